Context: an optimization exercise on an open-source flow, tuned for small area. The choices shown serve that exercise and are no tape-out recipe. The RTL was checked by simulation tests, not by an equivalence proof against the original design. Runs are listed by start time; runs that overlapped did not see each other's results, and the first one shown may already differ from the original design. Some runs may be left out. An edit can pass the tests and still lose a function that they never use. The flow treats the clock pin as an ideal source, which a real chip does not have. No activity file was given, so power comes from the tool's default toggle rates.

<file path="design/flow/config.mk">
export PLATFORM = sky130hd
export DESIGN_NAME = MultTop
export DESIGN_NICKNAME = MultTop
export VERILOG_FILES = /design/flow/design.v
export SDC_FILE = /design/flow/constraint.sdc
export NUM_CORES = 4
export LEC_CHECK = 0
export CAP_MARGIN = 20
export CORE_MARGIN = 2
export CORE_UTILIZATION = 40
export SLEW_MARGIN = 20
</file>
<file path="design/flow/constraint.sdc">
create_clock -name core_clock -period 12.0 [get_ports {clk}]
set_input_delay 2.4000 -clock core_clock [delete_from_list [all_inputs] [get_ports {clk}]]
set_output_delay 2.4000 -clock core_clock [all_outputs]
set_load 0.01 [all_outputs]
</file>
<file path="design/flow/design.v">
`timescale 1ns / 1ps
module BCD_SEG(
    input wire [3:0] BCD, 
    output reg [7:0] s
);
    always @(*) begin
        case(BCD)
            0: s = 8'b0000_0011; 
            1: s = 8'b1001_1111;
            2: s = 8'b0010_0101;
            3: s = 8'b0000_1101;
            4: s = 8'b1001_1001;
            5: s = 8'b0100_1001;
            6: s = 8'b0100_0001;
            7: s = 8'b0001_1111;
            8: s = 8'b0000_0001;
            9: s = 8'b0000_1001;
            default s = 8'b0000_0000;
        endcase
end
endmodule
`timescale 1ns / 1ps
`default_nettype none
module Multi_Driver(
    input wire clk, 
    input wire reset, 
    input wire [15:0] sw,
    output reg [3:0] an,
    output reg [7:0] seg
    );
    wire [7:0] segValues [3:0]; 
    genvar i;
    generate 
        for(i = 0; i < 4; i = i + 1) begin
            BCD_SEG x(sw[3 + 4 * i:4 * i], segValues[i]); 
        end
    endgenerate
    parameter DELAY = 4095; 
    reg [11:0] count;  
    always @(posedge clk) begin
        if(count < (DELAY / 4)) begin
            an <= 4'b1110;
            seg <= segValues[0];
        end
        else if (count < (DELAY / 2)) begin
            an <= 4'b1101;
            seg <= segValues[1];
        end
        else if (count < ((3 * DELAY) / 4)) begin
            an <= 4'b1011;
            seg <= segValues[2];
        end
        else begin
            an <= 4'b0111;
            seg <= segValues[3];
        end
    end
    always @(posedge clk or posedge reset) begin
        if(reset) count <= 0;
        else count <= count + 1;
    end
endmodule
`timescale 1ns / 1ps
module COUNT_BCD(
    input wire clk,  
    input wire reset, 
    input wire en,  
    input wire [15:0] count, 
    output reg [19:0] BCD,
    output reg rdy
    );
    parameter IDLE = 0; 
    parameter SHIFT = 1;
    parameter ADD = 2;
    reg [15:0] count_p;  
    reg [4:0] shift_idx;  
    reg [1:0] state;  
    reg [19:0] BCD_temp;  
    always @(posedge clk or posedge reset) begin
        if(reset) begin
            BCD <= 0;
            rdy <= 0; 
            shift_idx <= 0; 
            count_p <= 0; 
            state <= IDLE;
        end
        else begin
            case(state)
                IDLE : begin  
                    if((count_p != count) && en) begin  
                        rdy <= 0;
                        BCD <= 0;  
                        count_p <= count;  
                        shift_idx <= 0;  
                        state <= SHIFT;  
                    end 
                    else state <= IDLE;  
                    rdy <= 0;  
                end
                SHIFT : begin  
                    BCD <= {BCD[18:0], count_p[15 - shift_idx]};  
                    shift_idx <= shift_idx + 1;  
                    state <= ADD;  
                    rdy <= 0;  
                end
                ADD : begin  
                    if(shift_idx == 16) begin
                        rdy <= 1;     
                        state <= IDLE;   
                    end
                    else begin  
                        BCD <= {(BCD[15:12] >= 5) ? BCD[15:12] + 4'd3 : BCD[15:12], 
                            (BCD[11:8] >= 5) ? BCD[11:8] + 4'd3 : BCD[11:8],
                            (BCD[7:4] >= 5) ? BCD[7:4] + 4'd3 : BCD[7:4],
                            (BCD[3:0] >= 5) ? BCD[3:0] + 4'd3 : BCD[3:0]}; 
                        state <= SHIFT;  
                        rdy <= 0;  
                    end
                end
            endcase             
        end
    end
endmodule
`timescale 1ns / 1ps
module combo_mult(input wire [7:0] a, input wire [7:0] b, output wire [15:0] res);
    wire [15:0] m [7:0];
    wire [15:0] sums [7:0];
    genvar i; 
    generate 
        for(i = 0; i < 8; i = i + 1) begin
            assign m[i] = (a[i] != 0) ? ({{8'b0}, b} << i) : 16'b0;
        end
    endgenerate
    assign res = m[0] + m[1] + m[2] + m[3] + m[4] + m[5] + m[6] + m[7];
endmodule
`timescale 1ns / 1ps
module MultTop(input wire clk, input wire reset, input wire [7:0] a, input wire [7:0] b, 
               output wire [3:0] an, output wire [7:0] seg);
    wire rdy;
    reg [15:0] latched_BCD;  
    wire [15:0] mult_out; 
    combo_mult ComboMultiplier(.a(a), .b(b), .res(mult_out));
    wire [19:0] BCD_out; 
    COUNT_BCD converter(.clk(clk), .reset(reset), .en(1), .count(mult_out), .BCD(BCD_out), .rdy(rdy));
    always @(posedge clk or posedge reset) begin
        if(reset) begin
            latched_BCD <= 0;
        end
        else if(rdy) begin
            latched_BCD <= BCD_out[15:0]; 
        end
    end
    wire [3:0] md_an; wire [7:0] md_seg; 
    Multi_Driver MD(.clk(clk), .reset(reset), .sw(latched_BCD), .an(md_an), .seg(md_seg));
    assign an = md_an;
    assign seg = md_seg;
endmodule
</file>
<file path="design/flow/run.sh">
#!/bin/bash
# synth_recipe.tcl (not shown) runs the flow's synth.tcl, then flattens the netlist and writes it again
# the make line also repeats each setting of config.mk as NAME=value (left out here)
make -C /OpenROAD-flow-scripts/flow DESIGN_CONFIG=/design/flow/config.mk WORK_HOME=/design/flow/orfs CLKGATE_MAP_FILE= SYNTH_SCRIPT=/design/flow/synth_recipe.tcl finish
</file>
==> flow_summary.ini, run 1 <==
[run_status]
status = no timing/DRC/antenna violations

[timing]
setup_viol = 0
relSlewSlack = 0.420
fin_crit_ns = 9.57
tns_ns = 0
period_share = 0.797
clock_skew_ns = 0.00358
layout_setup_ws_ns = 2.43
worst_pin_slew_ns = 0.870
fmax_mhz = 105
drv_slew = 0
final-hold-violation-count = 0
rsz0062_at_grt = false

[finish]
final_cell_mix = inv_1, ha_1, dfrtp_1
nets = 891
layout_commonest_cell = inv_1
area_growth_pct = 11.0
utilization = 0.452
layout-drive-gt1-share = 0.0697
stdcell_area_um2 = 7790
final_cells = 1000
antenna_cells = 0

[power]
sw_frac_of_total = 0.405
comb_power_share = 0.504
switchingPower_uw = 538
p_clk_frac = 0.213
leakagePower_nw = 3.54
powerDensity_nw_per_um2 = 171
p_int_uw = 791
max-vdd-ir-drop_mv = 0.0933
power_frac_seq = 0.283

[cts]
cts.clk_slew.worst_paths_ns = 0.06
cts-htree-levels = 3
post-cts-setup-buffers = 0
postCtsHoldBufs = 0
cts_resized = 0
clock-sinks = 80
cts_max_path_buffers = 2
clock_latency_ns = 0.34
cts-root-buf = clkbuf_16
cts_made_buffers = 9
cts_tree = built

[setup_path]
crit_path_max_incr_delay_ns = 0.56
crit_buf_inv = 4
crit_fanout = 13
cp.required_ns = 12.22
path_delay_family = adder cells
crit_slowest_cell = fa_1
critPathKind = in2reg
arrival_ns = 9.79
crit_top_cell = fa_1
cp-end-kind = flop
startpoint_type = input port

[synthesis]
synth_top_area_frac = 0.242
synth-main-ff-cell = dfrtp_1
yosysSeqAreaShare = 0.277
synth_edf_count = 0
async_flop_share = 0.850
synth_cells = 755
synth_warnings = 6
ys_ff_latch = 80
yosysUniqueCellTypes = 61
yosys.area.top_type = dfrtp_1
synthTopCellsByArea = dfrtp_1, ha_1, fa_1
synth_area_um2 = 7020
syn_avg_cell_area_um2 = 9.30

[die]
coreArea_um2 = 17200
fp.dieH_um = 136
io-pin-count = 30
start_util = 0.407
fp-row-count = 48
dieArea_um2 = 18600
die_x_um = 136

[flow_run]
max_cap_violations = 0

[detailed_routing]
drt_wl_total_um = 14500
drtIter0Drc = 258
num_vias = 5222
drtAntennaViolNets = 0
wl_per_cell_um = 14.5
drt_first_pass_iters = 4
vias_per_cell = 5.22
drc = 0

[grt]
grt_pass1_vias = 5182
grt_pass1_wl_um = 25500
grt-ovfl-total = 0
grt_max_degree = 69
grtUsageMet1 = 0.225
grt.total_usage = 0.171
grt_use_met2 = 0.295
top_usage_layer = met2
antenna_found_initial = 0
use_met3 = 0.0172

[placement]
gp_congestion = 0.806
placed_area_um2 = 7490
dp_cells = 984
dp_slack_ns = 2.04
place_hpwl_um = 11200
port_buffers = 29

[hold_path]
min_path_type = reg2reg
## per-stage QoR
stage / power (mW) / hold WS (ns)
floorplan: 0.922 / 0.423
global placement: 1.06 / 0.445
finish: 1.33 / 0.458
global route: 1.46 / 0.498
detailed placement: 1.05 / 0.452
CTS: 1.34 / 0.461
## state kept, by name, summed over array words and instances, names as in the netlist
signal	flops
MD.an	4
MD.count	12
MD.seg	8
converter.BCD	16
converter.count_p	16
converter.rdy	1
converter.shift_idx	5
converter.state	2
latched_BCD	16
## power groups by stage
stage                     Clock (mW)  Sequential [mW]  Combinational (mW)
after floorplan                    0            0.355               0.567
after global placement             0            0.382               0.676
after detailed placement           0            0.382               0.671
after CTS                      0.290            0.376               0.675
after global routing           0.303            0.385               0.771
final                          0.283            0.376               0.670
## area by class of cell
| cell class | instances | area [um2] |
|---|---|---|
| multi-input cells | 570 | 4660 |
| clock inverters | 7 | 78.8 |
| fillers | 1670 | 9450 |
| flip-flops and latches | 80 | 1940 |
| clock buffers | 9 | 225 |
| inverters | 77 | 289 |
| well taps | 225 | 282 |
| repair buffers | 32 | 313 |
## cells by family (layout without fill, tap and decap cells)
family / after synthesis / count (layout) / share of synthesized area
adder cells (fa/ha/maj): 103 / 103 / 0.220
AO/OA/AOI/OAI: 144 / 144 / 0.126
flip-flops: 80 / 80 / 0.277
XOR/XNOR: 45 / 45 / 0.0581
AND/OR/NAND/NOR: 230 / 230 / 0.175
multiplexers: 48 / 48 / 0.0845
buffers and inverters: 105 / 125 / 0.0593
## routing by layer
metal / part of all wire / vias up
li1: - / 2619
met5: 0 / -
met4: 0.016 / 0
met3: 0.024 / 12
met1: 0.46 / 2517
met2: 0.50 / 74
## cell usage after synthesis, drive strengths merged, types with 3 or more instances
cell and number:
a211o 3, a211oi 4, a21o 3, a21oi 36
a22oi 5, a31oi 4, a32oi 3, and2 58
and3 5, buf 7, clkbuf 21, dfrtp 68
dfxtp 12, fa 34, ha 69, inv 76
mux2 31, mux2i 12, mux4 5, nand2 55
nand2b 11, nand3 18, nand4 3, nor2 38
nor2b 7, nor3 8, nor3b 7, nor4 4
nor4b 3, o21ai 54, o21bai 4, o221ai 6
o22ai 6, o311ai 4, or2 3, or3 5
xnor2 35, xor2 9
## final timing paths
kind	endpoint	slack (ns)	depth (start not counted)	start
worst max-delay path	converter.count_p[10]	2.43	26	a[0]
worst min-delay path	MD.count[0]	0.46	1	MD.count[0]
worst max register to register	converter.count_p[10]	9.02	8	converter.count_p[4]
worst min register to register	MD.count[0]	0.46	1	MD.count[0]
max in group asynchronous	converter.shift_idx[3]	8.79	3	reset
min in group asynchronous	MD.count[3]	2.62	3	reset
==> run 2, diff against run 1 <==
==> design/flow/design.v (replaced) <==
`timescale 1ns / 1ps
module BCD_SEG(
    input wire [3:0] BCD,
    output reg [7:0] s
);
    always @(*) begin
        case(BCD)
            0: s = 8'b0000_0011;
            1: s = 8'b1001_1111;
            2: s = 8'b0010_0101;
            3: s = 8'b0000_1101;
            4: s = 8'b1001_1001;
            5: s = 8'b0100_1001;
            6: s = 8'b0100_0001;
            7: s = 8'b0001_1111;
            8: s = 8'b0000_0001;
            9: s = 8'b0000_1001;
            default s = 8'b0000_0001;
        endcase
    end
endmodule
`timescale 1ns / 1ps
`default_nettype none
module Multi_Driver(
    input wire clk,
    input wire reset,
    input wire ld,
    input wire [15:0] sw,
    output wire [3:0] an,
    output wire [7:0] seg
    );
    reg q;
    always @(posedge clk or posedge reset) begin
        if (reset) q <= 1'b0;
        else q <= 1'b1;
    end
    reg [11:0] c;
    reg [15:0] m;
    always @(posedge clk) begin
        c <= q ? c + 1'b1 : 12'd0;
        if (ld) m <= sw;
    end
    wire [1:0] sel = c[11:10] + {1'b0, (&c[9:0]) & ~(&c[11:10])};
    wire [3:0] digit = m[4 * sel +: 4];
    assign an = ~(4'b0001 << sel);
    BCD_SEG dec(.BCD(digit), .s(seg));
endmodule
`default_nettype wire
`timescale 1ns / 1ps
module COUNT_BCD(
    input wire clk,
    input wire reset,
    input wire [15:0] count,
    output wire [15:0] BCD,
    output reg ld
    );
    reg [15:0] p;
    reg [5:0] t;
    reg [15:0] w;
    wire busy = t[5] ? ~t[4] : (t[4:0] != 5'd0);
    wire differ = (p != count);
    wire step = ~t[5] & ~t[4];
    function [3:0] adj;
        input [3:0] d;
        adj = (d >= 5) ? d + 4'd3 : d;
    endfunction
    wire [15:0] wa = {adj(w[15:12]), adj(w[11:8]), adj(w[7:4]), adj(w[3:0])};
    wire [15:0] wn = {wa[14:0], p[0]};
    always @(posedge clk or posedge reset) begin
        if (reset) begin
            p <= 0;
            t <= 0;
            w <= 0;
        end else begin
            p <= busy ? {p[14:0], p[15]} : count;
            t <= busy ? t - 1'b1 : (differ ? 6'd32 : 6'd48);
            w <= step ? wn : 16'd0;
        end
    end
    always @(posedge clk or posedge reset) begin
        if (reset) ld <= 1'b1;
        else ld <= (t == 6'd0);
    end
    assign BCD = w;
endmodule
`timescale 1ns / 1ps
module combo_mult(input wire [7:0] a, input wire [7:0] b, output wire [15:0] res);
    wire [7:0] pp [0:7];
    wire [7:0] s [0:7];
    wire [7:0] c [0:7];
    genvar i, j;
    generate
        for (i = 0; i < 8; i = i + 1) begin : g_pp
            assign pp[i] = a[i] ? b : 8'd0;
        end
        assign s[0] = pp[0];
        assign c[0] = 8'd0;
        for (i = 1; i < 8; i = i + 1) begin : g_row
            for (j = 0; j < 8; j = j + 1) begin : g_col
                wire x = pp[i][j];
                wire y = (j < 7) ? s[i-1][j+1] : 1'b0;
                wire z = c[i-1][j];
                assign s[i][j] = x ^ y ^ z;
                assign c[i][j] = (x & y) | (x & z) | (y & z);
            end
        end
        for (i = 0; i < 8; i = i + 1) begin : g_lo
            assign res[i] = s[i][0];
        end
    endgenerate
    assign res[15:8] = {1'b0, s[7][7:1]} + c[7];
endmodule
`timescale 1ns / 1ps
module MultTop(input wire clk, input wire reset, input wire [7:0] a, input wire [7:0] b,
               output wire [3:0] an, output wire [7:0] seg);
    wire [15:0] mult_out;
    combo_mult ComboMultiplier(.a(a), .b(b), .res(mult_out));
    wire [15:0] bcd;
    wire ld;
    COUNT_BCD converter(.clk(clk), .reset(reset), .count(mult_out), .BCD(bcd), .ld(ld));
    Multi_Driver MD(.clk(clk), .reset(reset), .ld(ld), .sw(bcd), .an(an), .seg(seg));
endmodule
==> run 2 against run 1 <==
Critical path depth fell by 7. Non-clock buffer count fell by 3. Clock skew rose by 0.0025 ns. Global-route usage fell by 2.1 points. Area after synthesis fell by 30%. Largest cell class unchanged.
==> flow_summary.ini, run 2 <==
[run_status]
status = no timing/DRC/antenna violations

[synthesis]
async_flop_share = 0.588
synth_top_family_by_area = adder cells
syn_avg_cell_area_um2 = 9.86
synth-main-ff-cell = dfrtp_1
yosysSeqAreaShare = 0.348
ys_ff_latch = 68
yosysMostFrequentCell = nand2_1
synth-compound-area-share = 0.0607
synth-adder-area-share = 0.250
synthSimpleGateAreaFrac = 0.197
synthMuxAreaShare = 0.0182
synth_cells = 502
yosysUniqueCellTypes = 45
synth_area_um2 = 4950
synth_top_area_frac = 0.197
synthTopCellsByArea = dfrtp_1, fa_1, edfxtp_1
yosys-top-cells-count = nand2_1, and2_1, inv_1
yosys.area.top_type = dfrtp_1
synth_warnings = 4
synth-xor-area-share = 0.0743
synth_edf_count = 16

[detailed_routing]
drtIter0Drc = 171
num_vias = 3342
drtAntennaViolNets = 0
drt_wl_total_um = 8880
wl_per_cell_um = 12.6
drc = 0
drt_first_pass_iters = 4
vias_per_cell = 4.73

[cts]
cts.clk_slew.worst_paths_ns = 0.06
cts-root-buf = clkbuf_16
cts_max_path_buffers = 2
clock_latency_ns = 0.33
cts_made_buffers = 9
cts-htree-levels = 3
postCtsHoldBufs = 0
cts_tree = built
post-cts-setup-buffers = 0
clock-sinks = 68
cts_resized = 0

[finish]
multi_input_area_um2 = 2980
fill_cells = 1145
top_regs = MD.m (16), converter.p (16), converter.w (16)
antenna_cells = 0
layout_commonest_cell = nand2_1
stdcell_area_um2 = 5700
area_growth_pct = 15.2
final_cells = 706
layout-drive-gt1-share = 0.0465
final_cell_mix = nand2_1, and2_1, inv_1
regArea_um2 = 1720
nets = 624

[grt]
grt_pass1_vias = 3410
grtUsageMet1 = 0.181
grt_pass1_wl_um = 15600
grt_use_met2 = 0.264
antenna_found_initial = 0
top_usage_layer = met2
grt-ovfl-total = 0
use_met3 = 0.0290
grt_max_degree = 41
grt.total_usage = 0.149

[timing]
hold_ws_ns = 0.450
tns_ns = 0
period_share = 0.675
relSlewSlack = 0.296
setup_viol = 0
rsz0062_at_grt = false
final-hold-violation-count = 0
drv_slew = 0
fin_crit_ns = 8.11
clock_skew_ns = 0.00604
fmax_mhz = 123
worst_pin_slew_ns = 1.06

[placement]
placed_area_um2 = 5410
dp_cells = 690
place_hpwl_um = 7020
port_buffers = 28
gp_congestion = 0.765

[power]
max-vdd-ir-drop_mv = 0.0741
leakagePower_nw = 2.52
powerDensity_nw_per_um2 = 192
p_total_mw = 1.10

[setup_path]
cp.required_ns = 12.27
r2r_setup_slack_ns = 9.31
critPathKind = in2reg
cp-end-kind = flop
startpoint_type = input port
arrival_ns = 8.38
crit_fanout = 8

[die]
io-pin-count = 30
die_x_um = 115
fp-row-count = 40
fp.dieH_um = 115
dieArea_um2 = 13300
coreArea_um2 = 12100
start_util = 0.410

[flow_run]
max_cap_violations = 0

[hold_path]
min_path_type = reg2reg
run 2: power breakdown:
part	switching (mW)	leakage [nW]	total [mW]	internal (mW)
sequential	0.0448	0.766	0.337	0.292
clock	0.0980	0.136	0.259	0.161
combinational	0.275	1.62	0.499	0.224
total	0.418	2.52	1.10	0.678
run 2: cells by family (layout without fill, tap and decap cells):
kind of cell	count (synthesis)	in the layout
XOR/XNOR	42	42
flip-flops	68	68
buffers and inverters	65	100
AO/OA/AOI/OAI	53	53
AND/OR/NAND/NOR	196	196
multiplexers	4	4
other	1	2
adder cells (fa/ha/maj)	73	73
run 2: stage by stage:
| stage | setup slack, ns | util |
|---|---|---|
| floorplan | 4.36 | - |
| global placement | 3.62 | 0.448 |
| detailed placement | 3.54 | 0.448 |
| CTS | 3.88 | 0.473 |
| global route | 3.48 | 0.473 |
| finish | 3.89 | 0.473 |
run 2: worst paths after layout:
| kind | from | end | cells after the start |
|---|---|---|---|
| worst max-delay path | b[6] | converter.t[4] | 19 |
| worst min-delay path | MD.c[0] | MD.c[0] | 1 |
| worst max register to register | converter.t[4] | converter.t[4] | 6 |
| worst min register to register | MD.c[0] | MD.c[0] | 1 |
| max in group asynchronous | reset | converter.ld | 3 |
| min in group asynchronous | reset | converter.w[12] | 3 |
run 2: worst max-delay path: stages:
cell and delay, ns:
clkdlybuf4s50_1 0.51, and2_1 0.22, ha_1 0.28, inv_1 0.05, fa_1 0.49, inv_1 0.05
fa_1 0.40, fa_1 0.53, fa_1 0.45, fa_1 0.54, fa_1 0.42, ha_1 0.22
fa_1 0.40, xor2_1 0.22, xnor2_1 0.14, nand2_1 0.06, or4_1 0.54, nor4_1 0.29
a31o_1 0.17
run 2: cell type report:
class | count | share of cell area
multi-input cells | 370 | 0.522
flip-flops and latches | 68 | 0.302
repair buffers | 29 | 0.0505
clock buffers | 11 | 0.0408
well taps | 168 | 0.0369
inverters | 55 | 0.0362
clock inverters | 5 | 0.0110
run 2: routing by layer:
| layer | vias to the layer above | share of wire |
|---|---|---|
| li1 | 1659 | - |
| met5 | - | 0 |
| met1 | 1625 | 0.44 |
| met3 | 10 | 0.026 |
| met2 | 48 | 0.51 |
| met4 | 0 | 0.017 |
==> run 3, diff against run 2 <==
--- a/design/flow/config.mk
+++ b/design/flow/config.mk
@@ -10,2 +10,3 @@
 export CORE_UTILIZATION = 40
+export CTS_BUF_LIST = sky130_fd_sc_hd__clkbuf_4
 export SLEW_MARGIN = 20
==> run 3 against run 2 <==
Power decreased by 9.9%. Critical path type unchanged. Critical path depth is the same. Fmax grew 1.3%. Worst hold slack improved by 0.011 ns. Design area fell by 2.6%.
==> flow_summary.ini, run 3 <==
[grt]
grt_pass1_vias = 3385
grt_pass1_wl_um = 15400
grt_max_degree = 41
antenna_found_initial = 0
grt.total_usage = 0.147
grt-ovfl-total = 0

[timing]
fmax_mhz = 125
fin_crit_ns = 8.00
tns_ns = 0
clock_skew_ns = 0.0139
worst_pin_slew_ns = 1.06
setup_viol = 0
period_share = 0.667
drv_slew = 0
hold_ws_ns = 0.461
rsz0062_at_grt = false
relSlewSlack = 0.294
final-hold-violation-count = 0

[synthesis]
yosysSeqAreaShare = 0.348
synth-main-ff-cell = dfrtp_1
syn_avg_cell_area_um2 = 9.86
yosysMostFrequentCell = nand2_1
synth_warnings = 4
synth_cells = 502
async_flop_share = 0.588
yosys-top-cells-count = nand2_1, and2_1, inv_1
synthTopCellsByArea = dfrtp_1, fa_1, edfxtp_1
synth_edf_count = 16
yosysUniqueCellTypes = 45
synth_top_area_frac = 0.197
ys_ff_latch = 68
yosys.area.top_type = dfrtp_1
synth_area_um2 = 4950

[cts]
postCtsHoldBufs = 0
cts_max_path_buffers = 2
cts.clk_slew.worst_paths_ns = 0.12
clock_latency_ns = 0.41
cts-root-buf = clkbuf_4
cts-htree-levels = 3
post-cts-setup-buffers = 0
cts_resized = 0
clock-sinks = 68
cts_tree = built
cts_made_buffers = 9

[die]
io-pin-count = 30
fp-row-count = 40
die_x_um = 115
fp.dieH_um = 115
start_util = 0.410
coreArea_um2 = 12100
dieArea_um2 = 13300

[flow_run]
max_cap_violations = 0

[finish]
fill_cells = 1167
nets = 624
layout_commonest_cell = nand2_1
regArea_um2 = 1720
antenna_cells = 0
layout-drive-gt1-share = 0.0502
area_growth_pct = 12.2
final_cell_mix = nand2_1, and2_1, inv_1
top_regs = MD.m (16), converter.p (16), converter.w (16)
multi_input_area_um2 = 2980

[detailed_routing]
wl_per_cell_um = 12.4
drtIter0Drc = 146
drt_first_pass_iters = 4
num_vias = 3329
drt_wl_total_um = 8740
drc = 0
drtAntennaViolNets = 0
vias_per_cell = 4.72

[power]
max-vdd-ir-drop_mv = 0.0635
powerDensity_nw_per_um2 = 178
leakagePower_nw = 2.46

[placement]
gp_congestion = 0.765
port_buffers = 28
place_hpwl_um = 7020

[setup_path]
r2r_cells = 6
cp-endpoint = converter.t[4]
cp.required_ns = 12.35
startpoint_type = input port
crit_fanout = 8
arrival_ns = 8.36
cp-end-kind = flop
critPathKind = in2reg
timing.rr.end = converter.t[4]
crit_path_start = b[6]
regToRegStartpoint = converter.t[4]
r2r_setup_slack_ns = 9.31

[hold_path]
min_path_type = reg2reg

[run_status]
status = no timing/DRC/antenna violations
run 3: final cells by class:
class / instances / share of cell area
timing repair buffer: 29 / 0.0518
multi-input combinational: 370 / 0.537
clock inverter: 5 / 0.0113
clock buffer: 11 / 0.0149
sequential: 68 / 0.310
inverter: 55 / 0.0372
tap: 168 / 0.0379
run 3: worst min path at each step:
| stage | startpoint | end | slack (ns) | depth (start not counted) |
|---|---|---|---|---|
| CTS | MD.c[0] | MD.c[0] | 0.46 | 1 |
| global placement | MD.c[0] | MD.c[0] | 0.43 | 1 |
| detailed placement | MD.c[0] | MD.c[0] | 0.44 | 1 |
| finish | MD.c[0] | MD.c[0] | 0.46 | 1 |
| global route | MD.c[0] | MD.c[0] | 0.50 | 1 |
| floorplan | MD.c[0] | MD.c[0] | 0.42 | 1 |
run 3: layer usage:
metal	vias up	GRT usage	share of wire
li1	1662	-	-
met1	1612	0.179	0.45
met2	43	0.257	0.50
met3	12	0.0274	0.028
met4	0	0.0562	0.020
met5	-	0	0
run 3: kinds of logic (layout without fill, tap and decap cells):
kind of cell | after synthesis | in the layout | share of synthesized area
AO/OA/AOI/OAI | 53 | 53 | 0.0607
XOR/XNOR | 42 | 42 | 0.0743
adder cells (fa/ha/maj) | 73 | 73 | 0.250
buffers and inverters | 65 | 100 | 0.0506
flip-flops | 68 | 68 | 0.348
multiplexers | 4 | 4 | 0.0182
other | 1 | 2 | 0.000758
AND/OR/NAND/NOR | 196 | 196 | 0.197
run 3: worst max-delay path: stages:
cell	delay [ns]
clkdlybuf4s50_1	0.51
and2_1	0.22
ha_1	0.27
inv_1	0.05
fa_1	0.49
inv_1	0.05
fa_1	0.40
fa_1	0.53
fa_1	0.45
fa_1	0.54
fa_1	0.42
ha_1	0.22
fa_1	0.40
xor2_1	0.22
xnor2_1	0.14
nand2_1	0.06
or4_1	0.53
nor4_1	0.28
a31o_1	0.17
run 3: metrics by stage:
| step | total power, mW | utilization | instance area, um2 | instances | worst slack (ns) |
|---|---|---|---|---|---|
| global placement | 0.834 | 0.448 | 5410 | 690 | 3.62 |
| CTS | 1.00 | 0.460 | 5550 | 706 | 3.99 |
| floorplan | 0.736 | - | 4950 | 503 | 4.36 |
| finish | 0.987 | 0.460 | 5550 | 706 | 4.00 |
| global route | 1.09 | 0.460 | 5550 | 706 | 3.59 |
| detailed placement | 0.847 | 0.448 | 5410 | 690 | 3.54 |
run 3: power breakdown:
part	leakage [nW]	internal, mW	switching, mW
registers	0.766	0.291	0.0448
logic	1.62	0.224	0.275
clock network	0.0733	0.0689	0.0824
==> run 4, diff against run 3 <==
--- a/design/flow/design.v
+++ b/design/flow/design.v
@@ -17,3 +17,8 @@
             9: s = 8'b0000_1001;
-            default s = 8'b0000_0001;
+            10: s = 8'b0010_0001;
+            11: s = 8'b0000_1101;
+            12: s = 8'b0000_1001;
+            13: s = 8'b0100_1001;
+            14: s = 8'b0100_0001;
+            default s = 8'b0001_1111;
         endcase
@@ -64,3 +69,8 @@
         input [3:0] d;
-        adj = (d >= 5) ? d + 4'd3 : d;
+        begin
+            adj[3] = d[3] | (d[2] & d[1]) | (d[2] & d[0]);
+            adj[2] = (d[2] & ~d[1] & ~d[0]) | (d[3] & d[0]);
+            adj[1] = (~d[2] & d[1]) | (d[1] & d[0]) | (d[3] & ~d[0]);
+            adj[0] = (~d[3] & ~d[2] & d[0]) | (d[2] & d[1] & ~d[0]) | (d[3] & ~d[0]);
+        end
     endfunction
@@ -87,26 +97,115 @@
 module combo_mult(input wire [7:0] a, input wire [7:0] b, output wire [15:0] res);
-    wire [7:0] pp [0:7];
-    wire [7:0] s [0:7];
-    wire [7:0] c [0:7];
-    genvar i, j;
-    generate
-        for (i = 0; i < 8; i = i + 1) begin : g_pp
-            assign pp[i] = a[i] ? b : 8'd0;
-        end
-        assign s[0] = pp[0];
-        assign c[0] = 8'd0;
-        for (i = 1; i < 8; i = i + 1) begin : g_row
-            for (j = 0; j < 8; j = j + 1) begin : g_col
-                wire x = pp[i][j];
-                wire y = (j < 7) ? s[i-1][j+1] : 1'b0;
-                wire z = c[i-1][j];
-                assign s[i][j] = x ^ y ^ z;
-                assign c[i][j] = (x & y) | (x & z) | (y & z);
-            end
-        end
-        for (i = 0; i < 8; i = i + 1) begin : g_lo
-            assign res[i] = s[i][0];
-        end
-    endgenerate
-    assign res[15:8] = {1'b0, s[7][7:1]} + c[7];
+    wire n1 = (a[0]&b[2]) ^ (a[1]&b[1]) ^ (a[2]&b[0]);
+    wire n2 = ((a[0]&b[2]) & (a[1]&b[1])) | ((a[0]&b[2]) & (a[2]&b[0])) | ((a[1]&b[1]) & (a[2]&b[0]));
+    wire n3 = (a[0]&b[3]) ^ (a[1]&b[2]) ^ (a[2]&b[1]);
+    wire n4 = ((a[0]&b[3]) & (a[1]&b[2])) | ((a[0]&b[3]) & (a[2]&b[1])) | ((a[1]&b[2]) & (a[2]&b[1]));
+    wire n5 = (a[0]&b[4]) ^ (a[1]&b[3]) ^ (a[2]&b[2]);
+    wire n6 = ((a[0]&b[4]) & (a[1]&b[3])) | ((a[0]&b[4]) & (a[2]&b[2])) | ((a[1]&b[3]) & (a[2]&b[2]));
+    wire n7 = (a[0]&b[5]) ^ (a[1]&b[4]) ^ (a[2]&b[3]);
+    wire n8 = ((a[0]&b[5]) & (a[1]&b[4])) | ((a[0]&b[5]) & (a[2]&b[3])) | ((a[1]&b[4]) & (a[2]&b[3]));
+    wire n9 = (a[3]&b[2]) ^ (a[4]&b[1]) ^ (a[5]&b[0]);
+    wire n10 = ((a[3]&b[2]) & (a[4]&b[1])) | ((a[3]&b[2]) & (a[5]&b[0])) | ((a[4]&b[1]) & (a[5]&b[0]));
+    wire n11 = (a[0]&b[6]) ^ (a[1]&b[5]) ^ (a[2]&b[4]);
+    wire n12 = ((a[0]&b[6]) & (a[1]&b[5])) | ((a[0]&b[6]) & (a[2]&b[4])) | ((a[1]&b[5]) & (a[2]&b[4]));
+    wire n13 = (a[3]&b[3]) ^ (a[4]&b[2]) ^ (a[5]&b[1]);
+    wire n14 = ((a[3]&b[3]) & (a[4]&b[2])) | ((a[3]&b[3]) & (a[5]&b[1])) | ((a[4]&b[2]) & (a[5]&b[1]));
+    wire n15 = (a[0]&b[7]) ^ (a[1]&b[6]) ^ (a[2]&b[5]);
+    wire n16 = ((a[0]&b[7]) & (a[1]&b[6])) | ((a[0]&b[7]) & (a[2]&b[5])) | ((a[1]&b[6]) & (a[2]&b[5]));
+    wire n17 = (a[3]&b[4]) ^ (a[4]&b[3]) ^ (a[5]&b[2]);
+    wire n18 = ((a[3]&b[4]) & (a[4]&b[3])) | ((a[3]&b[4]) & (a[5]&b[2])) | ((a[4]&b[3]) & (a[5]&b[2]));
+    wire n19 = (a[1]&b[7]) ^ (a[2]&b[6]) ^ (a[3]&b[5]);
+    wire n20 = ((a[1]&b[7]) & (a[2]&b[6])) | ((a[1]&b[7]) & (a[3]&b[5])) | ((a[2]&b[6]) & (a[3]&b[5]));
+    wire n21 = (a[4]&b[4]) ^ (a[5]&b[3]) ^ (a[6]&b[2]);
+    wire n22 = ((a[4]&b[4]) & (a[5]&b[3])) | ((a[4]&b[4]) & (a[6]&b[2])) | ((a[5]&b[3]) & (a[6]&b[2]));
+    wire n23 = (a[2]&b[7]) ^ (a[3]&b[6]) ^ (a[4]&b[5]);
+    wire n24 = ((a[2]&b[7]) & (a[3]&b[6])) | ((a[2]&b[7]) & (a[4]&b[5])) | ((a[3]&b[6]) & (a[4]&b[5]));
+    wire n25 = (a[5]&b[4]) ^ (a[6]&b[3]) ^ (a[7]&b[2]);
+    wire n26 = ((a[5]&b[4]) & (a[6]&b[3])) | ((a[5]&b[4]) & (a[7]&b[2])) | ((a[6]&b[3]) & (a[7]&b[2]));
+    wire n27 = (a[3]&b[7]) ^ (a[4]&b[6]) ^ (a[5]&b[5]);
+    wire n28 = ((a[3]&b[7]) & (a[4]&b[6])) | ((a[3]&b[7]) & (a[5]&b[5])) | ((a[4]&b[6]) & (a[5]&b[5]));
+    wire n29 = (a[4]&b[7]) ^ (a[5]&b[6]) ^ (a[6]&b[5]);
+    wire n30 = ((a[4]&b[7]) & (a[5]&b[6])) | ((a[4]&b[7]) & (a[6]&b[5])) | ((a[5]&b[6]) & (a[6]&b[5]));
+    wire n31 = (a[5]&b[7]) ^ (a[6]&b[6]) ^ (a[7]&b[5]);
+    wire n32 = ((a[5]&b[7]) & (a[6]&b[6])) | ((a[5]&b[7]) & (a[7]&b[5])) | ((a[6]&b[6]) & (a[7]&b[5]));
+    wire n33 = n2 ^ n3 ^ (a[3]&b[0]);
+    wire n34 = (n2 & n3) | (n2 & (a[3]&b[0])) | (n3 & (a[3]&b[0]));
+    wire n35 = n4 ^ n5 ^ (a[3]&b[1]);
+    wire n36 = (n4 & n5) | (n4 & (a[3]&b[1])) | (n5 & (a[3]&b[1]));
+    wire n37 = n6 ^ n7 ^ n9;
+    wire n38 = (n6 & n7) | (n6 & n9) | (n7 & n9);
+    wire n39 = n8 ^ n10 ^ n11;
+    wire n40 = (n8 & n10) | (n8 & n11) | (n10 & n11);
+    wire n41 = n12 ^ n14 ^ n15;
+    wire n42 = (n12 & n14) | (n12 & n15) | (n14 & n15);
+    wire n43 = n17 ^ (a[6]&b[1]) ^ (a[7]&b[0]);
+    wire n44 = (n17 & (a[6]&b[1])) | (n17 & (a[7]&b[0])) | ((a[6]&b[1]) & (a[7]&b[0]));
+    wire n45 = n16 ^ n18 ^ n19;
+    wire n46 = (n16 & n18) | (n16 & n19) | (n18 & n19);
+    wire n47 = n20 ^ n22 ^ n23;
+    wire n48 = (n20 & n22) | (n20 & n23) | (n22 & n23);
+    wire n49 = n24 ^ n26 ^ n27;
+    wire n50 = (n24 & n26) | (n24 & n27) | (n26 & n27);
+    wire n51 = n28 ^ n29 ^ (a[7]&b[4]);
+    wire n52 = (n28 & n29) | (n28 & (a[7]&b[4])) | (n29 & (a[7]&b[4]));
+    wire n53 = n32 ^ (a[6]&b[7]) ^ (a[7]&b[6]);
+    wire n54 = (n32 & (a[6]&b[7])) | (n32 & (a[7]&b[6])) | ((a[6]&b[7]) & (a[7]&b[6]));
+    wire n55 = n34 ^ n35 ^ (a[4]&b[0]);
+    wire n56 = (n34 & n35) | (n34 & (a[4]&b[0])) | (n35 & (a[4]&b[0]));
+    wire n57 = n38 ^ n39 ^ n13;
+    wire n58 = (n38 & n39) | (n38 & n13) | (n39 & n13);
+    wire n59 = n40 ^ n41 ^ n43;
+    wire n60 = (n40 & n41) | (n40 & n43) | (n41 & n43);
+    wire n61 = n42 ^ n44 ^ n45;
+    wire n62 = (n42 & n44) | (n42 & n45) | (n44 & n45);
+    wire n63 = n46 ^ n47 ^ n25;
+    wire n64 = (n46 & n47) | (n46 & n25) | (n47 & n25);
+    wire n65 = n48 ^ n49 ^ (a[6]&b[4]);
+    wire n66 = (n48 & n49) | (n48 & (a[6]&b[4])) | (n49 & (a[6]&b[4]));
+    wire n67 = n52 ^ n30 ^ n31;
+    wire n68 = (n52 & n30) | (n52 & n31) | (n30 & n31);
+    wire n69 = n56 ^ n36 ^ n37;
+    wire n70 = (n56 & n36) | (n56 & n37) | (n36 & n37);
+    wire n71 = n60 ^ n61 ^ n21;
+    wire n72 = (n60 & n61) | (n60 & n21) | (n61 & n21);
+    wire n73 = n64 ^ n65 ^ (a[7]&b[3]);
+    wire n74 = (n64 & n65) | (n64 & (a[7]&b[3])) | (n65 & (a[7]&b[3]));
+    wire n75 = n66 ^ n50 ^ n51;
+    wire n76 = (n66 & n50) | (n66 & n51) | (n50 & n51);
+    wire n77 = n70 ^ n57 ^ (a[6]&b[0]);
+    wire n78 = (n70 & n57) | (n70 & (a[6]&b[0])) | (n57 & (a[6]&b[0]));
+    wire n79 = n72 ^ n62 ^ n63;
+    wire n80 = (n72 & n62) | (n72 & n63) | (n62 & n63);
+    wire n81 = n78 ^ n58 ^ n59;
+    wire n82 = (n78 & n58) | (n78 & n59) | (n58 & n59);
+    wire n83 = n82 ^ n71 ^ (a[7]&b[1]);
+    wire n84 = (n82 & n71) | (n82 & (a[7]&b[1])) | (n71 & (a[7]&b[1]));
+    wire n85 = (a[0]&b[1]) ^ (a[1]&b[0]);
+    wire n86 = (a[0]&b[1]) & (a[1]&b[0]);
+    wire n87 = n1 ^ n86;
+    wire n88 = n1 & n86;
+    wire n89 = n33 ^ n88;
+    wire n90 = n33 & n88;
+    wire n91 = n55 ^ n90;
+    wire n92 = n55 & n90;
+    wire n93 = n69 ^ n92;
+    wire n94 = n69 & n92;
+    wire n95 = n77 ^ n94;
+    wire n96 = n77 & n94;
+    wire n97 = n81 ^ n96;
+    wire n98 = n81 & n96;
+    wire n99 = n83 ^ n98;
+    wire n100 = n83 & n98;
+    wire n101 = n84 ^ n79 ^ n100;
+    wire n102 = (n84 & n79) | (n84 & n100) | (n79 & n100);
+    wire n103 = n80 ^ n73 ^ n102;
+    wire n104 = (n80 & n73) | (n80 & n102) | (n73 & n102);
+    wire n105 = n74 ^ n75 ^ n104;
+    wire n106 = (n74 & n75) | (n74 & n104) | (n75 & n104);
+    wire n107 = n76 ^ n67 ^ n106;
+    wire n108 = (n76 & n67) | (n76 & n106) | (n67 & n106);
+    wire n109 = n68 ^ n53 ^ n108;
+    wire n110 = (n68 & n53) | (n68 & n108) | (n53 & n108);
+    wire n111 = n54 ^ (a[7]&b[7]) ^ n110;
+    wire n112 = (n54 & (a[7]&b[7])) | (n54 & n110) | ((a[7]&b[7]) & n110);
+    assign res = {n112, n111, n109, n107, n105, n103, n101, n99, n97, n95, n93, n91, n89, n87, n85, (a[0]&b[0])};
 endmodule
==> run 4 against run 3 <==
Clock power decreased by 5%. First-iteration DRC count decreased by 2.1%. Flip-flop and latch count is the same. Largest cell class unchanged. Largest power group unchanged. Critical endpoint unchanged. Worst hold slack improved by 0.0069 ns.
==> flow_summary.ini, run 4 <==
[power]
leakagePower_nw = 2.28
powerDensity_nw_per_um2 = 169
p_total_uw = 876
max-vdd-ir-drop_mv = 0.0892

[detailed_routing]
drc = 0
wl_per_cell_um = 12.7
vias_per_cell = 4.80
drtIter0Drc = 143
drt_wl_total_um = 8040
drtAntennaViolNets = 0
drt_first_pass_iters = 4
num_vias = 3046

[finish]
final_cells = 634
antenna_cells = 0
nets = 567
area_growth_pct = 11.8
layout-drive-gt1-share = 0.0468
layout_commonest_cell = nand2_1
final_cell_mix = nand2_1, inv_1, fa_1
top_regs = MD.m (16), converter.p (16), converter.w (16)

[grt]
grt_pass1_vias = 3245
grt.total_usage = 0.139
antenna_found_initial = 0
grt_pass1_wl_um = 14300
grt_max_degree = 41
grt-ovfl-total = 0

[hold_path]
min_path_type = reg2reg

[setup_path]
arrival_ns = 9.99
crit_fanout = 8
cp.required_ns = 12.32
path_cells = clkdlybuf4s50_1 > nand2_1 > fa_1 > fa_1 > fa_1 > fa_1 > fa_1 > fa_1 > fa_1 > inv_1 > ha_1 > fa_1 > fa_1 > fa_1 > fa_1 > inv_1 > fa_1 > fa_1 > xor2_1 > nand4_1 > nor4_1 > a21oi_1 > o22ai_1
cp-end-kind = flop
crit_top_cell = fa_1
crit_slowest_cell = clkdlybuf4s50_1
crit_path_max_incr_delay_ns = 0.61
startpoint_type = input port
critPathKind = in2reg
r2r_setup_slack_ns = 9.81

[synthesis]
synthTopCellsByArea = dfrtp_1, fa_1, edfxtp_1
yosysMostFrequentCell = nand2_1
yosys.area.top_type = dfrtp_1
yosysUniqueCellTypes = 42
async_flop_share = 0.588
synth_top_area_frac = 0.211
synth_warnings = 3
yosys-top-cells-count = nand2_1, inv_1, fa_1
ys_ff_latch = 68
syn_avg_cell_area_um2 = 10.2
synth-main-ff-cell = dfrtp_1
synth_area_um2 = 4630
synth_edf_count = 16
synth_cells = 455
yosysSeqAreaShare = 0.372

[cts]
cts_tree = built
cts-root-buf = clkbuf_4
cts_made_buffers = 9
clock-sinks = 68
postCtsHoldBufs = 0
cts_max_path_buffers = 2
cts_resized = 0
cts.clk_slew.worst_paths_ns = 0.11
clock_latency_ns = 0.40
post-cts-setup-buffers = 0
cts-htree-levels = 3

[placement]
gp_congestion = 0.786
place_hpwl_um = 6120
port_buffers = 28
dp_cells = 618

[die]
fp.dieH_um = 112
fp-row-count = 39
dieArea_um2 = 12400
io-pin-count = 30
die_x_um = 112
coreArea_um2 = 11400
start_util = 0.407

[timing]
clock_skew_ns = 0.0162
final-hold-violation-count = 0
tns_ns = 0
worst_pin_slew_ns = 1.07
setup_viol = 0
period_share = 0.806
relSlewSlack = 0.286
fin_crit_ns = 9.67
drv_slew = 0
fmax_mhz = 103
rsz0062_at_grt = false

[flow_run]
max_cap_violations = 0

[run_status]
status = no timing/DRC/antenna violations
==> run 4: cell count changes after synthesis, moves of 5 or more <==
cell	previous run	this run
nand2_1	63	83
nor2_1	36	23
xor2_1	15	7
ha_1	30	15
fa_1	43	48
and2_1	57	43
xnor2_1	27	20
nand3_1	7	2
==> run 4: final timing paths <==
path                           startpoint              end  cells past startpoint
setup / recovery                     a[0]   converter.t[4]                     23
hold / removal                    MD.c[0]          MD.c[0]                      1
setup reg to reg           converter.t[0]   converter.p[0]                      6
hold reg to reg                   MD.c[0]          MD.c[0]                      1
max in group asynchronous           reset   converter.p[9]                      3
min in group asynchronous           reset  converter.p[15]                      3
==> run 4: worst max-delay path, delay by kind of cell <==
kind	cells	cell delay (ns)
AO/OA/AOI/OAI	2	0.32
XOR/XNOR	1	0.21
adder cells (fa/ha/maj)	14	5.71
buffers and inverters	3	0.72
AND/OR/NAND/NOR	3	0.63
==> run 4: cells by family after synthesis <==
logic type | after synthesis | synth area share
and+or+nand+nor | 179 | 0.185
DFF | 68 | 0.372
buffers and inverters | 65 | 0.0573
adders and majority gates | 63 | 0.248
AOI/OAI and AO/OA | 44 | 0.0522
xor gates and xnor gates | 28 | 0.0546
muxes | 7 | 0.0295
other | 1 | 0.000811
==> run 4: stage by stage <==
step                       util  hold slack (ns)  area (um2)  setup WS, ns
after floorplan               -            0.433        4630          2.77
after global placement    0.443            0.454        5040          2.05
after detailed placement  0.443            0.456        5040          1.95
after CTS                 0.455            0.473        5170          2.33
after global routing      0.455            0.505        5170          1.95
final                     0.455            0.468        5170          2.33
==> run 4: routing by layer <==
layer	global-route usage	vias up	routed length [um]
met1	0.170	1505	3700
met4	0.0272	0	54
met2	0.251	42	4010
li1	-	1495	-
met5	0	-	0
met3	0.0343	4	275
==> run 4: cell type report <==
class / count / area, um2
Clock inverter: 7 / 65.1
Inverter: 55 / 206
Tap cell: 143 / 179
Sequential cell: 68 / 1720
Multi-Input combinational cell: 323 / 2640
Timing Repair Buffer: 29 / 288
Fill cell: 1076 / 6200
Clock buffer: 9 / 67.6
==> run 4: report_power, final <==
group          internal [mW]  leakage [nW]  switching [mW]
Clock                 0.0629        0.0807          0.0813
Combinational          0.179          1.44           0.213
Sequential             0.294         0.759          0.0456
==> run 5, diff against run 4 <==
--- a/design/flow/config.mk
+++ b/design/flow/config.mk
@@ -10,3 +10,5 @@
 export CORE_UTILIZATION = 40
-export CTS_BUF_LIST = sky130_fd_sc_hd__clkbuf_4
+export CTS_BUF_LIST = sky130_fd_sc_hd__clkbuf_2 sky130_fd_sc_hd__clkbuf_4
+export CTS_CLUSTER_DIAMETER = 40
+export CTS_CLUSTER_SIZE = 10
 export SLEW_MARGIN = 20
==> run 5 against run 4 <==
Utilization stayed put. Largest power group unchanged. Worst setup slack stayed put. Routed wire length stayed put. Die area stayed put. First-iteration DRC count stayed put. Critical path depth stayed put. Sequential share of layout area stayed put. Still clean. Combinational power hardly changed. Design area stayed put. Fmax stayed put. Clock-buffer cell count stayed put. Register-to-register slack hardly changed.
==> flow_summary.ini, run 5 <==
[timing]
tns_ns = 0
final-hold-violation-count = 0
clock_skew_ns = 0.0162
worst_pin_slew_ns = 1.07
period_share = 0.806
drv_slew = 0
fmax_mhz = 103
layout_setup_ws_ns = 2.33
fin_crit_ns = 9.67
relSlewSlack = 0.286
setup_viol = 0
rsz0062_at_grt = false

[synthesis]
synth_cells = 455
synth-main-ff-cell = dfrtp_1
yosys-top-cells-count = nand2_1, inv_1, fa_1
yosysSeqAreaShare = 0.372
synth_edf_count = 16
yosysUniqueCellTypes = 42
synth_area_um2 = 4630
ys_ff_latch = 68
yosysMostFrequentCell = nand2_1
async_flop_share = 0.588
synth_warnings = 3
synthTopCellsByArea = dfrtp_1, fa_1, edfxtp_1
synth_top_area_frac = 0.211
syn_avg_cell_area_um2 = 10.2
yosys.area.top_type = dfrtp_1

[die]
coreArea_um2 = 11400
dieArea_um2 = 12400
fp-row-count = 39
fp.dieH_um = 112
io-pin-count = 30
die_x_um = 112
start_util = 0.407

[power]
powerDensity_nw_per_um2 = 169
p_int_uw = 537
p_total_uw = 876
leakagePower_nw = 2.28
max-vdd-ir-drop_mv = 0.0892
comb_power_share = 0.448
power_frac_seq = 0.388
p_clk_frac = 0.165
sw_frac_of_total = 0.388
switchingPower_uw = 340

[detailed_routing]
wl_per_cell_um = 12.7
drtIter0Drc = 143
drt_wl_total_um = 8040
drt_first_pass_iters = 4
num_vias = 3046
drtAntennaViolNets = 0
vias_per_cell = 4.80
drc = 0

[finish]
utilization = 0.455
nets = 567
regArea_um2 = 1720
layout-drive-gt1-share = 0.0468
top_regs = MD.m (16), converter.p (16), converter.w (16)
antenna_cells = 0
multi_input_area_um2 = 2640
fill_cells = 1076
final_cell_mix = nand2_1, inv_1, fa_1
layout_commonest_cell = nand2_1
stdcell_area_um2 = 5170
area_growth_pct = 11.8

[setup_path]
critPathKind = in2reg
r2r_cells = 6
cp.required_ns = 12.32
arrival_ns = 9.99
cp-end-kind = flop
startpoint_type = input port
crit_fanout = 8

[cts]
clock_latency_ns = 0.40
cts_tree = built
postCtsHoldBufs = 0
post-cts-setup-buffers = 0
cts.clk_slew.worst_paths_ns = 0.11
cts_made_buffers = 9
cts_max_path_buffers = 2
clock-sinks = 68
cts-root-buf = clkbuf_4
cts_resized = 0
cts-htree-levels = 3

[grt]
grt_pass1_wl_um = 14300
grt_max_degree = 41
grt_pass1_vias = 3245
antenna_found_initial = 0
grt.total_usage = 0.139
grt-ovfl-total = 0

[placement]
gp_congestion = 0.786
port_buffers = 28
dp_slack_ns = 1.95
placed_area_um2 = 5040
place_hpwl_um = 6120

[hold_path]
holdPathStages = 1
min_path_type = reg2reg

[run_status]
status = no timing/DRC/antenna violations

[flow_run]
max_cap_violations = 0
## run 5: cell counts after synthesis
Identical to the previous run, type by type.
## run 5: cell type report
cell class	count	share of cell area
Multi-Input combinational cell	323	0.511
Clock inverter	7	0.0126
Timing Repair Buffer	29	0.0557
Inverter	55	0.0399
Sequential cell	68	0.333
Tap cell	143	0.0346
Clock buffer	9	0.0131
## run 5: metrics by stage
step | cells | hold slack (ns)
6_report | 634 | 0.468
5_1_grt | 634 | 0.505
4_1_cts | 634 | 0.473
3_5_place_dp | 618 | 0.456
3_3_place_gp | 618 | 0.454
2_1_floorplan | 456 | 0.433
## run 5: routing by layer
metal / track usage / wire length, um
met5: 0 / 0
met4: 0.0272 / 54
met3: 0.0343 / 275
met2: 0.251 / 4010
met1: 0.170 / 3700
## run 5: final timing paths
| path | from | to | slack, ns |
|---|---|---|---|
| max in group asynchronous | reset | converter.p[9] | 9.21 |
| min in group asynchronous | reset | converter.p[15] | 2.41 |
| worst max register to register | converter.t[0] | converter.p[0] | 9.81 |
| worst max-delay path | a[0] | converter.t[4] | 2.33 |
| worst min-delay path | MD.c[0] | MD.c[0] | 0.47 |
| worst min register to register | MD.c[0] | MD.c[0] | 0.47 |
## run 5: worst max-delay path: stages
cell,delay (ns)
clkdlybuf4s50_1,0.61
nand2_1,0.13
fa_1,0.57
fa_1,0.44
fa_1,0.43
fa_1,0.46
fa_1,0.46
fa_1,0.46
fa_1,0.54
inv_1,0.04
ha_1,0.19
fa_1,0.38
fa_1,0.40
fa_1,0.39
fa_1,0.37
inv_1,0.07
fa_1,0.18
fa_1,0.44
xor2_1,0.21
nand4_1,0.11
nor4_1,0.39
a21oi_1,0.14
o22ai_1,0.18
## run 5: cell families (layout without fill, tap and decap cells)
family	after synthesis	after routing	synth area share
flip-flops	68	68	0.372
XOR/XNOR	28	28	0.0546
multiplexers	7	7	0.0295
AO/OA/AOI/OAI	44	44	0.0522
adder cells (fa/ha/maj)	63	63	0.248
buffers and inverters	65	100	0.0573
other	1	2	0.000811
AND/OR/NAND/NOR	179	179	0.185
## run 5: power by group through the flow
stage | registers [mW] | logic, mW | clock network (mW)
global placement | 0.343 | 0.390 | 0
floorplan | 0.332 | 0.313 | 0
global route | 0.347 | 0.454 | 0.161
CTS | 0.340 | 0.400 | 0.150
detailed placement | 0.345 | 0.397 | 0
finish | 0.340 | 0.392 | 0.144
==> run 6, diff against run 5 <==
==> design/flow/flow/run.sh (new file) <==
#!/bin/bash
# Layout flow: the standard flow (standard.sh), with the input/output port
# buffers made from the smallest buffer cell and a leaner clock tree (no dummy
# loads). Each step's full output goes to its own log file in this folder.
set -euo pipefail
bash standard.sh synth > synth.log 2>&1
bash standard.sh \
  BUFFER_PORTS_ARGS="-buffer_cell sky130_fd_sc_hd__buf_1" \
  CTS_ARGS="-sink_clustering_enable -repair_clock_nets -dont_use_dummy_load -buf_list {sky130_fd_sc_hd__clkbuf_4 sky130_fd_sc_hd__clkbuf_8} -sink_clustering_size 20 -sink_clustering_max_diameter 60" \
  finish > layout.log 2>&1
==> design/flow/standard.sh (new file) <==
#!/bin/bash
# synth_recipe.tcl (not shown) runs the flow's synth.tcl, then flattens the netlist and writes it again
# the make line also repeats each setting of config.mk as NAME=value (left out here)
make -C /OpenROAD-flow-scripts/flow DESIGN_CONFIG=/design/flow/config.mk WORK_HOME=/design/flow/orfs CLKGATE_MAP_FILE= SYNTH_SCRIPT=/design/flow/synth_recipe.tcl "${@:-finish}"
--- a/design/flow/config.mk
+++ b/design/flow/config.mk
@@ -10,5 +10,2 @@
 export CORE_UTILIZATION = 40
-export CTS_BUF_LIST = sky130_fd_sc_hd__clkbuf_2 sky130_fd_sc_hd__clkbuf_4
-export CTS_CLUSTER_DIAMETER = 40
-export CTS_CLUSTER_SIZE = 10
 export SLEW_MARGIN = 20
removed: design/flow/run.sh
==> run 6 against run 5 <==
Still clean. Non-clock buffer count is 1 higher. Critical path depth stayed put. Combinational power is 3% lower. Die area stayed put. Cell count is 0.95% lower. Sequential share of layout area is 1.2 points higher. Clock power is 3% lower. Worst hold slack better by 0.0025 ns. Sequential power hardly changed. Worst setup slack better by 0.40 ns. Largest power group unchanged.
==> flow_summary.ini, run 6 <==
[grt]
antenna_found_initial = 0
grt_pass1_wl_um = 14100
grt-ovfl-total = 0
grt_pass1_vias = 3137
grt_max_degree = 41
grt.total_usage = 0.139

[setup_path]
critPathKind = in2reg
startpoint_type = input port
crit_top_cell = fa_1
arrival_ns = 9.52
path_cells = buf_1 > nand2_1 > fa_1 > fa_1 > fa_1 > fa_1 > fa_1 > fa_1 > fa_1 > inv_1 > ha_1 > fa_1 > fa_1 > fa_1 > fa_1 > inv_1 > fa_1 > fa_1 > xor2_1 > nand4_1 > nor4_1 > a21oi_1 > o22ai_1
crit_path_max_incr_delay_ns = 0.59
crit_fanout = 8
cp.required_ns = 12.26
cp-end-kind = flop
crit_slowest_cell = fa_1

[cts]
clock-sinks = 68
cts_max_path_buffers = 2
cts-root-buf = clkbuf_8
cts.clk_slew.worst_paths_ns = 0.09
cts-htree-levels = 3
cts_made_buffers = 9
clock_latency_ns = 0.35
post-cts-setup-buffers = 0
cts_resized = 0
postCtsHoldBufs = 0
cts_tree = built

[placement]
place_hpwl_um = 6170
placed_area_um2 = 4860
dp_cells = 618
gp_congestion = 0.797
port_buffers = 28

[timing]
drv_slew = 0
setup_viol = 0
clock_skew_ns = 0.0250
worst_pin_slew_ns = 0.683
hold_ws_ns = 0.471
final-hold-violation-count = 0
tns_ns = 0
rsz0062_at_grt = false
relSlewSlack = 0.544
fin_crit_ns = 9.27
period_share = 0.772
fmax_mhz = 108

[synthesis]
syn_avg_cell_area_um2 = 10.2
yosysUniqueCellTypes = 42
synth_area_um2 = 4630
ys_ff_latch = 68
yosysSeqAreaShare = 0.372
synth_edf_count = 16
yosysMostFrequentCell = nand2_1
async_flop_share = 0.588
synth_top_area_frac = 0.211
synth_warnings = 3
synth-main-ff-cell = dfrtp_1
synth_cells = 455
yosys-top-cells-count = nand2_1, inv_1, fa_1
yosys.area.top_type = dfrtp_1
synthTopCellsByArea = dfrtp_1, fa_1, edfxtp_1

[die]
io-pin-count = 30
start_util = 0.407
fp.dieH_um = 112
coreArea_um2 = 11400
fp-row-count = 39
dieArea_um2 = 12400
die_x_um = 112

[power]
p_int_uw = 534
p_clk_frac = 0.162
power_frac_seq = 0.396
max-vdd-ir-drop_mv = 0.0694
comb_power_share = 0.442
switchingPower_uw = 328
powerDensity_nw_per_um2 = 173
leakagePower_nw = 2.19
sw_frac_of_total = 0.381

[detailed_routing]
drtAntennaViolNets = 0
drt_wl_total_um = 7970
wl_per_cell_um = 12.7
vias_per_cell = 4.87
num_vias = 3059
drtIter0Drc = 187
drt_first_pass_iters = 4
drc = 0

[finish]
area_growth_pct = 7.95
layout_commonest_cell = nand2_1
fill_cells = 1070
final_cell_mix = nand2_1, inv_1, fa_1
final_cells = 628
regArea_um2 = 1720
nets = 568
stdcell_area_um2 = 4990
layout-drive-gt1-share = 0.0351
multi_input_area_um2 = 2640
antenna_cells = 0
top_regs = MD.m (16), converter.p (16), converter.w (16)

[run_status]
status = no timing/DRC/antenna violations

[flow_run]
max_cap_violations = 0

[hold_path]
min_path_type = reg2reg
## run 6: layout make-up
cell class                      instances  area share
Clock buffer                            9      0.0248
Inverter                               55      0.0413
Multi-Input combinational cell        323       0.529
Sequential cell                        68       0.345
Tap cell                              143      0.0358
Timing Repair Buffer                   30      0.0241
## run 6: kinds of logic (layout without fill, tap and decap cells)
kind of cell               after synthesis  count (layout)  synth area share
and+or+nand+nor                        179             179             0.185
DFF                                     68              68             0.372
xor gates and xnor gates                28              28            0.0546
muxes                                    7               7            0.0295
buffers and inverters                   65              94            0.0573
adders and majority gates               63              63             0.248
AOI/OAI and AO/OA                       44              44            0.0522
other                                    1               2          0.000811
## run 6: through the flow
stage / power [mW] / setup slack (ns) / utilization
after floorplan: 0.646 / 2.77 / -
after global placement: 0.723 / 2.41 / 0.428
after detailed placement: 0.733 / 2.34 / 0.428
after CTS: 0.875 / 2.68 / 0.439
after global routing: 0.945 / 2.29 / 0.439
final: 0.861 / 2.73 / 0.439
## run 6: metal layers
metal / routed length (um) / up-vias / GRT usage
met1: 3520 / 1498 / 0.180
li1: - / 1491 / -
met4: 39 / 0 / 0.0313
met3: 395 / 5 / 0.0343
met5: 0 / - / 0
met2: 4010 / 65 / 0.239
## run 6: worst paths after layout
kind                            slack (ns)               to            from  cells after the start
min in group asynchronous             2.16   converter.p[0]           reset                      3
worst max-delay path                  2.73   converter.t[4]            a[0]                     23
max in group asynchronous             9.47     converter.ld           reset                      3
worst min-delay path                  0.47          MD.m[2]  converter.w[2]                      0
worst max register to register        9.89  converter.p[13]  converter.t[0]                      7
worst min register to register        0.47          MD.m[2]  converter.w[2]                      0
## run 6: critical path: cells and delay by family
family          cells  cell delay, ns
compound gates      2            0.27
xor+xnor            1            0.18
fa+ha+maj          14            5.72
buf+inv             3            0.35
simple gates        3            0.61
## run 6: power by group through the flow
stage	registers [mW]	clock network (mW)	logic, mW
6_report	0.341	0.140	0.380
5_1_grt	0.350	0.154	0.441
4_1_cts	0.341	0.146	0.388
3_5_place_dp	0.344	0	0.388
3_3_place_gp	0.343	0	0.380
2_1_floorplan	0.332	0	0.313
==> run 7, diff against run 6 <==
==> design/flow/flow/run.sh (replaced) <==
#!/bin/bash
# Layout flow: the standard flow (standard.sh) with three changes.
#  1. After the standard synthesis, polarity.py picks the polarity of each full
#     adder and of each gate that comes in both polarities so that the netlist
#     needs fewer inverters; Yosys proves the new netlist equivalent to the
#     synthesized one (registers unchanged), else the synthesized one is kept.
#  2. The input/output port buffers use the smallest buffer cell.
#  3. Clock tree without dummy loads; leaf buffers with many flip-flops are
#     upsized after CTS (post_cts.tcl).
# Each step's full output goes to its own log file in this folder.
set -euo pipefail
HERE=$(pwd)
RES=$HERE/orfs/results/$FLOW_PLATFORM/MultTop/base
bash standard.sh synth > synth.log 2>&1
cp $RES/1_2_yosys.v $HERE/synth_orig.v
if python3 $HERE/flow/polarity.py $HERE/synth_orig.v $HERE/synth_pol.v > polarity.log 2>&1; then
  sed -E 's/\b(_[0-9]+_)\b/\1p/g; s/\b(_polinv[c]?[0-9]+_)\b/\1p/g' $HERE/synth_pol.v > $HERE/synth_pol_renamed.v
  sed "s|LIB|$FLOW_HOME/platforms/$FLOW_PLATFORM/lib/sky130_fd_sc_hd__tt_025C_1v80.lib|; s|GOLD|$HERE/synth_orig.v|; s|GATE|$HERE/synth_pol_renamed.v|" \
    $HERE/flow/eq.ys > $HERE/eq_run.ys
  if yosys -s $HERE/eq_run.ys > equiv.log 2>&1; then
    cp $HERE/synth_pol.v $RES/1_2_yosys.v
    echo "using the polarity-optimised netlist" >> polarity.log
  else
    echo "equivalence not proven; keeping the synthesized netlist" >> polarity.log
  fi
fi
bash standard.sh \
  BUFFER_PORTS_ARGS="-buffer_cell sky130_fd_sc_hd__buf_1" \
  CTS_ARGS="-sink_clustering_enable -repair_clock_nets -dont_use_dummy_load -buf_list sky130_fd_sc_hd__clkbuf_4" \
  POST_CTS_TCL=$HERE/flow/post_cts.tcl \
  finish > layout.log 2>&1
==> design/flow/flow/eq.ys (new file) <==
read_liberty -ignore_miss_func LIB
read_verilog GOLD
rename MultTop gold
read_verilog GATE
rename MultTop gate
hierarchy -check
flatten
opt_clean
async2sync
equiv_make gold gate eq
hierarchy -top eq
equiv_simple -seq 2
equiv_induct
equiv_status -assert
==> design/flow/flow/polarity.py (new file) <==
#!/usr/bin/env python3
"""Signal polarity optimisation of a mapped sky130hd netlist (yosys write_verilog).

Full adders are self-dual: inverting all three inputs inverts both outputs. Many
two-level gates come in both polarities (and2/nand2, or2/nor2, xor2/xnor2, a21o/
a21oi, ...), the inverting one usually smaller. This script chooses, for every
full adder and every such gate, which polarity to build, so that the inverters
the netlist needs (at most one per signal) and the gates' area are as small as
possible. Flip-flops and every other cell are kept as they are.

usage: polarity.py IN.v OUT.v
"""
import random
import re
import sys

AREA = {
    'inv_1': 3.7536, 'inv_2': 3.7536, 'clkinv_1': 3.7536, 'clkinv_2': 5.0048,
    'and2_0': 6.256, 'and2_1': 6.256, 'nand2_1': 3.7536,
    'or2_0': 6.256, 'or2_1': 6.256, 'nor2_1': 3.7536,
    'xor2_1': 8.7584, 'xnor2_1': 8.7584,
    'and3_1': 6.256, 'nand3_1': 5.0048, 'or3_1': 6.256, 'nor3_1': 5.0048,
    'and4_1': 8.7584, 'nand4_1': 6.256, 'or4_1': 7.5072, 'nor4_1': 6.256,
    'a21o_1': 7.5072, 'a21oi_1': 5.0048, 'o21a_1': 7.5072, 'o21ai_0': 5.0048,
    'o21ai_1': 5.0048,
    'a22o_1': 8.7584, 'a22oi_1': 7.5072, 'o22a_1': 8.7584, 'o22ai_1': 6.256,
    'a211o_1': 8.7584, 'a211oi_1': 7.5072, 'o211a_1': 10.0096, 'o211ai_1': 7.5072,
    'a31o_1': 8.7584, 'a31oi_1': 6.256, 'o31a_1': 8.7584, 'o31ai_1': 7.5072,
    'a32o_1': 10.0096, 'a32oi_1': 8.7584, 'o32a_1': 10.0096, 'o32ai_1': 8.7584,
    'a2bb2o_1': 10.0096, 'a2bb2oi_1': 8.7584, 'o2bb2a_1': 10.0096, 'o2bb2ai_1': 8.7584,
    'a221o_1': 10.0096, 'a221oi_1': 8.7584, 'o221a_1': 11.2608, 'o221ai_1': 8.7584,
    'mux2_1': 11.2608, 'mux2i_1': 10.0096,
    'and2b_1': 7.5072, 'nor2b_1': 6.256, 'or2b_1': 7.5072, 'nand2b_1': 6.256,
    'and3b_1': 8.7584, 'nor3b_1': 7.5072, 'or3b_1': 8.7584, 'nand3b_1': 7.5072,
    'a21bo_1': 10.0096, 'a21boi_0': 7.5072, 'o21ba_1': 10.0096, 'o21bai_1': 7.5072,
}
# cell -> (complementary cell, output pin of cell, output pin of complement);
# the pin names of the inputs are the same in both.
PAIRS = [
    ('and2_1', 'nand2_1', 'X', 'Y'), ('and2_0', 'nand2_1', 'X', 'Y'),
    ('or2_1', 'nor2_1', 'X', 'Y'), ('or2_0', 'nor2_1', 'X', 'Y'),
    ('xor2_1', 'xnor2_1', 'X', 'Y'),
    ('and3_1', 'nand3_1', 'X', 'Y'), ('or3_1', 'nor3_1', 'X', 'Y'),
    ('and4_1', 'nand4_1', 'X', 'Y'), ('or4_1', 'nor4_1', 'X', 'Y'),
    ('a21o_1', 'a21oi_1', 'X', 'Y'), ('o21a_1', 'o21ai_0', 'X', 'Y'),
    ('a22o_1', 'a22oi_1', 'X', 'Y'), ('o22a_1', 'o22ai_1', 'X', 'Y'),
    ('a211o_1', 'a211oi_1', 'X', 'Y'), ('o211a_1', 'o211ai_1', 'X', 'Y'),
    ('a31o_1', 'a31oi_1', 'X', 'Y'), ('o31a_1', 'o31ai_1', 'X', 'Y'),
    ('a32o_1', 'a32oi_1', 'X', 'Y'), ('o32a_1', 'o32ai_1', 'X', 'Y'),
    ('a2bb2o_1', 'a2bb2oi_1', 'X', 'Y'), ('o2bb2a_1', 'o2bb2ai_1', 'X', 'Y'),
    ('a221o_1', 'a221oi_1', 'X', 'Y'), ('o221a_1', 'o221ai_1', 'X', 'Y'),
    ('mux2_1', 'mux2i_1', 'X', 'Y'),
    ('and2b_1', 'nor2b_1', None, None),  # placeholder, not a complement pair
]
COMP = {}
for a, b, pa, pb in PAIRS:
    if pa is None:
        continue
    COMP[a] = (b, pa, pb)
    if b not in COMP:
        COMP[b] = (a, pb, pa)
# nand2/nor2/xnor2 map back to the _1 versions
COMP['nand2_1'] = ('and2_1', 'Y', 'X')
COMP['nor2_1'] = ('or2_1', 'Y', 'X')
COMP['o21ai_1'] = ('o21a_1', 'Y', 'X')

INV = {'inv_1', 'inv_2', 'clkinv_1', 'clkinv_2'}
OUTPINS = {'X', 'Y', 'Q', 'Q_N', 'SUM', 'COUT', 'HI', 'LO'}
INV_AREA = AREA['inv_1']
PFX = 'sky130_fd_sc_hd__'

CELL_RE = re.compile(r'^\s*(' + PFX + r'\w+)\s+(\\\S+\s|\S+)\s*\((.*?)\);', re.M | re.S)
PIN_RE = re.compile(r'\.(\w+)\(\s*(\\\S+\s|[^()]*?)\s*\)')


def parse(text):
    cells = []
    first = None
    last = None
    for m in CELL_RE.finditer(text):
        if first is None:
            first = m.start()
        last = m.end()
        typ = m.group(1)[len(PFX):]
        name = m.group(2).strip()
        pins = [(p, n.strip()) for p, n in PIN_RE.findall(m.group(3))]
        cells.append({'type': typ, 'name': name, 'pins': pins})
    return text[:first], cells, text[last:]


def fmt_net(n):
    return n + ' ' if n.startswith('\\') else n


def emit(head, cells, tail, new_wires):
    out = [head.rstrip('\n') + '\n']
    for w in new_wires:
        out.append(f'  wire {w};\n')
    for c in cells:
        pins = ',\n'.join(f'    .{p}({fmt_net(n)})' for p, n in c['pins'])
        out.append(f"  {PFX}{c['type']} {fmt_net(c['name'])} (\n{pins}\n  );\n")
    out.append(tail.lstrip('\n') if tail.strip() else 'endmodule\n')
    return ''.join(out)


def main():
    src, dst = sys.argv[1], sys.argv[2]
    text = open(src).read()
    if re.search(r'^\s*assign\s', text, re.M):
        sys.exit('netlist has assign statements; not handled')
    head, cells, tail = parse(text)
    ports = set()
    for m in re.finditer(r'^\s*output\s+(\[[^\]]*\]\s*)?(\S+);', head, re.M):
        ports.add(m.group(2))

    def is_port(net):
        base = net.split('[')[0].strip()
        return base in ports

    drv = {}   # net -> (cell index, pin)
    for i, c in enumerate(cells):
        for p, n in c['pins']:
            if p in OUTPINS:
                drv[n] = (i, p)
    # removable inverters: inv cells whose output is not a port
    removable = set()
    for i, c in enumerate(cells):
        if c['type'] in INV:
            out = [n for p, n in c['pins'] if p == 'Y'][0]
            if not is_port(out):
                removable.add(i)

    def trace(net):
        par = 0
        seen = 0
        while net in drv and drv[net][0] in removable:
            ci = drv[net][0]
            net = [n for p, n in cells[ci]['pins'] if p == 'A'][0]
            par ^= 1
            seen += 1
            if seen > 50:
                raise RuntimeError('inverter loop')
        return net, par

    # sinks: (cell index, pin index) -> (root net, parity)
    sinks = []
    for i, c in enumerate(cells):
        if i in removable:
            continue
        for k, (p, n) in enumerate(c['pins']):
            if p in OUTPINS:
                continue
            if n.startswith("1'") or n == '':
                continue
            root, par = trace(n)
            sinks.append((i, k, root, par))
    # output ports are sinks that need their net as it is
    port_sinks = []
    for n in drv:
        if is_port(n):
            root, par = trace(n)
            port_sinks.append((root, par))
    # variables: FA cells and complementable cells
    var_of_cell = {}
    nvar = 0
    for i, c in enumerate(cells):
        if i in removable:
            continue
        if c['type'] == 'fa_1' or c['type'] in COMP:
            var_of_cell[i] = nvar
            nvar += 1
    # root -> variable that flips it (driver)
    root_var = {}
    for root in set(s[2] for s in sinks) | set(r for r, _ in port_sinks):
        if root in drv and drv[root][0] in var_of_cell:
            root_var[root] = var_of_cell[drv[root][0]]
    roots = sorted(set(s[2] for s in sinks) | set(r for r, _ in port_sinks))
    rid = {r: k for k, r in enumerate(roots)}
    # per root: list of (sink parity, variable of sink cell if FA input else None)
    root_sinks = [[] for _ in roots]
    for (i, k, root, par) in sinks:
        sv = var_of_cell[i] if cells[i]['type'] == 'fa_1' else None
        root_sinks[rid[root]].append((par, sv))
    port_roots = set()
    for root, par in port_sinks:
        root_sinks[rid[root]].append((par, None))
        port_roots.add(rid[root])
    # variable -> roots it affects
    var_roots = [set() for _ in range(nvar)]
    for r, v in root_var.items():
        var_roots[v].add(rid[r])
    for k, lst in enumerate(root_sinks):
        for par, sv in lst:
            if sv is not None:
                var_roots[sv].add(k)
    cell_of_var = {v: i for i, v in var_of_cell.items()}
    root_drv_var = [root_var.get(r) for r in roots]

    def var_area(v, x):
        c = cells[cell_of_var[v]]
        if c['type'] == 'fa_1':
            return 0.0
        t = c['type'] if not x else COMP[c['type']][0]
        return AREA.get(t, 100.0)

    def root_cost(k, x):
        dv = root_drv_var[k]
        flip = x[dv] if dv is not None else 0
        for par, sv in root_sinks[k]:
            e = par ^ flip ^ (x[sv] if sv is not None else 0)
            if e:
                return 1e6 if k in port_roots else INV_AREA
        return 0.0

    def total(x):
        return sum(root_cost(k, x) for k in range(len(roots))) + \
            sum(var_area(v, x[v]) for v in range(nvar))

    x0 = [0] * nvar
    base = total(x0)
    best_x, best = x0[:], base
    rng = random.Random(1)
    for restart in range(40):
        x = best_x[:] if restart % 2 == 0 else [rng.randint(0, 1) if rng.random() < 0.3 else b
                                                  for b in best_x]
        cur = total(x)
        improved = True
        while improved:
            improved = False
            order = list(range(nvar))
            rng.shuffle(order)
            for v in order:
                aff = var_roots[v]
                before = sum(root_cost(k, x) for k in aff) + var_area(v, x[v])
                x[v] ^= 1
                after = sum(root_cost(k, x) for k in aff) + var_area(v, x[v])
                if after < before - 1e-9:
                    cur += after - before
                    improved = True
                else:
                    x[v] ^= 1
            # pairs of neighbouring variables
            if not improved:
                for v in order:
                    for k in list(var_roots[v]):
                        others = set()
                        dv = root_drv_var[k]
                        if dv is not None:
                            others.add(dv)
                        for par, sv in root_sinks[k]:
                            if sv is not None:
                                others.add(sv)
                        for w in others:
                            if w == v:
                                continue
                            aff = var_roots[v] | var_roots[w]
                            before = sum(root_cost(q, x) for q in aff) + var_area(v, x[v]) + var_area(w, x[w])
                            x[v] ^= 1
                            x[w] ^= 1
                            after = sum(root_cost(q, x) for q in aff) + var_area(v, x[v]) + var_area(w, x[w])
                            if after < before - 1e-9:
                                cur += after - before
                                improved = True
                            else:
                                x[v] ^= 1
                                x[w] ^= 1
        cur = total(x)
        if cur < best - 1e-9:
            best, best_x = cur, x[:]
    x = best_x
    # original area of removable inverters and complementable cells, for the report
    orig = sum(AREA.get(cells[i]['type'], 0) for i in removable) + \
        sum(var_area(v, 0) for v in range(nvar))
    sys.stderr.write(f'polarity: {nvar} variables, {len(removable)} inverters; '
                     f'area of the affected cells {orig:.1f} -> {best:.1f}\n')
    # rebuild
    new_cells = []
    new_wires = []
    inv_net = {}
    for k, r in enumerate(roots):
        dv = root_drv_var[k]
        flip = x[dv] if dv is not None else 0
        need = any(par ^ flip ^ (x[sv] if sv is not None else 0) for par, sv in root_sinks[k])
        if need:
            w = f'_polinv{k}_'
            inv_net[r] = w
            new_wires.append(w)
    sink_map = {}
    for (i, kk, root, par) in sinks:
        dv = root_var.get(root)
        flip = x[dv] if dv is not None else 0
        sv = var_of_cell[i] if cells[i]['type'] == 'fa_1' else None
        e = par ^ flip ^ (x[sv] if sv is not None else 0)
        sink_map[(i, kk)] = inv_net[root] if e else root
    for i, c in enumerate(cells):
        if i in removable:
            continue
        c2 = {'type': c['type'], 'name': c['name'], 'pins': []}
        v = var_of_cell.get(i)
        swap = v is not None and x[v] and c['type'] != 'fa_1'
        if swap:
            t2, pa, pb = COMP[c['type']]
            c2['type'] = t2
        for kk, (p, n) in enumerate(c['pins']):
            if (i, kk) in sink_map:
                n = sink_map[(i, kk)]
            if swap and p == pa:
                p = pb
            c2['pins'].append((p, n))
        new_cells.append(c2)
    for r, w in inv_net.items():
        new_cells.append({'type': 'inv_1', 'name': w.replace('_polinv', '_polinvc'),
                          'pins': [('A', r), ('Y', w)]})
    open(dst, 'w').write(emit(head, new_cells, tail, new_wires))


if __name__ == '__main__':
    main()
==> design/flow/flow/post_cts.tcl (new file) <==
# After clock tree synthesis: a clock buffer that drives many flip-flops gets the
# next larger size, to keep the slew at the flip-flops' clock pins low.
set upsized 0
foreach inst [get_cells clkbuf_*] {
  if { [get_property $inst ref_name] != "sky130_fd_sc_hd__clkbuf_4" } { continue }
  set opin [get_pins -of_objects $inst -filter "direction == output"]
  set net [get_nets -of_objects $opin]
  set n [llength [get_pins -of_objects $net -filter "direction == input"]]
  if { $n > 11 } {
    replace_cell $inst sky130_fd_sc_hd__clkbuf_8
    puts "post_cts: [get_full_name $inst] drives $n pins, now clkbuf_8"
    incr upsized
  }
}
if { $upsized > 0 } {
  detailed_placement
  estimate_parasitics -placement
}
==> run 7 against run 6 <==
Largest power group unchanged. Worst setup slack got worse by 0.13 ns. First-iteration DRC count shrank 8.6%. Non-clock buffer count fell by 1. Utilization about the same. Still clean on timing, DRC and antenna. Register-to-register slack got worse by 0.03 ns. Flip-flop and latch count did not move.
==> flow_summary.ini, run 7 <==
[setup_path]
critPathKind = in2reg
cp-end-kind = flop
cp.required_ns = 12.31
arrival_ns = 9.71
r2r_cells = 6
crit_fanout = 8
startpoint_type = input port

[detailed_routing]
top_layer_used = met4
route.met2.wl_um = 3560
num_vias = 2917
m1WireLength_um = 3520
vias_per_cell = 4.90
drt_wl_total_um = 7570
drtIter0Drc = 171
wl_per_cell_um = 12.7
drtAntennaViolNets = 0
met3_length_um = 334
drc = 0
drt_first_pass_iters = 5

[placement]
gp_congestion = 0.832
port_buffers = 28
place_hpwl_um = 5900

[run_status]
status = no timing/DRC/antenna violations

[die]
fp-row-count = 38
dieArea_um2 = 12000
fp.dieH_um = 109
coreArea_um2 = 10800
io-pin-count = 30
die_x_um = 109
start_util = 0.410

[finish]
layout_commonest_cell = nand2_1
antenna_cells = 0
area_growth_pct = 6.89
top_regs = MD.m (16), converter.p (16), converter.w (16)
layout-drive-gt1-share = 0.0352
nets = 538
final_cell_mix = nand2_1, fa_1, dfrtp_1

[cts]
cts.clk_slew.worst_paths_ns = 0.07
clock_latency_ns = 0.41
clock-sinks = 68
cts_tree = built

[timing]
tns_ns = 0
period_share = 0.783
fmax_mhz = 106
clock_skew_ns = 0.0292
final-hold-violation-count = 0
setup_viol = 0
drv_slew = 0
worst_pin_slew_ns = 1.01
relSlewSlack = 0.327
rsz0062_at_grt = false
fin_crit_ns = 9.40

[power]
comb_power_share = 0.456
sw_frac_of_total = 0.393
p_int_uw = 499
power_frac_seq = 0.414
p_total_uw = 821
leakagePower_nw = 1.94
p_clk_frac = 0.130
powerDensity_nw_per_um2 = 173
switchingPower_uw = 323
max-vdd-ir-drop_mv = 0.0631

[synthesis]
synth_warnings = 3
synth_cells = 426
synth_area_um2 = 4450
syn_avg_cell_area_um2 = 10.4

[grt]
antenna_found_initial = 0
grt_pass1_wl_um = 13200
grt_max_degree = 41
grt_pass1_vias = 2916
grt.total_usage = 0.143
grt-ovfl-total = 0

[hold_path]
holdPathStages = 1
min_path_type = reg2reg

[flow_run]
max_cap_violations = 0
-- run 7: path summary, 6_finish.rpt --
kind	start	end	slack (ns)
max	b[3]	converter.t[4]	2.60
min	converter.t[0]	converter.t[0]	0.47
max reg2reg	converter.t[0]	converter.p[0]	9.86
min reg2reg	converter.t[0]	converter.t[0]	0.47
max in group asynchronous	reset	converter.ld	9.55
min in group asynchronous	reset	converter.p[5]	2.07
-- run 7: worst max-delay path, cell delays in order --
cell,delay (ns)
buf_1,0.30
nand2_1,0.14
fa_1,0.55
fa_1,0.44
fa_1,0.43
fa_1,0.46
fa_1,0.45
fa_1,0.46
fa_1,0.47
inv_1,0.07
ha_1,0.14
inv_1,0.05
fa_1,0.37
fa_1,0.38
fa_1,0.38
fa_1,0.39
fa_1,0.39
fa_1,0.53
xor2_1,0.15
nand4_1,0.10
nor4_1,0.38
a21oi_1,0.12
o22ai_1,0.16
-- run 7: power by group through the flow --
stage          sequential, mW  combinational (mW)  clock (mW)
2_1_floorplan           0.332               0.310           0
3_3_place_gp            0.344               0.374           0
3_5_place_dp            0.345               0.382           0
5_1_grt                 0.349               0.438       0.123
6_report                0.340               0.375       0.106
-- run 7: metal layers --
layer | global-route usage | vias to the layer above
li1 | - | 1433
met1 | 0.186 | 1426
met2 | 0.232 | 47
met3 | 0.0421 | 11
met4 | 0.0434 | 0
met5 | 0 | -
-- run 7: final cells by class --
type,instances,area (um2)
Sequential cell,68,1720
Tap cell,140,175
Fill cell,1051,6080
Clock buffer,9,73.8
Timing Repair Buffer,29,113
Multi-Input combinational cell,323,2570
Inverter,26,97.6
-- run 7: per-stage QoR --
stage / utilization / cells / hold slack (ns) / setup WS (ns) / cell area [um2]
final: 0.439 / 595 / 0.475 / 2.60 / 4760
after global routing: 0.439 / 595 / 0.493 / 2.14 / 4760
after detailed placement: 0.432 / 586 / 0.459 / 2.13 / 4680
after global placement: 0.432 / 586 / 0.457 / 2.20 / 4680
after floorplan: - / 427 / 0.433 / 2.60 / 4450
==> run 8, diff against run 7 <==
--- a/design/flow/design.v
+++ b/design/flow/design.v
@@ -3,24 +3,13 @@
     input wire [3:0] BCD,
-    output reg [7:0] s
+    output wire [7:0] s
 );
-    always @(*) begin
-        case(BCD)
-            0: s = 8'b0000_0011;
-            1: s = 8'b1001_1111;
-            2: s = 8'b0010_0101;
-            3: s = 8'b0000_1101;
-            4: s = 8'b1001_1001;
-            5: s = 8'b0100_1001;
-            6: s = 8'b0100_0001;
-            7: s = 8'b0001_1111;
-            8: s = 8'b0000_0001;
-            9: s = 8'b0000_1001;
-            10: s = 8'b0010_0001;
-            11: s = 8'b0000_1101;
-            12: s = 8'b0000_1001;
-            13: s = 8'b0100_1001;
-            14: s = 8'b0100_0001;
-            default s = 8'b0001_1111;
-        endcase
-    end
+    wire d3 = BCD[3], d2 = BCD[2], d1 = BCD[1], d0 = BCD[0];
+    assign s[7] = ~d3 & ~d1 & (d2 ? ~d0 : d0);                    
+    assign s[6] = d2 & (d1 ? ~d0 : d0);                           
+    assign s[5] = ~d2 & d1 & ~d0;                                 
+    assign s[4] = (~d3 & ~d1 & (d2 ? ~d0 : d0)) | (d2 & d1 & d0);  
+    assign s[3] = d0 | (d2 & ~d1);                                
+    assign s[2] = (~d3 & ~d2 & (d1 | d0)) | (d1 & d0);            
+    assign s[1] = (~d3 & ~d2 & ~d1) | (d2 & d1 & d0);             
+    assign s[0] = 1'b1;
 endmodule
@@ -30,3 +19,3 @@
     input wire clk,
-    input wire reset,
+    input wire q,
     input wire ld,
@@ -36,7 +25,2 @@
     );
-    reg q;
-    always @(posedge clk or posedge reset) begin
-        if (reset) q <= 1'b0;
-        else q <= 1'b1;
-    end
     reg [11:0] c;
@@ -57,2 +41,3 @@
     input wire reset,
+    input wire q,
     input wire [15:0] count,
@@ -65,3 +50,3 @@
     wire busy = t[5] ? ~t[4] : (t[4:0] != 5'd0);
-    wire differ = (p != count);
+    wire differ = q ? (p != count) : (count != 16'd0);
     wire step = ~t[5] & ~t[4];
@@ -78,9 +63,10 @@
     wire [15:0] wn = {wa[14:0], p[0]};
+    always @(posedge clk) begin
+        p <= busy ? {p[14:0], p[15]} : count;
+    end
     always @(posedge clk or posedge reset) begin
         if (reset) begin
-            p <= 0;
-            t <= 0;
+            t <= 6'd48;
             w <= 0;
         end else begin
-            p <= busy ? {p[14:0], p[15]} : count;
             t <= busy ? t - 1'b1 : (differ ? 6'd32 : 6'd48);
@@ -216,6 +202,11 @@
     combo_mult ComboMultiplier(.a(a), .b(b), .res(mult_out));
+    reg q;
+    always @(posedge clk or posedge reset) begin
+        if (reset) q <= 1'b0;
+        else q <= 1'b1;
+    end
     wire [15:0] bcd;
     wire ld;
-    COUNT_BCD converter(.clk(clk), .reset(reset), .count(mult_out), .BCD(bcd), .ld(ld));
-    Multi_Driver MD(.clk(clk), .reset(reset), .ld(ld), .sw(bcd), .an(an), .seg(seg));
-endmodule
+    COUNT_BCD converter(.clk(clk), .reset(reset), .q(q), .count(mult_out), .BCD(bcd), .ld(ld));
+    Multi_Driver MD(.clk(clk), .q(q), .ld(ld), .sw(bcd), .an(an), .seg(seg));
+endmodule
==> run 8 against run 7 <==
Design area fell by 2.2%. Utilization fell by 0.60 points. Critical path depth is the same. Power increased by 9.9%. Worst setup slack got worse by 0.071 ns. Register-to-register slack better by 0.03 ns. Sequential share of layout area fell by 0.84 points. Area after synthesis is 2.0% lower. Combinational power is 14% higher. Global-route usage grew 0.46 points.
==> flow_summary.ini, run 8 <==
[hold_path]
hold_path_end = converter.p[4]
hp-start = converter.p[3]
holdPathStages = 2
min_path_type = reg2reg

[synthesis]
syn_avg_cell_area_um2 = 10.2
synth_cells = 427
synth_area_um2 = 4360
synth_warnings = 3

[setup_path]
r2r_cells = 4
crit_path_max_incr_delay_ns = 0.57
crit_top_cell = fa_1
cp-end-kind = flop
crit_fanout = 8
cp.required_ns = 12.29
path_cells = buf_1 > nand2_1 > fa_1 > fa_1 > fa_1 > fa_1 > fa_1 > fa_1 > fa_1 > inv_1 > ha_1 > inv_1 > fa_1 > fa_1 > fa_1 > fa_1 > fa_1 > fa_1 > xor2_1 > nand4_1 > nor3_1 > a211oi_1 > o32ai_1
arrival_ns = 9.76
crit_slowest_cell = fa_1
startpoint_type = input port
r2r_setup_slack_ns = 9.89
crit_buf_inv = 3
path_delay_family = adder cells
regToRegStartpoint = converter.t[4]
critPathKind = in2reg
timing.rr.end = converter.p[0]

[finish]
nets = 537
layout-drive-gt1-share = 0.0526
area_growth_pct = 6.63
top_regs = MD.m (16), converter.p (16), converter.w (16)
fill_cells = 1042
layout_commonest_cell = nand2_1
final_cell_mix = nand2_1, fa_1, dfxtp_1, inv_1, buf_1
antenna_cells = 0

[timing]
period_share = 0.789
fmax_mhz = 106
rsz0062_at_grt = false
tns_ns = 0
clock_skew_ns = 0.0298
layout_setup_ws_ns = 2.53
setup_viol = 0
final-hold-violation-count = 0
fin_crit_ns = 9.47
relSlewSlack = 0.365
worst_pin_slew_ns = 0.952
drv_slew = 0
hold_ws_ns = 0.447

[detailed_routing]
drtIter0Drc = 180
vias_per_cell = 4.84
drt_wl_total_um = 7680
drc = 0
num_vias = 2885
wl_per_cell_um = 12.9
drt_first_pass_iters = 4
drtAntennaViolNets = 0

[grt]
grt_pass1_wl_um = 13700
antenna_found_initial = 0
grt.total_usage = 0.148
grt_max_degree = 25
grt_pass1_vias = 2976
grt-ovfl-total = 0

[die]
dieArea_um2 = 11800
die_x_um = 108
fp.dieH_um = 108
fp-row-count = 38
start_util = 0.406
io-pin-count = 30
coreArea_um2 = 10700

[cts]
clock_latency_ns = 0.40
cts_tree = built
cts.clk_slew.worst_paths_ns = 0.10
clock-sinks = 68

[placement]
gp_congestion = 0.835
port_buffers = 28
place_hpwl_um = 5950
dp_slack_ns = 2.14

[run_status]
status = no timing/DRC/antenna violations

[flow_run]
max_cap_violations = 0

[power]
max-vdd-ir-drop_mv = 0.0713
leakagePower_nw = 1.78
powerDensity_nw_per_um2 = 194
==> run 8: power breakdown <==
| group | internal [mW] | switching, mW |
|---|---|---|
| clock | 0.0349 | 0.0667 |
| combinational | 0.187 | 0.242 |
| sequential | 0.314 | 0.0581 |
| total | 0.536 | 0.367 |
==> run 8: worst max path at each step <==
stage / startpoint / to / slack, ns / depth (start not counted)
after detailed placement: b[4] / converter.t[4] / 2.14 / 23
after global routing: b[4] / converter.t[4] / 2.14 / 23
final: b[4] / converter.t[4] / 2.53 / 23
after floorplan: a[2] / converter.t[4] / 2.62 / 23
after global placement: b[4] / converter.t[4] / 2.28 / 23
==> run 8: area by class of cell <==
cell class                      count  area (um2)  area share
Tap cell                          140         175      0.0377
Multi-Input combinational cell    323        2550       0.549
Inverter                           28         105      0.0226
Clock buffer                        9        67.6      0.0145
Timing Repair Buffer               28         105      0.0226
Sequential cell                    68        1650       0.354
==> run 8: through the flow <==
stage          power (mW)  instances  utilization  area [um2]
3_5_place_dp        0.812        587        0.426        4580
6_report            0.903        596        0.433        4650
3_3_place_gp        0.804        587        0.426        4580
2_1_floorplan       0.722        428            -        4360
5_1_grt              1.00        596        0.433        4650
==> run 8: layer usage <==
layer  track usage  part of all wire
met1         0.203              0.49
met2         0.232              0.46
met3        0.0241             0.024
met4        0.0632             0.020
met5             0                 0
==> run 8: tightest hold or removal path: stages, from the launching register on <==
cell	delay [ns]
dfxtp_1	0.33
nand2_1	0.06
nand2_1	0.04
==> run 9, diff against run 8 <==
--- a/design/flow/design.v
+++ b/design/flow/design.v
@@ -25,9 +25,16 @@
     );
-    reg [11:0] c;
+    reg [1:0] h;
+    reg x;
+    reg [9:0] l;
     reg [15:0] m;
+    wire z = ~|l[7:0];
+    wire fb = ~(l[9] ^ l[6]) ^ (&l[8:0]);
+    wire adv = l[9] & z & ((&h) ? x & ~l[8] : l[8]);
     always @(posedge clk) begin
-        c <= q ? c + 1'b1 : 12'd0;
+        l <= q ? {l[8:0], fb} : 10'd0;
+        h <= q ? h + {1'b0, adv} : 2'd0;
+        x <= &h;
         if (ld) m <= sw;
     end
-    wire [1:0] sel = c[11:10] + {1'b0, (&c[9:0]) & ~(&c[11:10])};
+    wire [1:0] sel = h;
     wire [3:0] digit = m[4 * sel +: 4];
==> run 9 against run 8 <==
First-iteration DRC count decreased by 16%. Global-route usage decreased by 0.80 points. Flip-flop and latch count increased by 1. Area after synthesis decreased by 1.9%. Routed wire length decreased by 7.4%. Combinational power decreased by 8.4%. Die area decreased by 1.8%. Clock-buffer cell count unchanged. Largest cell class unchanged. Power decreased by 7.4%. Still clean. Critical path depth decreased by 1. Critical path type unchanged. Cell count decreased by 6.9%. Critical endpoint unchanged.
==> flow_summary.ini, run 9 <==
[detailed_routing]
vias_per_cell = 4.91
drt_wl_total_um = 7110
drc = 0
wl_per_cell_um = 12.8
num_vias = 2725
drtAntennaViolNets = 0
drt_first_pass_iters = 4
drtIter0Drc = 151

[placement]
gp_congestion = 0.766
placed_area_um2 = 4500
place_hpwl_um = 5570
port_buffers = 28

[finish]
nets = 499
final_cell_mix = nand2_1, fa_1, dfxtp_1
layout-drive-gt1-share = 0.0788
utilization = 0.441
fill_cells = 1008
antenna_cells = 0
area_growth_pct = 6.81
stdcell_area_um2 = 4570
layout_commonest_cell = nand2_1
top_regs = MD.m (16), converter.p (16), converter.w (16)

[die]
start_util = 0.413
die_x_um = 107
fp.dieH_um = 107
coreArea_um2 = 10400
dieArea_um2 = 11500
io-pin-count = 30
fp-row-count = 37

[timing]
fin_crit_ns = 9.35
fmax_mhz = 107
clock_skew_ns = 0.0336
worst_pin_slew_ns = 0.923
setup_viol = 0
drv_slew = 0
rsz0062_at_grt = false
relSlewSlack = 0.384
final-hold-violation-count = 0
tns_ns = 0
period_share = 0.779

[synthesis]
synth_cells = 393
synth_area_um2 = 4280
syn_avg_cell_area_um2 = 10.9
synth_warnings = 3

[setup_path]
crit_top_cell = fa_1
critPathKind = in2reg
path_cells = buf_1 > nand2_1 > fa_1 > fa_1 > fa_1 > fa_1 > fa_1 > fa_1 > fa_1 > inv_1 > ha_1 > inv_1 > fa_1 > fa_1 > fa_1 > fa_1 > fa_1 > fa_1 > xnor2_1 > nor4_1 > nand4_2 > o31ai_2
crit_path_max_incr_delay_ns = 0.58
startpoint_type = input port
path_delay_family = adder cells
r2r_setup_slack_ns = 9.77
cp-end-kind = flop
crit_buf_inv = 3
crit_fanout = 9
arrival_ns = 9.66
crit_slowest_cell = fa_1
cp.required_ns = 12.31

[grt]
grt_pass1_vias = 2760
grt.total_usage = 0.140
grt_pass1_wl_um = 12700
grt_max_degree = 28
antenna_found_initial = 0
grt-ovfl-total = 0

[cts]
clock_latency_ns = 0.41
cts_tree = built
clock-sinks = 69
cts.clk_slew.worst_paths_ns = 0.08

[power]
max-vdd-ir-drop_mv = 0.0893
powerDensity_nw_per_um2 = 183
leakagePower_nw = 1.75

[flow_run]
max_cap_violations = 0

[hold_path]
min_path_type = reg2reg

[run_status]
status = no timing/DRC/antenna violations
run 9: where the power goes:
| group | total [mW] | leakage, nW | internal [mW] | switching (mW) |
|---|---|---|---|---|
| combinational | 0.393 | 1.00 | 0.177 | 0.216 |
| clock | 0.105 | 0.0440 | 0.0384 | 0.0663 |
| sequential | 0.339 | 0.704 | 0.298 | 0.0405 |
run 9: cell type report:
type	instances	area, um2	share of cell area
clock buffers	9	73.8	0.0162
inverters	28	105	0.0230
multi-input cells	285	2450	0.536
flip-flops and latches	69	1670	0.364
well taps	136	170	0.0372
repair buffers	28	105	0.0230
run 9: final timing paths:
| kind | startpoint | to | depth (start not counted) |
|---|---|---|---|
| worst min register to register | converter.t[0] | converter.t[0] | 1 |
| min in group asynchronous | reset | converter.w[14] | 2 |
| max in group asynchronous | reset | converter.w[3] | 2 |
| worst max-delay path | a[0] | converter.t[4] | 22 |
| worst max register to register | converter.t[0] | converter.p[6] | 5 |
| worst min-delay path | converter.t[0] | converter.t[0] | 1 |
run 9: per-layer routing:
layer	vias to the layer above	share of wire	global-route usage
met5	-	0	0
li1	1339	-	-
met4	0	0.0080	0.0330
met2	48	0.46	0.220
met3	4	0.040	0.0412
met1	1334	0.49	0.192
run 9: per-stage QoR:
step                      cells  setup slack (ns)  power, mW  hold slack, ns
after floorplan             394              2.58      0.658           0.427
after global placement      546              2.27      0.735           0.441
after detailed placement    546              2.21      0.742           0.452
after global routing        555              2.28      0.920           0.485
final                       555              2.65      0.836           0.458
==> run 10, diff against run 9 <==
--- a/design/flow/flow/polarity.py
+++ b/design/flow/flow/polarity.py
@@ -208,2 +208,4 @@
         flip = x[dv] if dv is not None else 0
+        if flip and k in port_roots:
+            return 1e6
         for par, sv in root_sinks[k]:
@@ -211,3 +213,3 @@
             if e:
-                return 1e6 if k in port_roots else INV_AREA
+                return INV_AREA
         return 0.0
==> run 10 against run 9 <==
Still clean. Critical path depth unchanged. Flip-flop and latch count unchanged. Register-to-register slack about the same. Worst hold slack unchanged. Combinational power about the same. Sequential power about the same.
==> flow_summary.ini, run 10 <==
[run_status]
status = no timing/DRC/antenna violations

[die]
fp-row-count = 37
start_util = 0.413
coreArea_um2 = 10400
dieArea_um2 = 11500
die_x_um = 107
fp.dieH_um = 107
io-pin-count = 30

[power]
powerDensity_nw_per_um2 = 183
switchingPower_uw = 323
comb_power_share = 0.470
power_frac_seq = 0.405
leakagePower_nw = 1.75
p_int_uw = 514
max-vdd-ir-drop_mv = 0.0893
p_clk_frac = 0.125
sw_frac_of_total = 0.386

[timing]
fmax_mhz = 107
relSlewSlack = 0.384
period_share = 0.779
tns_ns = 0
worst_pin_slew_ns = 0.923
clock_skew_ns = 0.0336
rsz0062_at_grt = false
layout_setup_ws_ns = 2.65
setup_viol = 0
fin_crit_ns = 9.35
final-hold-violation-count = 0
drv_slew = 0
hold_ws_ns = 0.458

[synthesis]
syn_avg_cell_area_um2 = 10.9
synth_cells = 393
synth_area_um2 = 4280
synth_warnings = 3

[setup_path]
cp.required_ns = 12.31
crit_slowest_cell = fa_1
crit_buf_inv = 3
r2r_cells = 5
timing.rr.end = converter.p[6]
critPathKind = in2reg
r2r_setup_slack_ns = 9.77
crit_top_cell = fa_1
regToRegStartpoint = converter.t[0]
startpoint_type = input port
cp-end-kind = flop
crit_fanout = 9
path_delay_family = adder cells
arrival_ns = 9.66
path_cells = buf_1 > nand2_1 > fa_1 > fa_1 > fa_1 > fa_1 > fa_1 > fa_1 > fa_1 > inv_1 > ha_1 > inv_1 > fa_1 > fa_1 > fa_1 > fa_1 > fa_1 > fa_1 > xnor2_1 > nor4_1 > nand4_2 > o31ai_2
crit_path_max_incr_delay_ns = 0.58

[hold_path]
min_path_type = reg2reg
hp-start = converter.t[0]
hold_path_end = converter.t[0]
holdPathStages = 1

[grt]
grt_pass1_vias = 2760
grt_max_degree = 28
grt.total_usage = 0.140
grt-ovfl-total = 0
antenna_found_initial = 0
grt_pass1_wl_um = 12700

[detailed_routing]
drtAntennaViolNets = 0
drt_wl_total_um = 7110
vias_per_cell = 4.91
num_vias = 2725
drt_first_pass_iters = 4
drtIter0Drc = 151
wl_per_cell_um = 12.8
drc = 0

[finish]
nets = 499
layout-drive-gt1-share = 0.0788
area_growth_pct = 6.81
final_cells = 555
fill_cells = 1008
layout_commonest_cell = nand2_1
top_regs = MD.m (16), converter.p (16), converter.w (16)
antenna_cells = 0
multi_input_area_um2 = 2450
final_cell_mix = nand2_1, fa_1, dfxtp_1
regArea_um2 = 1670

[cts]
clock-sinks = 69
clock_latency_ns = 0.41
cts_tree = built
cts.clk_slew.worst_paths_ns = 0.08

[placement]
place_hpwl_um = 5570
dp_cells = 546
dp_slack_ns = 2.21
gp_congestion = 0.766
port_buffers = 28

[flow_run]
max_cap_violations = 0
run 10: through the flow:
step / util / power (mW) / instance area, um2
finish: 0.441 / 0.836 / 4570
global route: 0.441 / 0.920 / 4570
detailed placement: 0.434 / 0.742 / 4500
global placement: 0.434 / 0.735 / 4500
floorplan: - / 0.658 / 4280
run 10: power groups by stage:
| stage | sequential (mW) | clock [mW] | combinational [mW] |
|---|---|---|---|
| after floorplan | 0.332 | 0 | 0.326 |
| after detailed placement | 0.344 | 0 | 0.398 |
| final | 0.339 | 0.105 | 0.393 |
| after global placement | 0.343 | 0 | 0.393 |
| after global routing | 0.346 | 0.121 | 0.452 |
run 10: cell type report:
class                      instances  area share
clock buffer                       9      0.0162
tap                              136      0.0372
sequential                        69       0.364
timing repair buffer              28      0.0230
multi-input combinational        285       0.536
inverter                          28      0.0230
run 10: how the worst max path moves through the flow:
stage / start / to / slack (ns) / cells past startpoint
final: a[0] / converter.t[4] / 2.65 / 22
after global routing: a[0] / converter.t[4] / 2.28 / 22
after floorplan: a[0] / converter.t[4] / 2.58 / 22
after global placement: a[0] / converter.t[4] / 2.27 / 22
after detailed placement: a[0] / converter.t[4] / 2.21 / 22
run 10: layer usage:
metal  global-route usage  up-vias  share of wire
li1                     -     1339              -
met2                0.220       48           0.46
met5                    0        -              0
met3               0.0412        4          0.040
met1                0.192     1334           0.49
met4               0.0330        0         0.0080
==> run 11, diff against run 10 <==
--- a/design/flow/design.v
+++ b/design/flow/design.v
@@ -32,2 +32,3 @@
     wire adv = l[9] & z & ((&h) ? x & ~l[8] : l[8]);
+    reg v;
     always @(posedge clk) begin
@@ -36,2 +37,3 @@
         x <= &h;
+        v <= q & (v | ld);
         if (ld) m <= sw;
@@ -39,3 +41,3 @@
     wire [1:0] sel = h;
-    wire [3:0] digit = m[4 * sel +: 4];
+    wire [3:0] digit = v ? m[4 * sel +: 4] : 4'd0;
     assign an = ~(4'b0001 << sel);
@@ -72,14 +74,10 @@
         p <= busy ? {p[14:0], p[15]} : count;
+        w <= step ? wn : 16'd0;
     end
     always @(posedge clk or posedge reset) begin
-        if (reset) begin
-            t <= 6'd48;
-            w <= 0;
-        end else begin
-            t <= busy ? t - 1'b1 : (differ ? 6'd32 : 6'd48);
-            w <= step ? wn : 16'd0;
-        end
+        if (reset) t <= 6'd48;
+        else t <= busy ? t - 1'b1 : (differ ? 6'd32 : 6'd48);
     end
     always @(posedge clk or posedge reset) begin
-        if (reset) ld <= 1'b1;
+        if (reset) ld <= 1'b0;
         else ld <= (t == 6'd0);
==> run 11 against run 10 <==
Worst setup slack got worse by 0.014 ns. Sequential power barely moved. Largest cell class unchanged. Area after synthesis is 0.50% lower. Clock power is 5% higher. Critical endpoint unchanged. Clock skew down 0.013 ns. Sequential share of layout area is 1.2 points lower. Still clean on timing, DRC and antenna. Via count grew 1.4%. Routed wire length up 3.4%. Design area is 0.41% lower. Critical path depth unchanged. Register-to-register slack got worse by 0.02 ns.
==> flow_summary.ini, run 11 <==
[timing]
relSlewSlack = 0.499
worst_pin_slew_ns = 0.749
period_share = 0.781
final-hold-violation-count = 0
tns_ns = 0
fin_crit_ns = 9.37
hold_ws_ns = 0.470
clock_skew_ns = 0.0210
layout_setup_ws_ns = 2.63
setup_viol = 0
fmax_mhz = 107
rsz0062_at_grt = false
drv_slew = 0

[cts]
cts_tree = built
cts.clk_slew.worst_paths_ns = 0.09
clock_latency_ns = 0.40
clock-sinks = 70

[power]
sw_frac_of_total = 0.386
p_int_uw = 521
leakagePower_nw = 1.69
comb_power_share = 0.467
p_clk_frac = 0.130
power_frac_seq = 0.403
powerDensity_nw_per_um2 = 186
switchingPower_uw = 327
p_total_uw = 847
max-vdd-ir-drop_mv = 0.0837

[die]
start_util = 0.412
io-pin-count = 30
die_x_um = 107
fp-row-count = 37
dieArea_um2 = 11500
coreArea_um2 = 10300
fp.dieH_um = 107

[finish]
layout_commonest_cell = nand2_1
regArea_um2 = 1600
layout-drive-gt1-share = 0.0784
nets = 501
top_regs = MD.m (16), converter.p (16), converter.w (12)
utilization = 0.441
multi_input_area_um2 = 2490
area_growth_pct = 6.91
final_cell_mix = nand2_1, fa_1, dfxtp_1
fill_cells = 1006
antenna_cells = 0

[grt]
grt_pass1_wl_um = 13200
grt-ovfl-total = 0
grt.total_usage = 0.145
grt_pass1_vias = 2864
grt_max_degree = 28
antenna_found_initial = 0

[synthesis]
syn_avg_cell_area_um2 = 10.8
synth_cells = 395
synth_area_um2 = 4260
synth_warnings = 3

[placement]
gp_congestion = 0.842
dp_slack_ns = 2.18
port_buffers = 28
place_hpwl_um = 5740

[detailed_routing]
route.met2.wl_um = 3380
drc = 0
met3_length_um = 374
m1WireLength_um = 3530
drtIter0Drc = 149
drt_first_pass_iters = 4
drtAntennaViolNets = 0
top_layer_used = met4
vias_per_cell = 4.96
drt_wl_total_um = 7360
num_vias = 2763
wl_per_cell_um = 13.2

[hold_path]
hp-start = MD.l[3]
min_path_type = reg2reg

[flow_run]
max_cap_violations = 0

[setup_path]
crit_top_cell = fa_1
critPathKind = in2reg
crit_fanout = 9
path_delay_family = adder cells
crit_path_max_incr_delay_ns = 0.58
crit_buf_inv = 3
cp-end-kind = flop
path_cells = buf_1 > nand2_1 > fa_1 > fa_1 > fa_1 > fa_1 > fa_1 > fa_1 > fa_1 > inv_1 > ha_1 > inv_1 > fa_1 > fa_1 > fa_1 > fa_1 > fa_1 > fa_1 > xnor2_1 > nor4_1 > nand4_2 > o31ai_2
arrival_ns = 9.69
crit_slowest_cell = fa_1
startpoint_type = input port
cp.required_ns = 12.32
crit_path_start = a[0]
regToRegStartpoint = converter.t[1]

[run_status]
status = no timing/DRC/antenna violations
run 11: cell count changes in the layout (fill, tap and decap cells not counted), moves of 2 or more:
cell	delta
a21oi_1	-2
a22oi_1	+2
and2_1	+2
dfrtp_1	-15
dfxtp_1	+17
nand2_1	-3
nor2_1	+2
nor3_1	-3
o21a_1	+3
run 11: metal layers:
metal	vias to the layer above	track usage
li1	1342	-
met1	1349	0.203
met2	64	0.224
met3	8	0.0365
met4	0	0.0445
met5	-	0
run 11: stage by stage:
step,cell area [um2],instances
finish,4550,557
global route,4550,557
detailed placement,4470,548
floorplan,4260,396
global placement,4470,548
run 11: path summary, 6_finish.rpt:
path / endpoint / slack (ns) / cells after the start
max: converter.t[4] / 2.63 / 22
min: MD.l[4] / 0.47 / 1
max reg2reg: converter.p[7] / 9.75 / 5
min reg2reg: MD.l[4] / 0.47 / 1
max in group asynchronous: converter.t[5] / 9.78 / 2
min in group asynchronous: converter.t[1] / 1.91 / 2
run 11: power groups by stage:
stage	Combinational [mW]	Clock, mW	Sequential, mW
finish	0.396	0.110	0.342
global route	0.452	0.128	0.350
detailed placement	0.399	0	0.347
global placement	0.391	0	0.345
floorplan	0.326	0	0.335
run 11: cell type report:
cell class / instances / area share
tap: 136 / 0.0374
sequential: 70 / 0.352
inverter: 27 / 0.0223
multi-input combinational: 287 / 0.547
timing repair buffer: 28 / 0.0231
clock buffer: 9 / 0.0176

## re-timing with driven ports
Ports are ideal in the flow. The routed layouts listed here were re-timed in OpenROAD.
Step 1 sets driving cells, clkbuf_16 on the clock port and buf_2 on the other inputs (assumed; they add their load-dependent delay and slew).
Step 2 also shifts input and output timing later by t, the mid clock arrival at the registers, as if the neighbouring blocks saw the same clock.
Slacks: ideal ports / drivers / drivers and shift; pairs: ideal ports / drivers.
run	t, ns	setup WS [ns]	hold WS [ns]
run 1	0.378	2.435 / 2.455 / 2.077	0.458 / 0.458 / 0.458
run 2	0.365	3.894 / 3.908 / 3.543	0.450 / 0.450 / 0.450
run 3	0.433	3.997 / 4.004 / 3.570	0.461 / 0.461 / 0.461
run 4	0.426	2.330 / 2.339 / 1.913	0.468 / 0.468 / 0.468
run 5	0.426	2.330 / 2.339 / 1.913	0.468 / 0.468 / 0.468
run 6	0.367	2.734 / 2.741 / 2.374	0.471 / 0.471 / 0.471
run 7	0.425	2.602 / 2.608 / 2.182	0.475 / 0.475 / 0.475
run 8	0.409	2.531 / 2.535 / 2.126	0.447 / 0.447 / 0.447
run 9	0.419	2.648 / 2.654 / 2.235	0.458 / 0.458 / 0.458
run 10	0.419	2.648 / 2.654 / 2.235	0.458 / 0.458 / 0.458
run 11	0.415	2.634 / 2.642 / 2.227	0.470 / 0.470 / 0.470
After both steps setup and hold are still met in every run listed. The setup slack of run 3, which loses most, moves by +0.007 ns with the drivers and by -0.427 ns with both steps.
